Context: an optimization exercise on an open-source flow, tuned for small area and a short achievable clock period. The choices shown serve that exercise and are no tape-out recipe.
At most, simulation tests tie the RTL to the original design; equivalence was not proved.
Runs are listed by start time; runs that overlapped did not see each other's results, and the first one shown may already differ from the original design.
Some runs may be left out. An edit can pass the tests and still lose a function that they never use.
Only the layout flow was run in run 2; the RTL was not checked for function there.

### design/flow/config.mk
export PLATFORM = sky130hd
export DESIGN_NAME = cpu_top
export DESIGN_NICKNAME = cpu_top
export VERILOG_FILES = /design/flow/design.v
export SDC_FILE = /design/flow/constraint.sdc
export NUM_CORES = 4
export LEC_CHECK = 0
export CAP_MARGIN = 20
export CORE_MARGIN = 2
export CORE_UTILIZATION = 40
export SETUP_SLACK_MARGIN = 0.3
export SLEW_MARGIN = 20
### design/flow/constraint.sdc
create_clock -name core_clock -period 9.0 [get_ports {clk}]
set_input_delay 1.8000 -clock core_clock [delete_from_list [all_inputs] [get_ports {clk}]]
set_output_delay 1.8000 -clock core_clock [all_outputs]
set_load 0.01 [all_outputs]
### design/flow/design.v
module control_unit(
    input wire [6:0] opcode,
    output reg reg_write,
    output reg alu_src,
    output reg branch,
    output reg jump,
    output reg [2:0] alu_control
);
    localparam R_TYPE = 7'b0110011;   
    localparam I_TYPE = 7'b0010011;   
    localparam S_TYPE = 7'b0100011;   
    localparam B_TYPE = 7'b1100011;   
    localparam J_TYPE = 7'b1101111;   
    localparam ADD  = 3'b000;
    localparam SUB  = 3'b001;
    localparam SLL  = 3'b010;
    localparam SLT  = 3'b011;
    localparam SLTU = 3'b100;
    localparam XOR  = 3'b101;
    localparam SRL  = 3'b110;
    localparam OR   = 3'b111;
    always @(*) begin
        reg_write = 1'b0;
        alu_src = 1'b0;
        branch = 1'b0;
        jump = 1'b0;
        alu_control = ADD;
        case (opcode)
            R_TYPE: begin
                reg_write = 1'b1;
                alu_src = 1'b0;
                branch = 1'b0;
                jump = 1'b0;
                alu_control = ADD;   
            end
            I_TYPE: begin
                reg_write = 1'b1;
                alu_src = 1'b1;
                branch = 1'b0;
                jump = 1'b0;
                alu_control = ADD;   
            end
            S_TYPE: begin
                reg_write = 1'b1;
                alu_src = 1'b0;
                branch = 1'b0;
                jump = 1'b0;
                alu_control = SLL;
            end
            B_TYPE: begin
                reg_write = 1'b0;
                alu_src = 1'b0;
                branch = 1'b1;
                jump = 1'b0;
                alu_control = SUB;   
            end
            J_TYPE: begin
                reg_write = 1'b0;
                alu_src = 1'b0;
                branch = 1'b0;
                jump = 1'b1;
                alu_control = ADD;   
            end
            default: begin
                reg_write = 1'b0;
                alu_src = 1'b0;
                branch = 1'b0;
                jump = 1'b0;
                alu_control = ADD;
            end
        endcase
    end
endmodule 
module register_file(
    input wire clk,
    input wire rst,
    input wire reg_write,
    input wire [4:0] rs1,
    input wire [4:0] rs2,
    input wire [4:0] rd,
    input wire [31:0] write_data,
    output reg [31:0] read_data1,
    output reg [31:0] read_data2
);
    reg [31:0] registers [0:31];
    always @(posedge clk or posedge rst) begin
        if (rst) begin
            for (integer i = 0; i < 32; i = i + 1) begin
                registers[i] <= 32'h0;
            end
        end else if (reg_write && rd != 0) begin
            registers[rd] <= write_data;
        end
    end
    always @(*) begin
        if (rs1 == 0)
            read_data1 = 32'h0;   
        else
            read_data1 = registers[rs1];
        if (rs2 == 0)
            read_data2 = 32'h0;   
        else
            read_data2 = registers[rs2];
    end
endmodule 
module alu(
    input wire [31:0] a,
    input wire [31:0] b,
    input wire [2:0] alu_control,
    output reg [31:0] result,
    output reg zero
);
    localparam ADD  = 3'b000;
    localparam SUB  = 3'b001;
    localparam SLL  = 3'b010;
    localparam SLT  = 3'b011;
    localparam SLTU = 3'b100;
    localparam XOR  = 3'b101;
    localparam SRL  = 3'b110;
    localparam OR   = 3'b111;
    always @(*) begin
        case (alu_control)
            ADD:  result = a + b;
            SUB:  result = a - b;
            SLL:  result = a << b[4:0];   
            SLT:  result = ($signed(a) < $signed(b)) ? 32'h1 : 32'h0;
            SLTU: result = (a < b) ? 32'h1 : 32'h0;
            XOR:  result = a ^ b;
            SRL:  result = a >> b[4:0];   
            OR:   result = a | b;
            default: result = 32'h0;
        endcase
        zero = (result == 32'h0);
    end
endmodule 
module immediate_generator(
    input wire [31:0] instruction,
    output reg [31:0] immediate
);
    wire [6:0] opcode = instruction[6:0];
    localparam I_TYPE = 7'b0010011;   
    localparam S_TYPE = 7'b0100011;   
    localparam B_TYPE = 7'b1100011;   
    localparam J_TYPE = 7'b1101111;   
    always @(*) begin
        case (opcode)
            I_TYPE: begin
                immediate = {{20{instruction[31]}}, instruction[31:20]};
            end
            S_TYPE: begin
                immediate = {{20{instruction[31]}}, instruction[31:25], instruction[11:7]};
            end
            B_TYPE: begin
                immediate = {{20{instruction[31]}}, instruction[7], instruction[30:25], instruction[11:8], 1'b0};
            end
            J_TYPE: begin
                immediate = {{12{instruction[31]}}, instruction[19:12], instruction[20], instruction[30:21], 1'b0};
            end
            default: immediate = 32'h0;
        endcase
    end
endmodule 
module seg7_controller(
    input wire clk,
    input wire rst,
    input wire [31:0] value,
    output reg [6:0] seg1,
    output reg [6:0] seg2
);
    wire [3:0] digit1 = value[3:0];
    wire [3:0] digit2 = value[7:4];
    always @(*) begin
        case (digit1)
            4'h0: seg1 = 7'b1000000;
            4'h1: seg1 = 7'b1111001;
            4'h2: seg1 = 7'b0100100;
            4'h3: seg1 = 7'b0110000;
            4'h4: seg1 = 7'b0011001;
            4'h5: seg1 = 7'b0010010;
            4'h6: seg1 = 7'b0000010;
            4'h7: seg1 = 7'b1111000;
            4'h8: seg1 = 7'b0000000;
            4'h9: seg1 = 7'b0010000;
            4'hA: seg1 = 7'b0001000;
            4'hB: seg1 = 7'b0000011;
            4'hC: seg1 = 7'b1000110;
            4'hD: seg1 = 7'b0100001;
            4'hE: seg1 = 7'b0000110;
            4'hF: seg1 = 7'b0001110;
            default: seg1 = 7'b1111111;
        endcase
        case (digit2)
            4'h0: seg2 = 7'b1000000;
            4'h1: seg2 = 7'b1111001;
            4'h2: seg2 = 7'b0100100;
            4'h3: seg2 = 7'b0110000;
            4'h4: seg2 = 7'b0011001;
            4'h5: seg2 = 7'b0010010;
            4'h6: seg2 = 7'b0000010;
            4'h7: seg2 = 7'b1111000;
            4'h8: seg2 = 7'b0000000;
            4'h9: seg2 = 7'b0010000;
            4'hA: seg2 = 7'b0001000;
            4'hB: seg2 = 7'b0000011;
            4'hC: seg2 = 7'b1000110;
            4'hD: seg2 = 7'b0100001;
            4'hE: seg2 = 7'b0000110;
            4'hF: seg2 = 7'b0001110;
            default: seg2 = 7'b1111111;
        endcase
    end
endmodule 
module cpu_top(
    input wire clk,
    input wire rst,
    input wire control,
    input wire [31:0] instr,
    output wire [31:0] pc,
    output wire [6:0] seg1,
    output wire [6:0] seg2
);
    wire [31:0] instruction;
    wire [31:0] alu_result;
    wire [31:0] reg_data1;
    wire [31:0] reg_data2;
    wire [31:0] immediate;
    wire [4:0] rs1;
    wire [4:0] rs2;
    wire [4:0] rd;
    wire [2:0] alu_control;
    wire reg_write;
    wire alu_src;
    wire branch;
    wire jump;
    wire [31:0] pc_next;
    wire [31:0] pc_plus_4;
    wire [31:0] branch_target;
    wire [31:0] jump_target;
    wire pc_src;
    wire [31:0] display_value;
    wire zero;
    reg [31:0] pc_reg;
    always @(posedge clk or posedge rst) begin
        if (rst)
            pc_reg <= 32'h0;
        else if (control)
            pc_reg <= pc_next;
    end
    assign pc = pc_reg;
    assign instruction = instr;
    control_unit ctrl(
        .opcode(instruction[6:0]),
        .reg_write(reg_write),
        .alu_src(alu_src),
        .branch(branch),
        .jump(jump),
        .alu_control(alu_control)
    );
    assign rs1 = instruction[19:15];
    assign rs2 = instruction[24:20];
    assign rd = instruction[11:7];
    register_file rf(
        .clk(clk),
        .rst(rst),
        .reg_write(reg_write),
        .rs1(rs1),
        .rs2(rs2),
        .rd(rd),
        .write_data(alu_result),
        .read_data1(reg_data1),
        .read_data2(reg_data2)
    );
    immediate_generator imm_gen(
        .instruction(instruction),
        .immediate(immediate)
    );
    alu alu_unit(
        .a(reg_data1),
        .b(alu_src ? immediate : reg_data2),
        .alu_control(alu_control),
        .result(alu_result),
        .zero(zero)
    );
    assign pc_plus_4 = pc + 4;
    assign branch_target = pc + immediate;
    assign jump_target = {pc[31:28], instruction[25:0], 2'b00};
    assign pc_src = (branch & ~zero) | jump;   
    assign pc_next = pc_src ? (jump ? jump_target : branch_target) : pc_plus_4;
    assign display_value = {{24{1'b0}}, alu_result[7:0]};   
    seg7_controller seg7_ctrl(
        .clk(clk),
        .rst(rst),
        .value(display_value),
        .seg1(seg1),
        .seg2(seg2)
    );
endmodule 
### design/flow/run.sh
#!/bin/bash
# synth_recipe.tcl (not shown) runs the flow's synth.tcl, then flattens the netlist and writes it again
# the make line also repeats each setting of config.mk as NAME=value (left out here)
make -C /OpenROAD-flow-scripts/flow DESIGN_CONFIG=/design/flow/config.mk WORK_HOME=/design/flow/orfs CLKGATE_MAP_FILE= SYNTH_SCRIPT=/design/flow/synth_recipe.tcl finish
==> summary.md, run 1 <==
| Metric | Value |
|---|---|
| Mean Syn Cell Area | ~8.7 um2 |
| Sink Count | approximately 1000 |
| Final WL | between 300 and 400 mm |
| Hold-fix buffers at CTS | 0 |
| GR Util All Layers | 0.453 |
| Number of nets with antenna violations after routing | 0 |
| Post-Syn Nets | around 7000 |
| Top FF cell, synth | dfrtp_1 |
| Global-route wire length before repair | around 490 mm |
| Syn-to-layout area delta | 23.4% |
| Vias in the first global route | between 60000 and 70000 |
| Hold path endpoint | pc_reg[31] |
| Maximum fanout along the worst path | 14 |
| Via density | 6.93 |
| Initial antenna violation count | 35 |
| Cts bufs inserted | 114 |
| Hold Crit Depth | 1 |
| Largest net degree at the start of global routing | 163 |
| DR pass1 iterations | 10 |
| Fmax | 117 MHz |
| Port buffer count | 80 |
| CP Data Required Time | 7200 ps |
| Post-DR wirelength/cell | about 37 um |
| Initial Util | 0.402 |
| Die width | between 300 and 400 um |
| Crit end category | primary output |
| CTS root buf | clkbuf_16 |
| Layout Skew | 99.8 ps |
| DIE HEIGHT | just under 400 um |
| Row Count | between 100 and 150 |
| Rel. slew slack | 0.178 |
| # IOs | ~80 |
| Tcrit/Tclk final | 0.954 |
| Number of enable flip-flop cells after synthesis | 0 |
| TNS Setup | 0 ps |
| #FFs+latches synth | between 1000 and 1500 |
| Gpl congestion | ~1.1 |
| Max-cap violations | 0 |
| R2r setup slk | around 2100 ps |
| Core area | between 100000 and 150000 um2 |
| Final nets | approximately 7600 |
| Max reg flops | about 990 |
| CP arrival | 6780 ps |
| Reg2reg start | rf.registers[9][0] |
| Cell count after synthesis | slightly below 7000 |
| # DRC | 0 |
| Max-slew violations | 0 |
| Unique masters post-synth | 111 |
| HP Start | pc_reg[31] |
| Vias | roughly 66000 |
| Layout cells sized above 1 | 0.208 |
| Register Area | around 26000 um2 |
| Worst setup startpoint | instr[18] |
| Fillers | approximately 14000 |
| Grt ovf | 0 |
| Status | finished clean |
| CTS tree | done |
| RSZ-0062 raised after global routing | false |
| Initial DRC count | ~11000 |
| Yosys warning count | 7 |
| Worst R2R End | pc_reg[27] |
| Least-Margin Pin Slew | ~1200 ps |
| Detail Placement HPWL | roughly 250 mm |
| Sequential area share after synthesis | 0.427 |
| Worst-path clk slew | 60 ps |
| Clk latency of the worst-skew pair | about 810 ps |
| Worst Hold Class | reg -> reg |
| Tmin final | around 8600 ps |
| Mapped Area | 60100 um2 |
| Die area | roughly 150000 um2 |
| Clk buf depth | 3 |
| CP startpoint kind | primary input |
| Final-report setup violation count | 0 |
| Final hold violation count | 0 |
| H-tree lvl count | 3 |
| Critical path start-end classification | in -> out |
| R2R depth | 31 |
| Synth async-reset ratio | 1.00 |
| Multi-input logic area | roughly 33000 um2 |
==> metal layers <==
layer	track usage	vias to the layer above	routed length (um)
li1	-	26700	-
met1	0.573	32200	131000
met2	0.634	5570	142000
met3	0.177	1670	51500
met4	0.304	30	29400
met5	0.00734	-	252
==> logic make-up (layout without fill, tap and decap cells) <==
group           after synthesis  count (layout)  share of synthesized area
fa+ha+maj                   110             110                     0.0233
xor+xnor                     41              41                    0.00598
buf+inv                     755            1319                     0.0497
other cells                   0              25                          0
flops                      1024            1024                      0.427
simple gates               2621            2621                      0.216
compound gates             2187            2188                      0.241
mux                         204             204                     0.0379
==> cell usage after synthesis, types with 29 or more instances <==
library cell | number | area share
dfrtp_1 | 1024 | 0.43
nand2_1 | 976 | 0.061
o21ai_0 | 758 | 0.063
clkbuf_1 | 543 | 0.034
and3_1 | 505 | 0.053
nor2_1 | 387 | 0.024
a22oi_1 | 362 | 0.045
a21oi_1 | 334 | 0.028
nand3_1 | 244 | 0.020
mux2_2 | 166 | 0.031
a2111oi_0 | 130 | 0.019
nand4_1 | 126 | 0.013
ha_1 | 107 | 0.022
inv_1 | 89 | 0.0056
a221oi_1 | 86 | 0.013
buf_1 | 61 | 0.0038
nor3_1 | 55 | 0.0046
a22o_1 | 53 | 0.0077
a31oi_1 | 46 | 0.0048
and4_1 | 41 | 0.0060
nor2b_1 | 40 | 0.0042
buf_2 | 38 | 0.0032
nor4_1 | 38 | 0.0040
mux2i_1 | 35 | 0.0058
a211oi_1 | 33 | 0.0041
o211ai_1 | 30 | 0.0037
a32oi_1 | 29 | 0.0042
==> through the flow <==
stage          instance area [um2]  hold WS (ps)  utilization  worst slack (ps)  instances
2_1_floorplan                60100           455            -             -6910       6942
4_1_cts                      73600           478        0.493               135       9513
3_5_place_dp                 69400           471        0.464              -533       9286
5_1_grt                      74100           512        0.496               298       9528
3_3_place_gp                 69400           467        0.464              -475       9286
6_report                     74100           479        0.496               417       9548
==> area by class of cell <==
cell class,count,area share
clock buffer,146,0.0431
multi-input combinational,5164,0.440
sequential,1024,0.346
clock inverter,62,0.0110
antenna,25,0.000844
tap,2016,0.0340
timing repair buffer,1017,0.120
inverter,94,0.00488
==> worst max-delay path, stage by stage <==
cell and delay [ps]:
buf_2 340, buf_4 210, and3b_4 290, buf_4 190, and3_1 160, a2111oi_0 540, and4_1 580, a21oi_1 230
buf_4 220, mux2_1 280, a221o_1 420, a221oi_4 400, buf_12 160, inv_1 70, ha_1 200, nand2_1 100
o21ai_0 90, a22o_1 180, dlygate4sd2_1 280
==> worst max path at each step <==
stage | to | cells after the start
after floorplan | pc_reg[0] | 1
after global placement | pc_reg[27] | 31
after detailed placement | pc_reg[27] | 31
after CTS | seg2[5] | 32
after global routing | seg2[6] | 23
final | seg2[6] | 19
==> repair_timing <==
action / 4_1_cts / 5_1_grt
setup buffers: 18 / 8
endpoints found under the setup margin: 23 / 46
gates resized for setup: 35 / 75
gates cloned: 1 / 2
pin swaps: 16 / 16
==> placed cells by master (no fill, tap or decap), drive strengths merged, types with 47 or more instances in the layout <==
cell type,instances
dfrtp,1024
nand2,978
buf,942
o21ai,766
and3,505
nor2,390
a22oi,362
a21oi,337
nand3,244
mux2,167
clkbuf,149
a2111oi,134
nand4,126
ha,107
inv,95
a221oi,88
clkdlybuf4s50,59
nor3,56
a22o,53
a31oi,47
Power of run 1 is not shown: the default activity estimate is doubtful for this run.
==> run 2, diff against run 1 <==
==> design/flow/design.v (replaced) <==
module cpu_top(
    input wire clk,
    input wire rst,
    input wire control,
    input wire [31:0] instr,
    output wire [31:0] pc,
    output wire [6:0] seg1,
    output wire [6:0] seg2
);
    wire [6:0] op  = instr[6:0];
    wire [4:0] rd  = instr[11:7];
    wire [4:0] rs1 = instr[19:15];
    wire [4:0] rs2 = instr[24:20];
    wire is_r = (op == 7'b0110011);
    wire is_i = (op == 7'b0010011);
    wire is_s = (op == 7'b0100011);
    wire is_b = (op == 7'b1100011);
    wire is_j = (op == 7'b1101111);
    wire reg_write = is_r | is_i | is_s;
    reg [31:0] pc_reg;
    reg [31:0] regs [1:31];
    reg [31:1] valid;
    reg [31:0] a, b2;
    integer i;
    always @(*) begin
        a = 32'h0;
        b2 = 32'h0;
        for (i = 1; i < 32; i = i + 1) begin
            a  = a  | ({32{(rs1 == i) & valid[i]}} & regs[i]);
            b2 = b2 | ({32{(rs2 == i) & valid[i]}} & regs[i]);
        end
    end
    wire [31:0] imm_i = {{20{instr[31]}}, instr[31:20]};
    wire [31:0] imm_b = {{20{instr[31]}}, instr[7], instr[30:25], instr[11:8], 1'b0};
    wire [31:0] sum = a + (is_i ? imm_i : b2);
    wire [31:0] shl = a << b2[4:0];
    wire [7:0]  dif = a[7:0] - b2[7:0];
    wire [31:0] wdata = is_s ? shl : sum;
    wire [7:0]  disp = is_s ? shl[7:0] : (is_b ? dif : sum[7:0]);
    wire taken = is_b & (a != b2);
    wire [31:0] pc_next = is_j ? {pc_reg[31:28], instr[25:0], 2'b00}
                        : taken ? pc_reg + imm_b : pc_reg + 32'd4;
    always @(posedge clk or posedge rst) begin
        if (rst)
            pc_reg <= 32'h0;
        else if (control)
            pc_reg <= pc_next;
    end
    assign pc = pc_reg;
    integer k;
    always @(posedge clk or posedge rst) begin
        if (rst)
            valid <= 31'h0;
        else if (reg_write && rd != 5'd0)
            valid[rd] <= 1'b1;
    end
    always @(posedge clk) begin
        if (reg_write && rd != 5'd0)
            regs[rd] <= wdata;
    end
    function [6:0] seg7(input [3:0] d);
        case (d)
            4'h0: seg7 = 7'b1000000;
            4'h1: seg7 = 7'b1111001;
            4'h2: seg7 = 7'b0100100;
            4'h3: seg7 = 7'b0110000;
            4'h4: seg7 = 7'b0011001;
            4'h5: seg7 = 7'b0010010;
            4'h6: seg7 = 7'b0000010;
            4'h7: seg7 = 7'b1111000;
            4'h8: seg7 = 7'b0000000;
            4'h9: seg7 = 7'b0010000;
            4'hA: seg7 = 7'b0001000;
            4'hB: seg7 = 7'b0000011;
            4'hC: seg7 = 7'b1000110;
            4'hD: seg7 = 7'b0100001;
            4'hE: seg7 = 7'b0000110;
            default: seg7 = 7'b0001110;
        endcase
    endfunction
    assign seg1 = seg7(disp[3:0]);
    assign seg2 = seg7(disp[7:4]);
endmodule
==> summary.md, run 2 <==
| Metric | Value |
|---|---|
| # DRC | 0 (unchanged) |
| Final non-filler cell area | 68400 um2 (-7.8%) |
| Tmin final | 8580 ps (-3.73 ps) |
| Number of enable flip-flop cells after synthesis | 992 (+992) |
| Post-DR wirelength/cell | 52.1 um (+40%) |
| Min Hold Slack | 472 ps (-6.84 ps) |
| Row Count | 139 (-2.1%) |
| DIE HEIGHT | 383 um (-2.1%) |
| Synth Area in Compound Gates | 0.143 (-0.0976) |
| Worst-path clk slew | 60 ps (about the same) |
| HP Start | pc_reg[31] |
| Commonest non-fill, non-tap cell in the layout | edfxtp_1 |
| Most used cell, CP | buf_4 |
| Status | finished with violations |
| Sequential area share after synthesis | 0.545 (+0.118) |
| CTS tree | done |
| Unique masters post-synth | 117 (+5.4%) |
| GR Util All Layers | 0.537 (+0.0836) |
| Final nets | 5838 (-23%) |
| Vias | 61500 (-7.0%) |
| Fillers | 13200 (-6.6%) |
| R2r setup slk | 2480 ps (+340 ps) |
| Fmax | 117 MHz (about the same) |
| Worst R2R End | regs[30][29] |
| CP Data Required Time | 7200 ps (about the same) |
| Grt ovf | 0 (unchanged) |
| Synth async-reset ratio | 0.0588 (-0.941) |
| Max stage delay on crit path | 460 ps (-120 ps) |
| Least-Margin Pin Slew | 1410 ps (+181 ps) |
| Via density | 7.91 (+14%) |
| Die width | 383 um (-2.1%) |
| Tcrit/Tclk final | 0.953 (about the same) |
| Vias in the first global route | 55000 (-11%) |
| RSZ-0062 raised after global routing | true |
| Layout cells sized above 1 | 0.173 (-0.0353) |
| Mean Syn Cell Area | 10.8 um2 (+24%) |
| Synth area leader | edfxtp_1 |
| Detail Placement HPWL | 267 mm (+8.8%) |
| Initial antenna violation count | 52 (+49%) |
| Most common cell in the synthesized netlist | edfxtp_1 |
| Most frequent cells in the layout | edfxtp_1 (992), nand2_1 (799), buf_4 (547) |
| Die area | 147000 um2 (-4.2%) |
| # IOs | 81 (unchanged) |
| Gpl congestion | 1.08 (+2.8%) |
| Global-route wire length before repair | 523 mm (+6.7%) |
| Synth top area share | 0.518 (+0.0912) |
| Crit end category | primary output |
| Cts bufs inserted | 116 (+1.8%) |
| Cell count after synthesis | 5349 (-23%) |
| Max-slew violations | 0 (unchanged) |
| Dpl cell area | 63900 um2 (-7.8%) |
| Clk buf depth | 3 (unchanged) |
| Adder-cell area share of the yosys netlist | 0.0215 (-0.00182) |
| Core area | 143000 um2 (-4.2%) |
| CTS root buf | clkbuf_16 |
| Blocking Checks | antenna violations |
| DR pass1 iterations | 13 (+3) |
| CP startpoint kind | primary input |
| Worst Hold Class | reg -> reg |
| Largest net degree at the start of global routing | 63 (-61%) |
| Final hold violation count | 0 (unchanged) |
| Initial DRC count | 12600 (+11%) |
| Port buffer count | 79 (-1.3%) |
| Maximum fanout along the worst path | 20 (+6) |
| Worst path slowest cell | mux4_2 |
| Simple-gate share of the synthesized area | 0.215 (-0.00135) |
| H-tree lvl count | 3 (unchanged) |
| Synth Area in XOR/XNOR | 0.0166 (+0.0106) |
| Largest family of logic cells by synthesized area | simple AND/OR/NAND/NOR gates |
| Area contributors post-synth | edfxtp_1 (52%), nand2_1 (5.2%), o22ai_1 (3.7%), nand4_1 (3.4%), dfrtp_1 (2.7%) |
| Top FF cell, synth | edfxtp_1 |
| Final-report setup violation count | 0 (unchanged) |
| Hold Crit Depth | 1 (unchanged) |
| Synth top cells by count | edfxtp_1 (992), nand2_1 (801), o22ai_1 (342), nand4_1 (316), clkbuf_1 (252) |
| CP cell instances | clkdlybuf4s50_1 > buf_12 > and3_2 > and3_1 > buf_4 > a221o_1 > nor4_2 > nand4_1 > buf_4 > buf_4 > ha_1 > a211oi_1 > nor2_1 > o21a_1 > nor2_1 > xnor2_1 > a21oi_1 > o21a_1 > ha_1 > inv_1 > mux4_2 > dlygate4sd2_1 |
| Post-synthesis mux area share | 0.0195 (-0.0184) |
| Post-Syn Nets | 5480 (-23%) |
| Sink Count | 1054 (+2.9%) |
| Rel. slew slack | 0.0599 (-0.118) |
| Clk latency of the worst-skew pair | 820 ps (about the same) |
| Reg2reg start | valid[3] |
| Max-cap violations | 0 (unchanged) |
| Initial Util | 0.402 (about the same) |
| Syn-to-layout area delta | 18.8% |
| Hold path endpoint | pc_reg[31] |
| Number of nets with antenna violations after routing | 1 (+1) |
| Mapped Area | 57500 um2 (-4.2%) |
| Hold-fix buffers at CTS | 0 (unchanged) |
| Critical path start-end classification | in -> out |
| R2R depth | 23 (-26%) |
| Yosys warning count | 1 (-6) |
| Layout Skew | 88.9 ps (-10.9 ps) |
| Max reg flops | 992 (unchanged) |
| Final WL | 405 mm (+14%) |
| #FFs+latches synth | 1054 (+2.9%) |
| CP arrival | 6780 ps (about the same) |
==> run 2: cell count changes after synthesis, sizes merged, moves of 156 or more <==
cell	before	now
edfxtp	0	992
dfrtp	1024	62
o21ai	766	90
and3	505	89
o22ai	27	344
a22oi	362	66
clkbuf	543	254
a21oi	336	114
nand4	126	318
or3	27	216
nor2	390	216
nand2	978	811
mux2	167	11
==> run 2: final cells by class <==
class | count | area, um2 | area share
multi-input combinational | 3779 | 24500 | 0.359
inverter | 91 | 342 | 0.00500
antenna | 70 | 175 | 0.00256
clock inverter | 81 | 891 | 0.0130
sequential | 1054 | 31400 | 0.459
timing repair buffer | 665 | 5630 | 0.0823
tap | 1903 | 2380 | 0.0348
clock buffer | 133 | 3040 | 0.0445
==> run 2: through the flow <==
| stage | setup TNS (ps) | std cells | worst slack (ps) | util |
|---|---|---|---|---|
| 3_5_place_dp | -948 | 7476 | -191 | 0.447 |
| 6_report | 0 | 7776 | 420 | 0.478 |
| 5_1_grt | 0 | 7711 | 276 | 0.477 |
| 2_1_floorplan | 0 | 5349 | 604 | - |
| 4_1_cts | 0 | 7694 | 302 | 0.475 |
| 3_3_place_gp | -1120 | 7474 | -207 | 0.446 |
==> run 2: repair_timing <==
| action | in CTS | in global routing |
|---|---|---|
| buffers inserted | 4 | 7 |
| setup endpoints to repair | 10 | 8 |
| resized for setup | 31 | 13 |
| pin swaps | 11 | 7 |
==> run 2: worst max path at each step <==
stage / from / to / depth (start not counted)
after floorplan: instr[23] / regs[10][30] / 26
after global placement: instr[22] / seg2[0] / 22
after detailed placement: instr[24] / seg2[6] / 23
after CTS: instr[22] / seg2[4] / 22
after global routing: instr[15] / seg2[3] / 22
final: instr[15] / seg2[3] / 22
==> run 2: per-layer routing <==
| metal | vias up | GRT usage | part of all wire |
|---|---|---|---|
| met3 | 2567 | 0.277 | 0.15 |
| met2 | 7175 | 0.736 | 0.39 |
| met1 | 29900 | 0.606 | 0.33 |
| met4 | 37 | 0.469 | 0.12 |
| met5 | - | 0.0215 | 0.0012 |
| li1 | 21900 | - | - |
==> run 2: worst max-delay path: cells and delay by family <==
| kind | cells | cell delay [ps] |
|---|---|---|
| buffers and inverters | 7 | 1500 |
| adders and majority gates | 2 | 580 |
| and+or+nand+nor | 6 | 1170 |
| muxes | 1 | 460 |
| AOI/OAI and AO/OA | 5 | 1070 |
| xor gates and xnor gates | 1 | 170 |
==> run 2: logic make-up (layout without fill, tap and decap cells) <==
logic type | after synthesis | after routing
AOI/OAI and AO/OA | 1140 | 1140
xor gates and xnor gates | 109 | 109
adders and majority gates | 97 | 97
buffers and inverters | 516 | 970
DFF | 1054 | 1054
muxes | 108 | 108
other | 1 | 71
and+or+nand+nor | 2324 | 2324
Power of run 2 is not shown: the default activity estimate is doubtful for this run.
==> run 3, diff against run 2 <==
--- a/design/flow/design.v
+++ b/design/flow/design.v
@@ -34,9 +34,25 @@
     wire [31:0] imm_b = {{20{instr[31]}}, instr[7], instr[30:25], instr[11:8], 1'b0};
     wire [31:0] sum = a + (is_i ? imm_i : b2);
     wire [31:0] shl = a << b2[4:0];
-    wire [7:0]  dif = a[7:0] - b2[7:0];
     wire [31:0] wdata = is_s ? shl : sum;
-    wire [7:0]  disp = is_s ? shl[7:0] : (is_b ? dif : sum[7:0]);
+    wire [7:0] xa = a[7:0];
+    wire [7:0] ya = is_i ? imm_i[7:0] : b2[7:0];
+    wire [7:0] ys = ~b2[7:0];
+    wire [4:0] lo_a  = {1'b0, xa[3:0]} + {1'b0, ya[3:0]};
+    wire [3:0] hi_a0 = xa[7:4] + ya[7:4];
+    wire [3:0] hi_a1 = xa[7:4] + ya[7:4] + 4'd1;
+    wire [4:0] lo_s  = {1'b0, xa[3:0]} + {1'b0, ys[3:0]} + 5'd1;
+    wire [3:0] hi_s0 = xa[7:4] + ys[7:4];
+    wire [3:0] hi_s1 = xa[7:4] + ys[7:4] + 4'd1;
+    wire [7:0] shl8 = xa << b2[4:0];
+    wire [6:0] s1_add = seg7(lo_a[3:0]);
+    wire [6:0] s2_add = lo_a[4] ? seg7(hi_a1) : seg7(hi_a0);
+    wire [6:0] s1_sub = seg7(lo_s[3:0]);
+    wire [6:0] s2_sub = lo_s[4] ? seg7(hi_s1) : seg7(hi_s0);
+    wire [6:0] s1_shl = seg7(shl8[3:0]);
+    wire [6:0] s2_shl = seg7(shl8[7:4]);
+    assign seg1 = is_s ? s1_shl : (is_b ? s1_sub : s1_add);
+    assign seg2 = is_s ? s2_shl : (is_b ? s2_sub : s2_add);
     wire taken = is_b & (a != b2);
     wire [31:0] pc_next = is_j ? {pc_reg[31:28], instr[25:0], 2'b00}
                         : taken ? pc_reg + imm_b : pc_reg + 32'd4;
@@ -78,6 +94,4 @@
             default: seg7 = 7'b0001110;
         endcase
     endfunction
-    assign seg1 = seg7(disp[3:0]);
-    assign seg2 = seg7(disp[7:4]);
 endmodule
--- a/design/flow/config.mk
+++ b/design/flow/config.mk
@@ -7,6 +7,6 @@
 export LEC_CHECK = 0
 export CAP_MARGIN = 20
 export CORE_MARGIN = 2
-export CORE_UTILIZATION = 40
-export SETUP_SLACK_MARGIN = 0.3
+export CORE_UTILIZATION = 65
+export SETUP_SLACK_MARGIN = 2.5
 export SLEW_MARGIN = 20
==> summary.md, run 3 <==
| Metric | Value |
|---|---|
| Top FF cell, synth | edfxtp_1 |
| Gpl congestion | 1.30 (+20%) |
| Yosys warning count | 1 (unchanged) |
| #FFs+latches synth | 1054 (unchanged) |
| Synth area leader | edfxtp_1 |
| Synth top cells by count | nand2_1 (1099), edfxtp_1 (992), o22ai_1 (608), nand4_1 (389), clkbuf_1 (280) |
| CTS root buf | clkbuf_16 |
| Last stage | global routing (5_1_grt) |
| Die width | 303 um (-21%) |
| Initial Util | 0.658 (+0.256) |
| Area contributors post-synth | edfxtp_1 (51%), nand2_1 (7.1%), o22ai_1 (6.5%), nand4_1 (4.2%), ha_1 (2.7%) |
| Cts bufs inserted | 105 (-9.5%) |
| Number of enable flip-flop cells after synthesis | 992 (unchanged) |
| Sequential area share after synthesis | 0.538 (-0.00721) |
| Row Count | 109 (-22%) |
| Clk buf depth | 3 (unchanged) |
| Mapped Area | 58300 um2 (+1.3%) |
| # IOs | 81 (unchanged) |
| First Err | [ERROR GRT-0232] Routing congestion too high. Check the congestion heatmap in the GUI. |
| Detail Placement HPWL | 200 mm (-25%) |
| Synth async-reset ratio | 0.0588 (unchanged) |
| DIE HEIGHT | 303 um (-21%) |
| Unique masters post-synth | 104 (-11%) |
| Mean Syn Cell Area | 10.3 um2 (-4.6%) |
| Status | aborted with a tool error |
| Synth top area share | 0.511 (-0.00686) |
| Dpl cell area | 63500 um2 (-0.71%) |
| Cell count after synthesis | 5685 (+6.3%) |
| Largest net degree at the start of global routing | 63 |
| Port buffer count | 79 (unchanged) |
| Sink Count | 1054 (unchanged) |
| Hold-fix buffers at CTS | 0 (unchanged) |
| Grt ovf | 2 |
| GR Util All Layers | 0.778 |
| H-tree lvl count | 3 (unchanged) |
| Most common cell in the synthesized netlist | nand2_1 |
| Post-Syn Nets | 5850 (+6.8%) |
## run 3: cell types whose count changed after synthesis, moves of 26 or more
cell,previous run,this run
nand2_1,801,1099
o22ai_1,342,608
nand3_1,245,102
or3_1,216,95
nand4_1,316,389
nor3_1,57,118
nor4_1,77,136
a22oi_1,66,9
buf_1,27,77
and3_1,88,40
ha_1,93,125
o22a_1,38,8
clkbuf_1,252,280
and2_1,38,12
## run 3: cells by family after synthesis
kind of cell / count (synthesis) / share of synthesized area
AO/OA/AOI/OAI: 1284 / 0.149
AND/OR/NAND/NOR: 2399 / 0.202
flip-flops: 1054 / 0.538
adder cells (fa/ha/maj): 131 / 0.0287
multiplexers: 132 / 0.0239
XOR/XNOR: 118 / 0.0180
other: 1 / 0.0000643
buffers and inverters: 566 / 0.0403
## run 3: worst max-delay path by stage
| stage | to | slack, ps | depth (start not counted) |
|---|---|---|---|
| after floorplan | seg2[4] | 1250 | 23 |
| after global placement | seg2[1] | -300 | 26 |
| after detailed placement | seg2[0] | -420 | 24 |
| after CTS | seg2[0] | 1000 | 24 |
## run 3: what timing repair did
item	in CTS
buffers inserted	96
pin swaps	81
gates cloned	10
setup endpoints to repair	782
gates resized for setup	288
## run 3: metrics by stage
step,instances,setup WS (ps)
2_1_floorplan,5685,1250
3_3_place_gp,6919,-295
3_5_place_dp,6921,-421
4_1_cts,7224,999
## run 3: metal layers
metal | global-route usage | overflow
met2 | 0.889 | 0
met3 | 0.666 | 0
met1 | 0.799 | 0
met5 | 0.531 | 0
met4 | 0.725 | 2
==> run 4, diff against run 3 <==
==> design/flow/design.v (replaced) <==
module rf_decode_a(
    input wire [4:0] rs,
    input wire [31:1] valid_n,
    output wire [31:1] sel
);
    wire [4:0] rn;
    wire [3:0] lo_n;
    wire [7:0] hi_n;
    genvar i;
    generate
        for (i = 0; i < 5; i = i + 1) begin : iv
            g_inv u (.a(rs[i]), .y(rn[i]));
        end
        for (i = 0; i < 4; i = i + 1) begin : pl
            g_nand2 u (.a(i[0] ? rs[0] : rn[0]), .b(i[1] ? rs[1] : rn[1]), .y(lo_n[i]));
        end
        for (i = 0; i < 8; i = i + 1) begin : ph
            g_nand3 u (.a(i[0] ? rs[2] : rn[2]), .b(i[1] ? rs[3] : rn[3]),
                       .c(i[2] ? rs[4] : rn[4]), .y(hi_n[i]));
        end
        for (i = 1; i < 32; i = i + 1) begin : s
            g_nor3 u (.a(lo_n[i % 4]), .b(hi_n[i / 4]), .c(valid_n[i]), .y(sel[i]));
        end
    endgenerate
endmodule
module rf_ao16(
    input wire [7:0] s,
    input wire [7:0] d,
    output wire o
);
    assign o = |(s & d);
endmodule
module rf_ao14(
    input wire [6:0] s,
    input wire [6:0] d,
    output wire o
);
    assign o = |(s & d);
endmodule
module rf_read_bit(
    input wire [31:1] sel,
    input wire [31:1] d,
    output wire q
);
    wire [3:0] o;     
    wire [1:0] u;     
    rf_ao14 n0 (.s(sel[7:1]), .d(d[7:1]), .o(o[0]));
    rf_ao16 n1 (.s(sel[15:8]), .d(d[15:8]), .o(o[1]));
    rf_ao16 n2 (.s(sel[23:16]), .d(d[23:16]), .o(o[2]));
    rf_ao16 n3 (.s(sel[31:24]), .d(d[31:24]), .o(o[3]));
    g_nor2 m0 (.a(o[0]), .b(o[1]), .y(u[0]));
    g_nor2 m1 (.a(o[2]), .b(o[3]), .y(u[1]));
    g_nand2 f (.a(u[0]), .b(u[1]), .y(q));
endmodule
module rf_read_bit2(
    input wire [31:1] sel,
    input wire [31:1] d,
    output wire q,
    output wire q2
);
    wire [3:0] o;
    wire [1:0] u;
    rf_ao14 n0 (.s(sel[7:1]), .d(d[7:1]), .o(o[0]));
    rf_ao16 n1 (.s(sel[15:8]), .d(d[15:8]), .o(o[1]));
    rf_ao16 n2 (.s(sel[23:16]), .d(d[23:16]), .o(o[2]));
    rf_ao16 n3 (.s(sel[31:24]), .d(d[31:24]), .o(o[3]));
    g_nor2 m0 (.a(o[0]), .b(o[1]), .y(u[0]));
    g_nor2 m1 (.a(o[2]), .b(o[3]), .y(u[1]));
    g_nand2 f (.a(u[0]), .b(u[1]), .y(q));
    g_nand2 f2 (.a(u[0]), .b(u[1]), .y(q2));
endmodule
module g_inv(input wire a, output wire y);
    assign y = ~a;
endmodule
module g_nand2(input wire a, input wire b, output wire y);
    assign y = ~(a & b);
endmodule
module g_nand3(input wire a, input wire b, input wire c, output wire y);
    assign y = ~(a & b & c);
endmodule
module g_nand4(input wire a, input wire b, input wire c, input wire d, output wire y);
    assign y = ~(a & b & c & d);
endmodule
module g_nor2(input wire a, input wire b, output wire y);
    assign y = ~(a | b);
endmodule
module g_nor3(input wire a, input wire b, input wire c, output wire y);
    assign y = ~(a | b | c);
endmodule
module g_xor2(input wire a, input wire b, output wire y);
    assign y = a ^ b;
endmodule
module g_xnor2(input wire a, input wire b, output wire y);
    assign y = ~(a ^ b);
endmodule
module g_mux2(input wire s, input wire a0, input wire a1, output wire y);
    assign y = s ? a1 : a0;
endmodule
module g_aoi22(input wire a1, input wire a2, input wire b1, input wire b2, output wire y);
    assign y = ~((a1 & a2) | (b1 & b2));
endmodule
module g_aoi222(input wire a1, input wire a2, input wire b1, input wire b2,
                input wire c1, input wire c2, output wire y);
    assign y = ~((a1 & a2) | (b1 & b2) | (c1 & c2));
endmodule
module g_nor2b(input wire a, input wire b, output wire y);
    assign y = ~a & b;
endmodule
module g_nand2b(input wire a, input wire b, output wire y);
    assign y = a | ~b;
endmodule
module g_and2(input wire a, input wire b, output wire y);
    assign y = a & b;
endmodule
module add32(
    input wire [31:0] a,
    input wire [31:0] b,
    output wire [31:0] s
);
    wire [31:0] g [0:5];
    wire [31:0] p [0:5];
    wire [31:0] h;
    genvar i, l;
    generate
        for (i = 0; i < 32; i = i + 1) begin : pg
            g_and2 ug (.a(a[i]), .b(b[i]), .y(g[0][i]));
            g_xor2 uh (.a(a[i]), .b(b[i]), .y(h[i]));
            assign p[0][i] = h[i];
        end
        for (l = 0; l < 5; l = l + 1) begin : lv
            for (i = 0; i < 32; i = i + 1) begin : b
                if (((i >> l) & 1) == 1) begin : c
                    pfx_gp u (.gh(g[l][i]), .ph(p[l][i]),
                              .gl(g[l][((i >> l) << l) - 1]), .pl(p[l][((i >> l) << l) - 1]),
                              .g(g[l+1][i]), .p(p[l+1][i]));
                end else begin : k
                    assign g[l+1][i] = g[l][i];
                    assign p[l+1][i] = p[l][i];
                end
            end
        end
        assign s[0] = h[0];
        for (i = 1; i < 32; i = i + 1) begin : sm
            g_xor2 us (.a(h[i]), .b(g[5][i-1]), .y(s[i]));
        end
    endgenerate
endmodule
module pfx_gp(
    input wire gh,
    input wire ph,
    input wire gl,
    input wire pl,
    output wire g,
    output wire p
);
    assign g = gh | (ph & gl);
    assign p = ph & pl;
endmodule
module seg7_digit(
    input wire [3:0] s,
    input wire [3:0] sn,
    output wire [6:0] seg
);
    wire [3:0] ta;
    g_nand4 ua0 (.a(sn[0]), .b(sn[1]), .c(s[2]), .d(sn[3]), .y(ta[0]));
    g_nand4 ua1 (.a(s[0]), .b(sn[1]), .c(sn[2]), .d(sn[3]), .y(ta[1]));
    g_nand4 ua2 (.a(s[0]), .b(sn[1]), .c(s[2]), .d(s[3]), .y(ta[2]));
    g_nand4 ua3 (.a(s[0]), .b(s[1]), .c(sn[2]), .d(s[3]), .y(ta[3]));
    g_nand4 oa (.a(ta[0]), .b(ta[1]), .c(ta[2]), .d(ta[3]), .y(seg[0]));
    wire [3:0] tb;
    g_nand3 ub0 (.a(sn[0]), .b(s[1]), .c(s[2]), .y(tb[0]));
    g_nand3 ub1 (.a(sn[0]), .b(s[2]), .c(s[3]), .y(tb[1]));
    g_nand4 ub2 (.a(s[0]), .b(sn[1]), .c(s[2]), .d(sn[3]), .y(tb[2]));
    g_nand3 ub3 (.a(s[0]), .b(s[1]), .c(s[3]), .y(tb[3]));
    g_nand4 ob (.a(tb[0]), .b(tb[1]), .c(tb[2]), .d(tb[3]), .y(seg[1]));
    wire [2:0] tc;
    g_nand4 uc0 (.a(sn[0]), .b(s[1]), .c(sn[2]), .d(sn[3]), .y(tc[0]));
    g_nand3 uc1 (.a(sn[0]), .b(s[2]), .c(s[3]), .y(tc[1]));
    g_nand3 uc2 (.a(s[1]), .b(s[2]), .c(s[3]), .y(tc[2]));
    g_nand3 oc (.a(tc[0]), .b(tc[1]), .c(tc[2]), .y(seg[2]));
    wire [3:0] td;
    g_nand4 ud0 (.a(sn[0]), .b(sn[1]), .c(s[2]), .d(sn[3]), .y(td[0]));
    g_nand4 ud1 (.a(sn[0]), .b(s[1]), .c(sn[2]), .d(s[3]), .y(td[1]));
    g_nand4 ud2 (.a(s[0]), .b(sn[1]), .c(sn[2]), .d(sn[3]), .y(td[2]));
    g_nand3 ud3 (.a(s[0]), .b(s[1]), .c(s[2]), .y(td[3]));
    g_nand4 od (.a(td[0]), .b(td[1]), .c(td[2]), .d(td[3]), .y(seg[3]));
    wire [2:0] te;
    g_nand3 ue0 (.a(s[0]), .b(sn[1]), .c(sn[2]), .y(te[0]));
    g_nand2 ue1 (.a(s[0]), .b(sn[3]), .y(te[1]));
    g_nand3 ue2 (.a(sn[1]), .b(s[2]), .c(sn[3]), .y(te[2]));
    g_nand3 oe (.a(te[0]), .b(te[1]), .c(te[2]), .y(seg[4]));
    wire [3:0] tf;
    g_nand4 uf0 (.a(s[0]), .b(sn[1]), .c(s[2]), .d(s[3]), .y(tf[0]));
    g_nand3 uf1 (.a(s[0]), .b(s[1]), .c(sn[3]), .y(tf[1]));
    g_nand3 uf2 (.a(s[0]), .b(sn[2]), .c(sn[3]), .y(tf[2]));
    g_nand3 uf3 (.a(s[1]), .b(sn[2]), .c(sn[3]), .y(tf[3]));
    g_nand4 of (.a(tf[0]), .b(tf[1]), .c(tf[2]), .d(tf[3]), .y(seg[5]));
    wire [2:0] tg;
    g_nand4 ug0 (.a(sn[0]), .b(sn[1]), .c(s[2]), .d(s[3]), .y(tg[0]));
    g_nand4 ug1 (.a(s[0]), .b(s[1]), .c(s[2]), .d(sn[3]), .y(tg[1]));
    g_nand3 ug2 (.a(sn[1]), .b(sn[2]), .c(sn[3]), .y(tg[2]));
    g_nand3 og (.a(tg[0]), .b(tg[1]), .c(tg[2]), .y(seg[6]));
endmodule
module cy2(input wire g1, input wire t1, input wire g0, output wire c);
    assign c = ~g1 | (~t1 & ~g0);
endmodule
module cy3(input wire g2, input wire t2, input wire g1, input wire t1, input wire g0,
           output wire c);
    assign c = ~g2 | (~t2 & ~g1) | (~t2 & ~t1 & ~g0);
endmodule
module cy4(input wire g3, input wire t3, input wire g2, input wire t2, input wire g1,
           input wire t1, input wire g0, output wire c);
    assign c = ~g3 | (~t3 & ~g2) | (~t3 & ~t2 & ~g1) | (~t3 & ~t2 & ~t1 & ~g0);
endmodule
module carry4_c0(
    input wire [3:0] g,
    input wire [3:0] t,
    output wire [4:1] c
);
    g_inv u1 (.a(g[0]), .y(c[1]));
    cy2 u2 (.g1(g[1]), .t1(t[1]), .g0(g[0]), .c(c[2]));
    cy3 u3 (.g2(g[2]), .t2(t[2]), .g1(g[1]), .t1(t[1]), .g0(g[0]), .c(c[3]));
    cy4 u4 (.g3(g[3]), .t3(t[3]), .g2(g[2]), .t2(t[2]), .g1(g[1]), .t1(t[1]), .g0(g[0]), .c(c[4]));
endmodule
module carry4_c1(
    input wire [3:0] g,
    input wire [3:0] t,
    output wire [4:1] c
);
    g_inv u1 (.a(t[0]), .y(c[1]));
    cy2 u2 (.g1(g[1]), .t1(t[1]), .g0(t[0]), .c(c[2]));
    cy3 u3 (.g2(g[2]), .t2(t[2]), .g1(g[1]), .t1(t[1]), .g0(t[0]), .c(c[3]));
    cy4 u4 (.g3(g[3]), .t3(t[3]), .g2(g[2]), .t2(t[2]), .g1(g[1]), .t1(t[1]), .g0(t[0]), .c(c[4]));
endmodule
module seg7_sum4(
    input wire [3:1] p,
    input wire [3:1] c,
    input wire s0,
    input wire s0n,
    output wire [6:0] seg
);
    wire [3:0] s, sn;
    assign s[0] = s0;
    assign sn[0] = s0n;
    genvar k;
    generate
        for (k = 1; k < 4; k = k + 1) begin : x
            g_xor2 u (.a(p[k]), .b(c[k]), .y(s[k]));
            g_xnor2 un (.a(p[k]), .b(c[k]), .y(sn[k]));
        end
    endgenerate
    seg7_digit d (.s(s), .sn(sn), .seg(seg));
endmodule
module seg7_add8(
    input wire [7:0] x,
    input wire [7:0] y,
    output wire [6:0] seg1,
    output wire [6:0] seg20,
    output wire [6:0] seg21,
    output wire c4
);
    wire [7:0] g, t, p, pn;
    genvar k;
    generate
        for (k = 0; k < 8; k = k + 1) begin : pg
            g_nand2 ug (.a(x[k]), .b(y[k]), .y(g[k]));      
            g_nor2  ut (.a(x[k]), .b(y[k]), .y(t[k]));      
            g_xor2  up (.a(x[k]), .b(y[k]), .y(p[k]));      
            if (k == 0 || k == 4) begin : n
                g_xnor2 un (.a(x[k]), .b(y[k]), .y(pn[k]));
            end
        end
    endgenerate
    wire [4:1] cl, ch0, ch1;
    carry4_c0 u (.g(g[3:0]), .t(t[3:0]), .c(cl));
    carry4_c0 uh0 (.g(g[7:4]), .t(t[7:4]), .c(ch0));
    carry4_c1 uh1 (.g(g[7:4]), .t(t[7:4]), .c(ch1));
    seg7_sum4 d1 (.p(p[3:1]), .c(cl[3:1]), .s0(p[0]), .s0n(pn[0]), .seg(seg1));
    seg7_sum4 d20 (.p(p[7:5]), .c(ch0[3:1]), .s0(p[4]), .s0n(pn[4]), .seg(seg20));
    seg7_sum4 d21 (.p(p[7:5]), .c(ch1[3:1]), .s0(pn[4]), .s0n(p[4]), .seg(seg21));
    assign c4 = cl[4];
endmodule
module seg7_sub8(
    input wire [7:0] x,
    input wire [7:0] y,
    output wire [6:0] seg1,
    output wire [6:0] seg20,
    output wire [6:0] seg21,
    output wire c4
);
    wire [7:0] g, t, p, pn;
    genvar k;
    generate
        for (k = 0; k < 8; k = k + 1) begin : pg
            g_nand2b ug (.a(y[k]), .b(x[k]), .y(g[k]));     
            g_nor2b  ut (.a(x[k]), .b(y[k]), .y(t[k]));     
            g_xnor2  up (.a(x[k]), .b(y[k]), .y(p[k]));     
            if (k == 0 || k == 4) begin : n
                g_xor2   un (.a(x[k]), .b(y[k]), .y(pn[k]));
            end
        end
    endgenerate
    wire [4:1] cl, ch0, ch1;
    carry4_c1 u (.g(g[3:0]), .t(t[3:0]), .c(cl));
    carry4_c0 uh0 (.g(g[7:4]), .t(t[7:4]), .c(ch0));
    carry4_c1 uh1 (.g(g[7:4]), .t(t[7:4]), .c(ch1));
    seg7_sum4 d1 (.p(p[3:1]), .c(cl[3:1]), .s0(pn[0]), .s0n(p[0]), .seg(seg1));
    seg7_sum4 d20 (.p(p[7:5]), .c(ch0[3:1]), .s0(p[4]), .s0n(pn[4]), .seg(seg20));
    seg7_sum4 d21 (.p(p[7:5]), .c(ch1[3:1]), .s0(pn[4]), .s0n(p[4]), .seg(seg21));
    assign c4 = cl[4];
endmodule
module seg7_shl8(
    input wire [7:0] x,
    input wire [4:0] s,
    output wire [6:0] seg1,
    output wire [6:0] seg2
);
    wire [7:0] v = x << s;
    wire [7:0] vn = ~v;
    seg7_digit d1 (.s(v[3:0]), .sn(vn[3:0]), .seg(seg1));
    seg7_digit d2 (.s(v[7:4]), .sn(vn[7:4]), .seg(seg2));
endmodule
module seg7_opsel(
    input wire is_s,
    input wire is_b,
    input wire is_i,
    input wire is_a,
    input wire vs,
    input wire vb,
    input wire vi,
    input wire va,
    output wire y
);
    wire t0, t1;
    g_aoi22 u0 (.a1(is_s), .a2(vs), .b1(is_b), .b2(vb), .y(t0));
    g_aoi22 u1 (.a1(is_i), .a2(vi), .b1(is_a), .b2(va), .y(t1));
    g_nand2 u2 (.a(t0), .b(t1), .y(y));
endmodule
module seg7_opsel2(
    input wire is_s,
    input wire vs,
    input wire eb1, input wire eb0, input wire vb1, input wire vb0,
    input wire ei1, input wire ei0, input wire vi1, input wire vi0,
    input wire ea1, input wire ea0, input wire va1, input wire va0,
    output wire y
);
    wire t0, t1, t2, t3;
    g_nand2 u0 (.a(is_s), .b(vs), .y(t0));
    g_aoi22 u1 (.a1(eb1), .a2(vb1), .b1(eb0), .b2(vb0), .y(t1));
    g_aoi22 u2 (.a1(ei1), .a2(vi1), .b1(ei0), .b2(vi0), .y(t2));
    g_aoi22 u3 (.a1(ea1), .a2(va1), .b1(ea0), .b2(va0), .y(t3));
    g_nand4 u4 (.a(t0), .b(t1), .c(t2), .d(t3), .y(y));
endmodule
module seg7_en(
    input wire op,
    input wire c4,
    output wire e1,
    output wire e0
);
    g_and2 u1 (.a(op), .b(c4), .y(e1));
    g_nor2b u0 (.a(c4), .b(op), .y(e0));
endmodule
module cpu_top(
    input wire clk,
    input wire rst,
    input wire control,
    input wire [31:0] instr,
    output wire [31:0] pc,
    output wire [6:0] seg1,
    output wire [6:0] seg2
);
    wire [6:0] op  = instr[6:0];
    wire [4:0] rd  = instr[11:7];
    wire [4:0] rs1 = instr[19:15];
    wire [4:0] rs2 = instr[24:20];
    wire is_r = (op == 7'b0110011);
    wire is_i = (op == 7'b0010011);
    wire is_s = (op == 7'b0100011);
    wire is_b = (op == 7'b1100011);
    wire is_j = (op == 7'b1101111);
    wire is_a = ~is_s & ~is_b & ~is_i;
    wire reg_write = is_r | is_i | is_s;
    reg [31:0] pc_reg;
    reg [31:0] regs [1:31];
    reg [31:1] valid;
    wire [31:0] imm_i = {{20{instr[31]}}, instr[31:20]};
    wire [31:0] imm_b = {{20{instr[31]}}, instr[7], instr[30:25], instr[11:8], 1'b0};
    wire [31:1] valid_n = ~valid;
    wire [31:1] sel1, sel2, sel1l, sel2l;
    rf_decode_a dec1 (.rs(rs1), .valid_n(valid_n), .sel(sel1));
    rf_decode_a dec2 (.rs(rs2), .valid_n(valid_n), .sel(sel2));
    rf_decode_a dec1l (.rs(rs1), .valid_n(valid_n), .sel(sel1l));
    rf_decode_a dec2l (.rs(rs2), .valid_n(valid_n), .sel(sel2l));
    wire [31:0] a, b;      
    wire [7:0] a_d, b_d;   
    genvar gi, gk;
    generate
        for (gk = 0; gk < 32; gk = gk + 1) begin : rb
            wire [31:1] d;
            for (gi = 1; gi < 32; gi = gi + 1) begin : r
                assign d[gi] = regs[gi][gk];
            end
            if (gk < 8) begin : lo
                rf_read_bit2 ra (.sel(sel1l), .d(d), .q(a[gk]), .q2(a_d[gk]));
                rf_read_bit2 rb (.sel(sel2l), .d(d), .q(b[gk]), .q2(b_d[gk]));
            end else begin : hi
                rf_read_bit ra (.sel(sel1), .d(d), .q(a[gk]));
                rf_read_bit rb (.sel(sel2), .d(d), .q(b[gk]));
            end
        end
    endgenerate
    wire [31:0] sum;
    add32 uadd (.a(a), .b(is_i ? imm_i : b), .s(sum));
    wire [31:0] shl = a << b[4:0];
    wire [31:0] wdata = is_s ? shl : sum;
    wire [6:0] s1_add, s20_add, s21_add, s1_adi, s20_adi, s21_adi;
    wire [6:0] s1_sub, s20_sub, s21_sub, s1_shl, s2_shl;
    wire c4_add, c4_adi, c4_sub;
    seg7_add8 dadd (.x(a_d), .y(b_d), .seg1(s1_add), .seg20(s20_add), .seg21(s21_add), .c4(c4_add));
    seg7_add8 dadi (.x(a_d), .y(imm_i[7:0]), .seg1(s1_adi), .seg20(s20_adi), .seg21(s21_adi), .c4(c4_adi));
    seg7_sub8 dsub (.x(a_d), .y(b_d), .seg1(s1_sub), .seg20(s20_sub), .seg21(s21_sub), .c4(c4_sub));
    seg7_shl8 dshl (.x(a), .s(b[4:0]), .seg1(s1_shl), .seg2(s2_shl));
    wire ea1, ea0, ei1, ei0, eb1, eb0;
    seg7_en ena (.op(is_a), .c4(c4_add), .e1(ea1), .e0(ea0));
    seg7_en eni (.op(is_i), .c4(c4_adi), .e1(ei1), .e0(ei0));
    seg7_en enb (.op(is_b), .c4(c4_sub), .e1(eb1), .e0(eb0));
    generate
        for (gk = 0; gk < 7; gk = gk + 1) begin : os
            seg7_opsel o1 (.is_s(is_s), .is_b(is_b), .is_i(is_i), .is_a(is_a),
                           .vs(s1_shl[gk]), .vb(s1_sub[gk]), .vi(s1_adi[gk]), .va(s1_add[gk]),
                           .y(seg1[gk]));
            seg7_opsel2 o2 (.is_s(is_s), .vs(s2_shl[gk]),
                            .eb1(eb1), .eb0(eb0), .vb1(s21_sub[gk]), .vb0(s20_sub[gk]),
                            .ei1(ei1), .ei0(ei0), .vi1(s21_adi[gk]), .vi0(s20_adi[gk]),
                            .ea1(ea1), .ea0(ea0), .va1(s21_add[gk]), .va0(s20_add[gk]),
                            .y(seg2[gk]));
        end
    endgenerate
    wire taken = is_b & (a != b);
    wire [31:0] pc_next = is_j ? {pc_reg[31:28], instr[25:0], 2'b00}
                        : taken ? pc_reg + imm_b : pc_reg + 32'd4;
    always @(posedge clk or posedge rst) begin
        if (rst)
            pc_reg <= 32'h0;
        else if (control)
            pc_reg <= pc_next;
    end
    assign pc = pc_reg;
    always @(posedge clk or posedge rst) begin
        if (rst)
            valid <= 31'h0;
        else if (reg_write && rd != 5'd0)
            valid[rd] <= 1'b1;
    end
    always @(posedge clk) begin
        if (reg_write && rd != 5'd0)
            regs[rd] <= wdata;
    end
endmodule
--- a/design/flow/config.mk
+++ b/design/flow/config.mk
@@ -7,6 +7,7 @@
 export LEC_CHECK = 0
 export CAP_MARGIN = 20
 export CORE_MARGIN = 2
-export CORE_UTILIZATION = 65
+export CORE_UTILIZATION = 45
 export SETUP_SLACK_MARGIN = 2.5
 export SLEW_MARGIN = 20
+export SYNTH_HIERARCHICAL = 1
==> summary.md, run 4 <==
| Metric | Value |
|---|---|
| Most frequent cells in the layout | edfxtp_1 (992), a22oi_1 (886), nand4_1 (393) |
| H-tree lvl count | 3 (unchanged) |
| Via density | 6.95 |
| Worst-path clk slew | 60 ps |
| CP arrival | between 5000 and 6000 ps |
| Grt ovf | 0 |
| Final nets | just over 5000 |
| CTS root buf | clkbuf_16 |
| Utilization after layout | 0.561 |
| DIE HEIGHT | 352 um (+16%) |
| Final-report setup violation count | 0 |
| # IOs | 81 (unchanged) |
| GR Util All Layers | 0.328 |
| # DRC | 0 |
| Max-slew violations | 0 |
| Die area | approximately 120000 um2 |
| RSZ-0062 raised after global routing | true |
| Number of nets with antenna violations after routing | 0 |
| Hold-fix buffers at CTS | 0 (unchanged) |
| Status | finished clean |
| Mean Syn Cell Area | 12.2 um2 (+18%) |
| Least-Margin Pin Slew | approximately 1200 ps |
| Max-cap violations | 0 |
| Crit end category | primary output |
| Detail Placement HPWL | 140 mm (-30%) |
| Maximum fanout along the worst path | 12 |
| Clk latency of the worst-skew pair | between 800 and 900 ps |
| Post-DR wirelength/cell | between 30 and 40 um |
| Cell count after synthesis | 4494 (-21%) |
| Layout cells sized above 1 | 0.217 |
| Vias in the first global route | approximately 44000 |
| Cts bufs inserted | 112 (+6.7%) |
| Clk buf depth | 3 (unchanged) |
| Initial Util | 0.455 (-0.203) |
| Max reg flops | 992 |
| CP startpoint kind | primary input |
| Sink Count | 1054 (unchanged) |
| Final hold violation count | 0 |
| Gpl congestion | 0.989 (-24%) |
| CP Data Required Time | between 7000 and 8000 ps |
| Tcrit/Tclk final | 0.766 |
| Final WL | between 200 and 250 mm |
| Fillers | 9967 |
| CTS tree | done |
| Row Count | 127 (+17%) |
| Commonest non-fill, non-tap cell in the layout | edfxtp_1 |
| Yosys warning count | 9 (+8) |
| Core area | between 100000 and 150000 um2 |
| Vias | 47000 |
| Layout Skew | between 100 and 150 ps |
| Die width | 352 um (+16%) |
| Largest net degree at the start of global routing | 63 |
| Critical path start-end classification | in -> out |
| Fmax | 145 MHz |
| Syn-to-layout area delta | 23.4% |
| Mapped Area | 54600 um2 (-6.3%) |
| Post-Syn Nets | 4574 (-22%) |
| TNS Setup | 0 ps |
| Worst Hold Class | reg -> reg |
| Initial antenna violation count | 1 |
| Tmin final | about 6900 ps |
| Initial DRC count | between 7000 and 8000 |
| Global-route wire length before repair | around 300 mm |
| Rel. slew slack | 0.224 |
| Port buffer count | 79 (unchanged) |
| DR pass1 iterations | 7 |
==> run 4: critical path, cell delays in order <==
cell and delay [ps]:
buf_12 120, clkinvlp_4 120, buf_12 110, nand2_8 80, buf_4 160, nor3_4 340
a22oi_1 170, nand4_1 240, nor2_4 100, buf_12 140, nand2_8 120, mux4_2 590
a22oi_2 220, buf_2 190, nand4_1 100, nand4_1 100, nand2_1 60, nand4_1 160
buf_2 160
==> run 4: per-layer routing <==
layer | wire length [um] | GRT usage | vias to the layer above
met2 | 94900 | 0.504 | 3271
met5 | 0 | 0 | -
met1 | 80800 | 0.442 | 23300
met4 | 14600 | 0.192 | 0
li1 | - | - | 19800
met3 | 21400 | 0.0532 | 577
==> run 4: through the flow <==
stage / worst slack [ps] / instance area (um2) / std cells / hold slack [ps]
after floorplan: 2340 / 54600 / 4494 / 437
after global placement: 199 / 59800 / 6372 / 521
after detailed placement: 88.4 / 59800 / 6373 / 533
after CTS: 2200 / 66600 / 6702 / 542
after global routing: 2040 / 67400 / 6754 / 559
final: 2110 / 67400 / 6754 / 548
==> run 4: layout make-up <==
| class | instances | area (um2) | share of cell area |
|---|---|---|---|
| clock inverters | 74 | 783 | 0.0116 |
| diodes | 1 | 2.50 | 0.0000371 |
| clock buffers | 134 | 2960 | 0.0439 |
| repair buffers | 491 | 4350 | 0.0646 |
| well taps | 1612 | 2020 | 0.0299 |
| multi-input cells | 3292 | 25500 | 0.379 |
| repair inverters | 2 | 15.0 | 0.000223 |
| flip-flops and latches | 1054 | 31300 | 0.465 |
| inverters | 94 | 394 | 0.00585 |
==> run 4: path summary, 6_finish.rpt <==
kind	startpoint	endpoint	slack, ps	cells after the start
max reg2reg	valid[1]	regs[10][24]	3670	20
max in group asynchronous	rst	pc_reg[31]	6720	3
min	valid[1]	valid[1]	550	1
min in group asynchronous	rst	pc_reg[9]	1650	3
max	instr[21]	seg2[3]	2110	19
min reg2reg	valid[1]	valid[1]	550	1
==> run 4: timing repair <==
action / CTS / global route
cloned: 9 / 2
buffers inserted: 112 / 48
gates resized for setup: 496 / 59
endpoints found under the setup margin: 789 / 502
pin swaps: 150 / 83
Power of run 4 is not shown: the default activity estimate is doubtful for this run.
==> run 5, diff against run 4 <==
--- a/design/flow/config.mk
+++ b/design/flow/config.mk
@@ -8,6 +8,8 @@
 export CAP_MARGIN = 20
 export CORE_MARGIN = 2
 export CORE_UTILIZATION = 45
+export CTS_CLUSTER_DIAMETER = 80
+export CTS_CLUSTER_SIZE = 20
 export SETUP_SLACK_MARGIN = 2.5
 export SLEW_MARGIN = 20
 export SYNTH_HIERARCHICAL = 1
==> summary.md, run 5 <==
| Metric | Value |
|---|---|
| Global-route wire length before repair | 302 mm (+0.20%) |
| Most used cell, CP | buf_6 |
| Final WL | 213 mm (+0.71%) |
| Hold path endpoint | valid[1] |
| Clk latency of the worst-skew pair | 690 ps (-120 ps) |
| Post-Syn Nets | 4574 (unchanged) |
| Hold-fix buffers at CTS | 0 (unchanged) |
| Largest net degree at the start of global routing | 63 (unchanged) |
| Row Count | 127 (unchanged) |
| Die width | 352 um (unchanged) |
| Worst path slowest cell | nor2_4 |
| Sink Count | 1054 (unchanged) |
| # DRC | 0 (unchanged) |
| Fmax | 146 MHz (+0.38%) |
| Mean Syn Cell Area | 12.2 um2 (unchanged) |
| CTS tree | done |
| Max-cap violations | 0 (unchanged) |
| Final nets | 5123 (-0.078%) |
| Clk buf depth | 3 (unchanged) |
| DR pass1 iterations | 10 (+3) |
| Detail Placement HPWL | 140 mm (unchanged) |
| Rel. slew slack | 0.237 (+0.0121) |
| Fillers | 9970 (+0.030%) |
| Cts bufs inserted | 70 (-38%) |
| CP cell instances | buf_12 > clkinvlp_4 > nand2_8 > buf_6 > nor3_4 > buf_6 > a22oi_2 > nand4_1 > nor2_4 > nand2_2 > buf_8 > nor2b_4 > o21ai_4 > buf_6 > buf_12 > xnor2_4 > buf_6 > buf_12 > nand4_1 > nand4_1 > a22oi_2 > nand2_1 > buf_2 |
| Layout cells sized above 1 | 0.225 (+0.00753) |
| HP Start | valid[1] |
| Initial antenna violation count | 1 (unchanged) |
| R2r setup slk | 3750 ps (+80 ps) |
| CP arrival | 5070 ps (-20 ps) |
| Multi-input logic area | 25900 um2 (+1.6%) |
| Mapped Area | 54600 um2 (unchanged) |
| Final-report setup violation count | 0 (unchanged) |
| Tcrit/Tclk final | 0.763 (-0.00292) |
| RSZ-0062 raised after global routing | true |
| Max reg flops | 992 (unchanged) |
| Initial Util | 0.455 (unchanged) |
| Maximum fanout along the worst path | 8 (-4) |
| Worst Path Buf+Inv | 10 (+3) |
| TNS Setup | 0 ps (unchanged) |
| Vias | 47000 (+0.16%) |
| Syn-to-layout area delta | 21.9% |
| Reg2reg start | valid[11] |
| Port buffer count | 79 (unchanged) |
| Tmin final | 6870 ps (-26.3 ps) |
| Final hold violation count | 0 (unchanged) |
| GR Util All Layers | 0.329 (+0.000715) |
| Yosys warning count | 9 (unchanged) |
| Die area | 124000 um2 (unchanged) |
| Critical path start-end classification | in -> out |
| Commonest non-fill, non-tap cell in the layout | edfxtp_1 |
| Initial DRC count | 7534 (-0.79%) |
| Max stage delay on crit path | 290 ps (-300 ps) |
| DIE HEIGHT | 352 um (unchanged) |
| Gpl congestion | 0.989 (unchanged) |
| Worst R2R End | regs[23][24] |
| Cell count after synthesis | 4494 (unchanged) |
| Worst-path clk slew | 90 ps (+30 ps) |
| Core area | 120000 um2 (unchanged) |
| Register Area | 31300 um2 (unchanged) |
| Via density | 7.04 (+1.2%) |
| Hold Crit Depth | 1 (unchanged) |
| Worst Hold Class | reg -> reg |
| R2R depth | 20 (unchanged) |
| CP Data Required Time | 7200 ps (about the same) |
| Number of nets with antenna violations after routing | 0 (unchanged) |
| Status | finished clean |
| Vias in the first global route | 43600 (-0.15%) |
| Least-Margin Pin Slew | 1140 ps (-18.0 ps) |
| H-tree lvl count | 3 (unchanged) |
| CP startpoint kind | primary input |
| Crit end category | primary output |
| CTS root buf | clkbuf_16 |
| Most frequent cells in the layout | edfxtp_1 (992), a22oi_1 (866), nand4_1 (393) |
| Grt ovf | 0 (unchanged) |
| Post-DR wirelength/cell | 31.9 um (+1.8%) |
| # IOs | 81 (unchanged) |
| Top Family by Delay on Critical Path | buffers and inverters |
| Layout Skew | 69.1 ps (-43.6 ps) |
| Max-slew violations | 0 (unchanged) |
-- run 5: worst max path at each step --
stage | cells past startpoint | start | slack [ps] | to
final | 23 | instr[16] | 2130 | seg1[0]
after global routing | 17 | instr[24] | 2010 | seg2[3]
after CTS | 20 | instr[21] | 2240 | seg2[3]
after detailed placement | 17 | instr[17] | 90 | seg2[3]
after global placement | 17 | instr[17] | 200 | seg2[3]
after floorplan | 21 | instr[21] | 2340 | regs[10][28]
-- run 5: timing repair --
| action | in CTS | in global routing |
|---|---|---|
| setup buffers | 147 | 50 |
| pin swaps | 215 | 85 |
| setup endpoints to repair | 789 | 483 |
| cloned | 12 | 0 |
| endpoints found under the hold margin | 0 | 0 |
| resized for setup | 597 | 74 |
-- run 5: cell type report --
class | count | area share
Inverter | 94 | 0.00592
Antenna cell | 1 | 0.0000376
Tap cell | 1612 | 0.0303
Sequential cell | 1054 | 0.471
Timing Repair Buffer | 531 | 0.0707
Clock inverter | 23 | 0.00504
Timing Repair inverter | 1 | 0.000113
Multi-Input combinational cell | 3291 | 0.390
Clock buffer | 77 | 0.0273
-- run 5: routing by layer --
metal	vias to the layer above	track usage	wire length [um]
li1	19700	-	-
met1	23400	0.445	81800
met2	3317	0.510	96100
met3	597	0.0505	21100
met4	0	0.182	14400
met5	-	0	0
-- run 5: stage by stage --
| stage | worst slack (ps) | instance area (um2) | std cells | hold slack (ps) | utilization |
|---|---|---|---|---|---|
| 6_report | 2130 | 66600 | 6684 | 559 | 0.554 |
| 5_1_grt | 2010 | 66600 | 6684 | 565 | 0.554 |
| 4_1_cts | 2240 | 65800 | 6632 | 548 | 0.547 |
| 3_5_place_dp | 88.4 | 59800 | 6373 | 533 | 0.498 |
| 3_3_place_gp | 199 | 59800 | 6372 | 521 | 0.498 |
| 2_1_floorplan | 2340 | 54600 | 4494 | 437 | - |
Power of run 5 is not shown: the default activity estimate is doubtful for this run.
==> run 6, diff against run 5 <==
--- a/design/flow/config.mk
+++ b/design/flow/config.mk
@@ -8,8 +8,8 @@
 export CAP_MARGIN = 20
 export CORE_MARGIN = 2
 export CORE_UTILIZATION = 45
-export CTS_CLUSTER_DIAMETER = 80
-export CTS_CLUSTER_SIZE = 20
+export CTS_CLUSTER_DIAMETER = 100
+export CTS_CLUSTER_SIZE = 25
 export SETUP_SLACK_MARGIN = 2.5
 export SLEW_MARGIN = 20
 export SYNTH_HIERARCHICAL = 1
==> summary.md, run 6 <==
| Metric | Value |
|---|---|
| Detail Placement HPWL | 140 mm (unchanged) |
| Final non-filler cell area | 65000 um2 (-2.4%) |
| Dpl cell area | 59800 um2 (unchanged) |
| Status | finished clean |
| Syn-to-layout area delta | 19.0% |
| RSZ-0062 raised after global routing | true |
| Commonest non-fill, non-tap cell in the layout | edfxtp_1 |
| Setup ws final | 2120 ps (-17.9 ps) |
| Clk latency of the worst-skew pair | 740 ps (+50 ps) |
| Post-DR wirelength/cell | 31.7 um (-0.61%) |
| CTS root buf | clkbuf_16 |
| DIE HEIGHT | 352 um (unchanged) |
| Least-Margin Pin Slew | 1130 ps (-11.1 ps) |
| Row Count | 127 (unchanged) |
| Layout cells sized above 1 | 0.201 (-0.0231) |
| Max-cap violations | 0 (unchanged) |
| Layout Skew | 90.0 ps (+20.9 ps) |
| Hold-fix buffers at CTS | 0 (unchanged) |
| Most frequent cells in the layout | edfxtp_1 (992), a22oi_1 (891), nand4_1 (393) |
| Vias in the first global route | 42800 (-1.9%) |
| CTS tree | done |
| # DRC | 0 (unchanged) |
| Final nets | 5052 (-1.4%) |
| GR Util All Layers | 0.324 (-0.00552) |
| Grt ovf | 0 (unchanged) |
| Vias | 46400 (-1.4%) |
| Fmax | 145 MHz (-0.26%) |
| Yosys warning count | 9 (unchanged) |
| Die area | 124000 um2 (unchanged) |
| Largest net degree at the start of global routing | 63 (unchanged) |
| Mapped Area | 54600 um2 (unchanged) |
| Tmin final | 6880 ps (+17.9 ps) |
| Clk buf depth | 3 (unchanged) |
| Initial DRC count | 7569 (+0.46%) |
| Hold Crit Depth | 1 (unchanged) |
| Maximum fanout along the worst path | 11 (+3) |
| Number of nets with antenna violations after routing | 0 (unchanged) |
| Cell count after synthesis | 4494 (unchanged) |
| Post-Syn Nets | 4574 (unchanged) |
| Die width | 352 um (unchanged) |
| TNS Setup | 0 ps (unchanged) |
| Gpl congestion | 0.989 (unchanged) |
| Final WL | 210 mm (-1.8%) |
| Crit end category | primary output |
| H-tree lvl count | 2 (-1) |
| CP arrival | 5080 ps (about the same) |
| Max reg flops | 992 (unchanged) |
| Rel. slew slack | 0.244 (+0.00738) |
| # IOs | 81 (unchanged) |
| Port buffer count | 79 (unchanged) |
| CP startpoint kind | primary input |
| Initial antenna violation count | 1 (unchanged) |
| Final-report setup violation count | 0 (unchanged) |
| Critical path start-end classification | in -> out |
| R2R depth | 20 (unchanged) |
| Via density | 7.02 (-0.26%) |
| Core area | 120000 um2 (unchanged) |
| Global-route wire length before repair | 298 mm (-1.6%) |
| Tcrit/Tclk final | 0.765 (+0.00199) |
| Mean Syn Cell Area | 12.2 um2 (unchanged) |
| Utilization after layout | 0.541 (-0.0130) |
| DR pass1 iterations | 7 (-3) |
| Max-slew violations | 0 (unchanged) |
| Initial Util | 0.455 (unchanged) |
| CP Data Required Time | 7200 ps (about the same) |
| Sink Count | 1054 (unchanged) |
| Worst Hold Class | reg -> reg |
| Final hold violation count | 0 (unchanged) |
| Dpl ws | 88.4 ps (unchanged) |
| Cts bufs inserted | 52 (-26%) |
| Worst-path clk slew | 100 ps (about the same) |
## run 6: cell count changes in the layout (fill, tap and decap cells not counted), moves of 9 or more
cell       previous run  this run
a22oi_1             866       891
a22oi_2              71        46
buf_12               28        17
buf_4               374       361
buf_6                50        23
clkbuf_16            72        52
nand2_1             221       230
nand3_1             252       262
nand3_2              22        13
## run 6: final cells by class
cell class / count / area (um2)
fillers: 10200 / 55100
inverters: 94 / 387
multi-input cells: 3291 / 25600
flip-flops and latches: 1054 / 31300
diodes: 2 / 5.00
well taps: 1612 / 2020
repair inverters: 2 / 15.0
repair buffers: 477 / 4050
clock buffers: 59 / 1330
clock inverters: 16 / 297
## run 6: worst paths after layout
path / from / to / slack (ps)
setup reg to reg: valid[1] / regs[21][24] / 3710
min in group asynchronous: rst / valid[1] / 1660
setup / recovery: instr[18] / seg2[3] / 2120
hold reg to reg: valid[1] / valid[1] / 550
hold / removal: valid[1] / valid[1] / 550
max in group asynchronous: rst / valid[23] / 6710
## run 6: timing repair
action | in CTS | in global routing
gates cloned | 8 | 2
gates resized for setup | 467 | 86
setup buffers | 88 | 58
hold endpoints to repair | 0 | 0
setup endpoints to repair | 789 | 512
pin swaps | 134 | 88
## run 6: per-stage QoR
step	std cells	hold slack [ps]
3_3_place_gp	6372	521
6_report	6607	554
5_1_grt	6606	569
4_1_cts	6544	551
3_5_place_dp	6373	533
2_1_floorplan	4494	437
## run 6: critical path, cell delays in order
cell and delay, ps:
buf_6 190, inv_4 110, nand3_4 160, nor3_4 90, a22oi_1 250, nand4_1 210
nor2_2 330, nand2_4 210, buf_4 200, nand2b_4 80, o21a_1 170, o21ai_4 70
buf_12 140, xor2_4 170, buf_4 160, nand4_1 80, nand4_1 90, a22oi_2 200
nand4_1 170, buf_2 180
## run 6: metal layers
| layer | global-route usage | up-vias | wire, um |
|---|---|---|---|
| met4 | 0.187 | 0 | 14400 |
| met1 | 0.439 | 23100 | 80800 |
| li1 | - | 19600 | - |
| met5 | 0 | - | 0 |
| met2 | 0.499 | 3179 | 93700 |
| met3 | 0.0449 | 552 | 20600 |
Power of run 6 is not shown: the default activity estimate is doubtful for this run.
==> run 7, diff against run 6 <==
--- a/design/flow/design.v
+++ b/design/flow/design.v
@@ -1,25 +1,27 @@
 module rf_decode_a(
     input wire [4:0] rs,
-    input wire [31:1] valid_n,
+    input wire [31:1] valid,
     output wire [31:1] sel
 );
     wire [4:0] rn;
-    wire [3:0] lo_n;
-    wire [7:0] hi_n;
+    wire [3:0] lo;
+    wire [7:0] hi;
+    wire [31:1] sel_n;
     genvar i;
     generate
         for (i = 0; i < 5; i = i + 1) begin : iv
             g_inv u (.a(rs[i]), .y(rn[i]));
         end
         for (i = 0; i < 4; i = i + 1) begin : pl
-            g_nand2 u (.a(i[0] ? rs[0] : rn[0]), .b(i[1] ? rs[1] : rn[1]), .y(lo_n[i]));
+            g_nor2 u (.a(i[0] ? rn[0] : rs[0]), .b(i[1] ? rn[1] : rs[1]), .y(lo[i]));
         end
         for (i = 0; i < 8; i = i + 1) begin : ph
-            g_nand3 u (.a(i[0] ? rs[2] : rn[2]), .b(i[1] ? rs[3] : rn[3]),
-                       .c(i[2] ? rs[4] : rn[4]), .y(hi_n[i]));
+            g_nor3 u (.a(i[0] ? rn[2] : rs[2]), .b(i[1] ? rn[3] : rs[3]),
+                      .c(i[2] ? rn[4] : rs[4]), .y(hi[i]));
         end
         for (i = 1; i < 32; i = i + 1) begin : s
-            g_nor3 u (.a(lo_n[i % 4]), .b(hi_n[i / 4]), .c(valid_n[i]), .y(sel[i]));
+            g_nand3 u (.a(lo[i % 4]), .b(hi[i / 4]), .c(valid[i]), .y(sel_n[i]));
+            g_inv v (.a(sel_n[i]), .y(sel[i]));
         end
     endgenerate
 endmodule
@@ -385,12 +387,11 @@
     reg [31:1] valid;
     wire [31:0] imm_i = {{20{instr[31]}}, instr[31:20]};
     wire [31:0] imm_b = {{20{instr[31]}}, instr[7], instr[30:25], instr[11:8], 1'b0};
-    wire [31:1] valid_n = ~valid;
     wire [31:1] sel1, sel2, sel1l, sel2l;
-    rf_decode_a dec1 (.rs(rs1), .valid_n(valid_n), .sel(sel1));
-    rf_decode_a dec2 (.rs(rs2), .valid_n(valid_n), .sel(sel2));
-    rf_decode_a dec1l (.rs(rs1), .valid_n(valid_n), .sel(sel1l));
-    rf_decode_a dec2l (.rs(rs2), .valid_n(valid_n), .sel(sel2l));
+    rf_decode_a dec1 (.rs(rs1), .valid(valid), .sel(sel1));
+    rf_decode_a dec2 (.rs(rs2), .valid(valid), .sel(sel2));
+    rf_decode_a dec1l (.rs(rs1), .valid(valid), .sel(sel1l));
+    rf_decode_a dec2l (.rs(rs2), .valid(valid), .sel(sel2l));
     wire [31:0] a, b;      
     wire [7:0] a_d, b_d;   
     genvar gi, gk;
==> summary.md, run 7 <==
| Metric | Value |
|---|---|
| Max-cap violations | 0 (unchanged) |
| RSZ-0062 raised after global routing | true |
| Placed cells | 6455 (+1.3%) |
| Sink Count | 1054 (unchanged) |
| GR peak layer | met2 |
| Row Count | 127 (unchanged) |
| GR Util All Layers | 0.306 (-0.0179) |
| Cell count after synthesis | 4591 (+2.2%) |
| Hold-fix buffers at CTS | 0 (unchanged) |
| Initial DRC count | 7358 (-2.8%) |
| Detail Placement HPWL | 133 mm (-4.9%) |
| Final nets | 5125 (+1.4%) |
| Rel. slew slack | 0.216 (-0.0277) |
| Die width | 352 um (about the same) |
| Final hold violation count | 0 (unchanged) |
| Vias in the first global route | 42500 (-0.55%) |
| DR pass1 iterations | 11 (+4) |
| Core area | 120000 um2 (unchanged) |
| Max-slew violations | 0 (unchanged) |
| Vias | 45700 (-1.5%) |
| TNS Setup | 0 ps (unchanged) |
| CP startpoint kind | primary input |
| Clk latency of the worst-skew pair | 680 ps (-60 ps) |
| Least-Margin Pin Slew | 1180 ps (+44.2 ps) |
| R2r setup slk | 3760 ps (+50 ps) |
| Global-route wire length before repair | 285 mm (-4.2%) |
| Layout Skew | 57.8 ps (-32.2 ps) |
| Mapped Area | 54500 um2 (-0.15%) |
| Global-route met3 utilization | 0.0390 (-0.00590) |
| Mean Syn Cell Area | 11.9 um2 (-2.3%) |
| CTS tree | done |
| Commonest non-fill, non-tap cell in the layout | edfxtp_1 |
| Syn-to-layout area delta | 18.0% |
| Top Family by Delay on Critical Path | simple AND/OR/NAND/NOR gates |
| Number of nets with antenna violations after routing | 0 (unchanged) |
| Tmin final | 6800 ps (-88.0 ps) |
| GR Util met1 | 0.418 (-0.0217) |
| Max stage delay on crit path | 500 ps (+170 ps) |
| Largest net degree at the start of global routing | 63 (unchanged) |
| Critical path start-end classification | in -> out |
| Post-DR wirelength/cell | 29.7 um (-6.4%) |
| CP Data Required Time | 7200 ps (about the same) |
| Final non-filler cell total | 6675 (+1.0%) |
| Gpl congestion | 0.984 (-0.58%) |
| GR Util met2 | 0.482 (-0.0167) |
| Final WL | 198 mm (-5.5%) |
| # DRC | 0 (unchanged) |
| Most frequent cells in the layout | edfxtp_1 (992), a22oi_1 (883), nand4_1 (390) |
| Layout cells sized above 1 | 0.187 (-0.0144) |
| Maximum fanout along the worst path | 8 (-3) |
| Initial Util | 0.454 (-0.000667) |
| Worst Hold Class | reg -> reg |
| Final-report setup violation count | 0 (unchanged) |
| Worst Path Buf+Inv | 7 (+1) |
| Via density | 6.84 (-2.5%) |
| CP cell instances | buf_8 > inv_6 > nor2_4 > buf_4 > nand3_1 > inv_2 > a22oi_2 > nand4_1 > nor2_4 > nand2_8 > mux4_2 > nor4b_4 > a31oi_2 > buf_4 > buf_6 > nand4_1 > nand4_1 > nand2_1 > nand4_1 > buf_2 |
| Crit end category | primary output |
| Utilization after layout | 0.535 (-0.00568) |
| Post-Syn Nets | 4671 (+2.1%) |
| DIE HEIGHT | 352 um (about the same) |
| Initial antenna violation count | 0 (-1) |
| Port buffer count | 79 (unchanged) |
| Worst-path clk slew | 100 ps (about the same) |
| Most used cell, CP | nand4_1 |
| # IOs | 81 (unchanged) |
| CP arrival | 5000 ps (-80 ps) |
| H-tree lvl count | 2 (unchanged) |
| CTS root buf | clkbuf_16 |
| Status | finished clean |
| Cts bufs inserted | 49 (-5.8%) |
| Tcrit/Tclk final | 0.755 (-0.00978) |
| Fmax | 147 MHz (+1.3%) |
| Die area | 124000 um2 (-0.14%) |
| Max reg flops | 992 (unchanged) |
| Worst path slowest cell | mux4_2 |
| Clk buf depth | 3 (unchanged) |
| Yosys warning count | 9 (unchanged) |
| Grt ovf | 0 (unchanged) |
==> run 7: repair_timing <==
action                                  in CTS  in global routing
resized for setup                          545                 68
pin swaps                                  152                 48
setup buffers                               96                 39
gates cloned                                14                  2
endpoints found under the hold margin        0                  0
endpoints found under the setup margin     882                354
==> run 7: final timing paths <==
check | start | end | depth (start not counted)
min in group asynchronous | rst | pc_reg[29] | 3
worst min register to register | pc_reg[31] | pc_reg[31] | 1
worst min-delay path | pc_reg[31] | pc_reg[31] | 1
max in group asynchronous | rst | valid[3] | 3
worst max-delay path | instr[20] | seg2[0] | 20
worst max register to register | valid[24] | pc_reg[29] | 17
==> run 7: cell type report <==
cell class | instances | area, um2
Inverter | 178 | 781
Tap cell | 1612 | 2020
Antenna cell | 1 | 2.50
Clock buffer | 62 | 1280
Fill cell | 10200 | 55800
Timing Repair Buffer | 448 | 4170
Multi-Input combinational cell | 3313 | 24600
Sequential cell | 1054 | 31300
Clock inverter | 6 | 85.1
Timing Repair inverter | 1 | 7.51
==> run 7: per-stage QoR <==
step	worst slack, ps	instance area (um2)	hold slack (ps)
CTS	2310	63500	486
floorplan	2560	54500	502
finish	2200	64300	485
global placement	527	59200	464
detailed placement	340	59200	472
global route	2100	64300	507
==> run 7: metal layers <==
| layer | share of wire | up-vias |
|---|---|---|
| met3 | 0.094 | 417 |
| met5 | 0 | - |
| met2 | 0.46 | 2876 |
| li1 | - | 19700 |
| met4 | 0.060 | 0 |
| met1 | 0.39 | 22700 |
==> run 7: worst register-to-register path: cells and delay by family, from the launching register on <==
family,cells,cell delay (ps)
and+or+nand+nor,8,2450
DFF,1,530
buffers and inverters,4,900
xor gates and xnor gates,1,440
AOI/OAI and AO/OA,4,850
Power of run 7 is not shown: the default activity estimate is doubtful for this run.

==> port drivers added, routing unchanged <==
The flow's constraints put no driver on any port. The routed layouts listed below were extracted and timed again, unchanged, in two steps. Step 1 assumes that a clkbuf_16 drives the clock port and a buf_2 every other input. Step 2 also shifts input and output timing later by t, the mid clock arrival at the registers, as if the neighbouring blocks saw the same clock. Three values: ideal ports, drivers, drivers and shift; two values: the first two.
| run | t (ns) | setup slack, ns | worst setup path after step 2 | worst slew at a driven data input, ns | cell pins on the clock port's net |
|---|---|---|---|---|---|
| run 1 | 0.860 | 0.417 / 0.392 / -0.101 | input to register | 0.05 | 1 |
| run 2 | 0.867 | 0.420 / 0.394 / -0.138 | input to register | 0.05 | 1 |
| run 4 | 0.825 | 2.108 / 2.060 / 1.666 | input to register | 0.09 | 1 |
| run 5 | 0.734 | 2.134 / 2.056 / 1.800 | input to register | 0.09 | 1 |
| run 6 | 0.770 | 2.116 / 2.077 / 1.770 | input to register | 0.09 | 1 |
| run 7 | 0.730 | 2.204 / 2.140 / 1.820 | input to register | 0.10 | 1 |
For run 2, which loses most, drivers alone change the setup slack by -0.026 ns; drivers and shift together by -0.558 ns.
